From an optimization exercise on the open Yosys and OpenROAD flow, aimed at small area and a short achievable clock period; shortcuts taken in it are not production practice.
Only simulation tests tie the RTL to the original design; equivalence was not proved.
The runs stand in the order in which they began. Some may have run side by side, so a run need not build on the results above it, and the first need not be the original design.
Not every run is shown, and edits may drop behaviour that the tests do not exercise.
Power and IR drop assume default switching activity.

==> flow/design.v <==
module SE #(parameter bitWidth = 16) (in, out);
	input logic [bitWidth-1:0] in;
	output logic [63:0] out;
	assign out[bitWidth-1:0] = in;
	genvar i;
	generate 
		for (i = bitWidth; i<64; i=i+1) begin: singlebit
			assign out[i] = in[bitWidth-1];
		end
	endgenerate
endmodule
module shifter(
	input logic		[63:0]	value,
	input logic					direction,  
	input	logic		[5:0]		distance,
	output logic	[63:0]	result
	);
	always_comb begin
		if (direction == 0)
			result = value << distance;
		else
			result = value >> distance;
	end
endmodule
`timescale 10ps/1fs
module mux2to1_lab2 (select, in1, in2, out);
	input logic select, in1, in2;
	output logic out;
	logic [2:0] temp;
	not d (temp[2], select);
	and a (temp[0], temp[2], in1);
	and b (temp[1], in2, select);
	or c (out, temp[1], temp[0]);
endmodule
module mux8to1_lab2 (select, in, out);
	input logic [2:0] select;
	input logic [7:0] in;
	output logic out;
	logic temp[10:0];
	not a (temp[0], select[0]);
	not b (temp[1], select[1]);
	not c (temp[2], select[2]);
	and d (temp[3], temp[2], temp[1], temp[0], in[0]);
	and e (temp[4], temp[2], temp[1], select[0], in[1]);
	and f (temp[5], temp[2], select[1], temp[0], in[2]);
	and g (temp[6], temp[2], select[1], select[0], in[3]);
	and h (temp[7], select[2], temp[1], temp[0], in[4]);
	and i (temp[8], select[2], temp[1], select[0], in[5]);
	and j (temp[9], select[2], select[1], temp[0], in[6]);
	and k (temp[10], select[2], select[1], select[0], in[7]);
	or l (out, temp[3], temp[4], temp[5], temp[6], temp[7], temp[8], temp[9], temp[10]);
endmodule 
`timescale 10ps/1fs
module mux64X32to1 (select, in, out);
	input logic [4:0] select;
	input logic [31:0][63:0] in;
	output logic [63:0] out;
	logic [63:0][31:0] fixed;
	int i, j;
	always_comb begin
		for (i = 0; i < 32; i=i+1)
			for (j = 0; j < 64; j=j+1)
				fixed[j][i] = in[i][j];
	end
	genvar k;
	generate 
		for (k=0; k<64; k=k+1) begin : mux32 
			mux32to1 imdonewiththislabalready (select, fixed[k][31:0], out[k]);
		end
	endgenerate
endmodule
module mux32to1 (select, in, out);
	input logic [4:0] select;
	input logic [31:0] in;
	output logic out;
	logic [1:0] muxcheck;
	mux16to1 a (select[3:0], in[15:0], muxcheck[0]);
	mux16to1 b (select[3:0], in[31:16], muxcheck[1]);
	mux2to1 c (select[4], muxcheck, out);
endmodule
module mux16to1 (select, in, out); 
	input logic [3:0] select;
	input logic [15:0] in;
	output logic out;
	logic [3:0] muxcheck;
	mux4to1 a (select[1:0], in[3:0], muxcheck[0]);
	mux4to1 b (select[1:0], in[7:4], muxcheck[1]);
	mux4to1 c (select[1:0], in[11:8], muxcheck[2]);
	mux4to1 d (select[1:0], in[15:12], muxcheck[3]);
	mux4to1 e (select[3:2], muxcheck[3:0], out);
endmodule
module mux4to1 (select, in, out);
	input logic [1:0] select;
	input logic [3:0] in;
	output logic out;
	logic [3:0] temp;
	logic [1:0] notselect;
	not a (notselect[0], select[0]);
	not b (notselect[1], select[1]);
	and c (temp[0], in[0], notselect[0], notselect[1]);
	and d (temp[1], in[1], select[0], notselect[1]);
	and e (temp[2], in[2], notselect[0], select[1]);
	and f (temp[3], in[3], select[0], select[1]);
	or g (out, temp[0], temp[2], temp[1], temp[3]);
endmodule
module mux2to1 (select, in, out);
	input logic select;
	input logic [1:0] in;
	output logic out;
	logic [1:0] temp;
	logic notselect;
	not d (notselect, select);
	and a (temp[0], notselect, in[0]);
	and b (temp[1], in[1], select);
	or c (out, temp[1], temp[0]);
endmodule
module mux2to1v2 (select, in1, in2, out);
	input logic select, in1, in2;
	output logic out;
	logic [1:0] temp;
	logic notselect;
	not d (notselect, select);
	and a (temp[0], notselect, in1);
	and b (temp[1], in2, select);
	or c (out, temp[1], temp[0]);
endmodule
`timescale 10ps/1fs
module adder (a, b, out, Cin, Cout);
	input logic a, b, Cin;
	output logic Cout, out;
	logic [2:0] temp;
	xor ab (temp[0], a, b);
	and cd (temp[1], a, b);
	xor ef (out, Cin, temp[0]);
	and gh (temp[2], Cin, temp[0]);
	or ij (Cout, temp[2], temp[1]);
endmodule
`timescale 10ps/1fs
module adder64bit (in1, in2, out);
	input logic [63:0] in1, in2;
	output logic [63:0] out; 
	logic [63:0] Cout;
	adder firstbit (in1[0], in2[0], out[0], 1'b0, Cout[0]);
	genvar i;
	generate
		for (i = 1; i<64; i=i+1) begin: adder1
			adder bits (in1[i], in2[i], out[i], Cout[i-1], Cout[i]);
		end
	endgenerate 
endmodule
`timescale 10ps/1fs
module test_zero (in, out);
	input logic [63:0] in;
	output logic out;
	logic [8:0] temp;
	or a (temp[0], in[0], in[1], in[2], in[3], in[4], in[5], in[6], in[7]);
	or b (temp[1], in[8], in[9], in[10], in[11], in[12], in[13], in[14], in[15]);
	or c (temp[2], in[16], in[17], in[18], in[19], in[20], in[21], in[22], in[23]);
	or d (temp[3], in[24], in[25], in[26], in[27], in[28], in[29], in[30], in[31]);
	or e (temp[4], in[32], in[33], in[34], in[35], in[36], in[37], in[38], in[39]);
	or f (temp[5], in[40], in[41], in[42], in[43], in[44], in[45], in[46], in[47]);
	or g (temp[6], in[48], in[49], in[50], in[51], in[52], in[53], in[54], in[55]);
	or h (temp[7], in[56], in[57], in[58], in[59], in[60], in[61], in[62], in[63]);
	or i (temp[8], temp[0], temp[1], temp[2], temp[3], temp[4], temp[5], temp[6], temp[7]);
	not j (out, temp[8]);
endmodule
`timescale 10ps/1fs
module alu1bit (select, a, b, Cin, Cout, out);
	input logic [2:0] select;
	input logic a, b, Cin;
	output logic out, Cout;
	logic bnot, badd;
	logic [7:0] temp;
	assign temp[0] = b;  
	assign temp[1] = 0;  
	assign temp[7] =0;  
	assign temp[3] = temp[2];  
	not f (bnot, b);
	and g (temp[4], a, b); 
	or h (temp[5], a, b);
	xor i (temp[6], a, b);
	mux2to1_lab2 d (select[0], b, bnot, badd);
	adder e (a, badd, temp[2], Cin, Cout);
	mux8to1_lab2 j (select, temp, out);
endmodule 
`timescale 10ps/1fs
module alu (A, B, cntrl, result, negative, zero, overflow, carry_out);
	input logic [63:0] A, B;
	input logic [2:0] cntrl;
	output logic [63:0] result;
	output logic negative, zero, overflow, carry_out;
	logic [63:0] alu_carry;
	assign negative = result[63];
	assign carry_out = alu_carry[63];
	alu1bit firstbit (cntrl, A[0], B[0], cntrl[0], alu_carry[0], result[0]);
	genvar i;
	generate 
		for (i = 1; i<64; i=i+1) begin: alubits
			alu1bit plswork (cntrl, A[i], B[i], alu_carry[i-1], alu_carry[i], result[i]);
		end
	endgenerate
	xor overflo (overflow, carry_out, alu_carry[62]);
	test_zero test00 (result, zero);
endmodule 
module D_FF (q, d, reset, clk);
	output reg q;
	input d, reset, clk;
	always_ff @(posedge clk)
		if (reset)
		q <= 0;  
		else
		q <= d;  
endmodule
`timescale 10ps/1fs
module flagReg (clk, reset, en, in, out);
	input logic clk, reset, en;
	input logic [3:0] in;
	output logic [3:0] out;
	logic [3:0] flag;
	genvar i;
	generate 
		for (i=0; i<4; i=i+1) begin: flags
			mux2to1_lab2 flagmux (en, out[i], in[i], flag[i]);
			D_FF dff_flag(out[i], flag[i], reset, clk);
		end
	endgenerate 
endmodule
`timescale 10ps/1fs
module regfile (ReadData1, ReadData2, WriteData, ReadRegister1, ReadRegister2, WriteRegister, RegWrite, clk);
	input logic clk, RegWrite;
	input logic [4:0] ReadRegister1, ReadRegister2, WriteRegister;
	input logic [63:0] WriteData;
	output logic [63:0] ReadData1, ReadData2;
	logic [31:0][63:0] regdata;
	logic [31:0] register;
	assign regdata [31][63:0] = 64'b0;
	decoder decode (RegWrite, WriteRegister, register);
	genvar i;
	generate 
		for (i = 0; i < 31; i++) begin : inputToReg
			input_register pls (WriteData[63:0], regdata[i][63:0], register[i], clk);
		end
	endgenerate
	mux64X32to1 mux1 (ReadRegister1, regdata, ReadData1);
	mux64X32to1 mux2 (ReadRegister2, regdata, ReadData2);
endmodule
module decoder (enable, in, select);
	input logic enable;
	input logic [4:0] in;
	output logic [31:0] select;
	logic[3:0] decoder_select;
	decode2to4 a (enable, in[4:3], decoder_select);
	decode3to8 b (decoder_select[0], in[2:0], select[7:0]);
	decode3to8 c (decoder_select[1], in[2:0], select[15:8]);
	decode3to8 d (decoder_select[2], in[2:0], select[23:16]);
	decode3to8 e (decoder_select[3], in[2:0], select[31:24]);
endmodule
module decode2to4 (en, in, out);
	input logic [1:0] in;
	input logic en;
	output logic [3:0] out;
	logic [1:0] notin;
	not a (notin[0], in[0]);
	not b (notin[1], in[1]);
	and c (out[0], en, notin[0], notin[1]);
	and d (out[1], en, notin[1], in[0]);
	and e (out[2], en, notin[0], in[1]);
	and f (out[3], en, in[1], in[0]);
endmodule
module decode3to8 (en, in, out);
	input logic [2:0] in;
	input logic en;
	output logic [7:0] out;
	logic [2:0] notin;
	not a (notin[0], in[0]);
	not b (notin[1], in[1]);
	not c (notin[2], in[2]);
	and d (out[0], en, notin[2], notin[1], notin[0]);
	and e (out[1], en, notin[2], notin[1], in[0]);
	and f (out[2], en, notin[2], in[1], notin[0]);
	and g (out[3], en, notin[2], in[1], in[0]);
	and h (out[4], en, in[2], notin[1], notin[0]);
	and i (out[5], en, in[2], notin[1], in[0]);
	and j (out[6], en, in[2], in[1], notin[0]);
	and k (out[7], en, in[2], in[1], in[0]);
endmodule
module input_register (data, stored, select, clk);
	input logic  [63:0] data;
	input logic  select, clk;
	output logic [63:0] stored;
	logic [63:0] temp;
	genvar i;
	generate
		for(i=0; i<64; i++) begin: eachDff
			mux2to1v2 TheMux (select, stored[i], data[i], temp[i]); 																			
			D_FF theDFF (stored[i], temp[i], 1'b0, clk);
		end
	endgenerate
endmodule
`timescale 10ps/1fs
module MOVZ (Imm16, Shamt, out);
	input logic [15:0] Imm16;
	input logic [1:0] Shamt;
	output logic [63:0] out; 
	logic [63:0] shamt1, shamt2, shamt3, shamt4;
	SE #(17) test({1'b0, Imm16}, shamt1);
	shifter X16 (shamt1, 1'b0, 6'd16, shamt2);
	shifter X32 (shamt1, 1'b0, 6'd32, shamt3);
	shifter X48 (shamt1, 1'b0, 6'd48, shamt4);
	genvar i;
	generate 
		for (i = 0; i < 64; i=i+1) begin: mux
			mux4to1 shamt_all (Shamt, {shamt4[i], shamt3[i], shamt2[i], shamt1[i]}, out[i]);
		end
	endgenerate 
endmodule
module MOVK (Db, Imm16, Shamt, out);
	input logic [63:0] Db;
	input logic [15:0] Imm16;
	input logic [1:0] Shamt;
	output logic [63:0] out; 
	logic [63:0] shamt1, shamt2, shamt3, shamt4;
	assign shamt1[15:0] = Imm16;
	assign shamt1[63:16] = Db[63:16];
	assign shamt2[15:0] = Db[15:0];
	assign shamt2[31:16] = Imm16;
	assign shamt2[63:32] = Db[63:32];
	assign shamt3[31:0] = Db[31:0];
	assign shamt3[47:32] = Imm16;
	assign shamt3[63:48] = Db[63:48];
	assign shamt4[47:0] = Db[47:0];
	assign shamt4[63:48] = Imm16;
	genvar i;
	generate 
		for (i = 0; i < 64; i=i+1) begin: mux
			mux4to1 shamt_all (Shamt, {shamt4[i], shamt3[i], shamt2[i], shamt1[i]}, out[i]);
		end
	endgenerate 
endmodule
`timescale 10ps/1fs
module instruction_datapath(clk, reset, UncondBr, BrTaken, instruction, PC);
	input logic clk, reset, UncondBr, BrTaken;
	input logic [31:0] instruction;
	output logic [63:0] PC;
	logic [63:0] CondAddr, BrAddr, newBrAddr, shifted, nextPC, added1, added2;
	SE #(19) condaddr19 (instruction[23:5], CondAddr);
	SE #(26) Braddr26 (instruction[25:0], BrAddr);
	genvar i;
	generate
		for (i=0; i < 64; i=i+1) begin: uncondbrmux
			mux2to1_lab2 branchpick (UncondBr, CondAddr[i], BrAddr[i], newBrAddr[i]);
			mux2to1_lab2 nextpc1 (BrTaken, added1[i], added2[i], nextPC[i]);
			D_FF PCnew (PC[i], nextPC[i], reset, clk);
		end
	endgenerate
	shifter X4 (newBrAddr, 1'b0, 6'b000010, shifted);
	adder64bit branch (PC, shifted, added2);
	adder64bit plus4 (PC, 64'd4, added1);
endmodule
module CPU_control (instruction, ALUOp, Reg2Loc, ALUSrc, MemToReg, RegWrite, MemWrite, BrTaken, UncondBr, xfer_size, zero, negative, overflow, carry_out, ZF, NF, OF, CoF, SetFlag, loadB);
	input logic [31:0] instruction;
	input logic zero, negative, overflow, carry_out, ZF, NF, OF, CoF;
	output logic [1:0] ALUSrc, MemToReg;
	output logic [2:0] ALUOp;
	output logic [3:0] xfer_size;
	output logic Reg2Loc, RegWrite, MemWrite, BrTaken, UncondBr, SetFlag, loadB;
	localparam logic [10:0] ADDI = 11'b1001000100X;
	localparam logic [10:0] ADDS = 11'b10101011000;
	localparam logic [10:0] B = 11'b000101XXXXX;
	localparam logic [10:0] BLT = 11'b01010100XXX;
	localparam logic [10:0] CBZ = 11'b10110100XXX;
	localparam logic [10:0] LDUR = 11'b11111000010;
	localparam logic [10:0] LDURB = 11'b00111000010;
	localparam logic [10:0] MOVK = 11'b111100101XX;
	localparam logic [10:0] MOVZ = 11'b110100101XX;
	localparam logic [10:0] STUR = 11'b11111000000;
	localparam logic [10:0] STURB = 11'b00111000000;
	localparam logic [10:0] SUBS = 11'b11101011000;
	always_comb begin
		casex (instruction[31:21])
			ADDI: begin
				Reg2Loc = 1'bX;
				ALUSrc = 2'b10;
				MemToReg = 0;
				RegWrite = 1;
				MemWrite = 0;
				BrTaken = 0;
				UncondBr = 1'bX;
				ALUOp = 3'b010;
				xfer_size = 4'd8;
				SetFlag = 0;
				loadB = 0;
			end
			ADDS: begin
				Reg2Loc = 1;
				ALUSrc = 0;
				MemToReg = 0;
				RegWrite = 1;
				MemWrite = 0;
				BrTaken = 0;
				UncondBr = 1'bX;
				ALUOp = 3'b010;
				xfer_size = 4'd8;
				SetFlag = 1;
				loadB = 0;
			end
			B: begin
				Reg2Loc = 1'bX;
				ALUSrc = 2'bXX;
				MemToReg = 2'bXX;
				RegWrite = 0;
				MemWrite = 0;
				BrTaken = 1;
				UncondBr = 1;
				SetFlag = 0;
				xfer_size = 4'd8;
				ALUOp = 3'bXXX;
				loadB = 0;
			end
			BLT: begin
				Reg2Loc = 0;
				ALUSrc = 0;
				MemToReg = 2'bXX;
				RegWrite = 0;
				MemWrite = 0;
				BrTaken = (NF ^ OF);
				UncondBr = 0;
				ALUOp = 3'bXXX;
				xfer_size = 4'd8;
				SetFlag = 0;
				loadB = 0;
			end 
			CBZ: begin
				Reg2Loc = 0;
				ALUSrc = 0;
				MemToReg = 2'bXX;
				RegWrite = 0;
				MemWrite = 0;
				BrTaken = zero;
				UncondBr = 0;
				ALUOp = 3'b000;
				xfer_size = 4'd8;
				SetFlag = 0;
				loadB = 0;
			end 
			LDUR: begin
				Reg2Loc = 1'bX;
				ALUSrc = 1;
				MemToReg = 1;
				RegWrite = 1;
				MemWrite = 0;
				BrTaken = 0;
				UncondBr = 1'bX;
				ALUOp = 3'b010;
				xfer_size = 4'd8;
				SetFlag = 0;
				loadB = 0;
			end 
			LDURB: begin
				Reg2Loc = 1'bX;
				ALUSrc = 1;
				MemToReg = 1;
				RegWrite = 1;
				MemWrite = 0;
				BrTaken = 0;
				UncondBr = 1'bX;
				ALUOp = 3'b010;
				xfer_size = 4'd1;
				SetFlag = 0;
				loadB = 1;
			end 
			MOVK: begin
				Reg2Loc = 0;
				ALUSrc = 2'bXX;
				MemToReg = 3;
				RegWrite = 1;
				MemWrite = 0;
				BrTaken = 0;
				UncondBr= 1'bX;
				ALUOp = 3'bXXX;
				xfer_size = 4'd8;
				SetFlag = 0;
				loadB = 0;
			end 
			MOVZ: begin
				Reg2Loc = 0;
				ALUSrc = 2'bXX;
				MemToReg = 2;
				RegWrite = 1;
				MemWrite = 0;
				BrTaken = 0;
				UncondBr = 1'bX;
				ALUOp = 3'bXXX;
				xfer_size = 4'd8;
				SetFlag = 0;
				loadB = 0;
			end 
			STUR: begin 
				Reg2Loc = 0;
				ALUSrc = 1;
				MemToReg = 2'bXX;
				RegWrite = 0;
				MemWrite = 1;
				BrTaken = 0;
				UncondBr = 1'bX;
				ALUOp = 3'b010;
				xfer_size = 4'd8;
				SetFlag = 0;
				loadB = 0;
			end 
			STURB: begin
				Reg2Loc = 0;
				ALUSrc = 1;
				MemToReg = 2'bXX;
				RegWrite = 0;
				MemWrite = 1;
				BrTaken = 0;
				UncondBr = 1'bX;
				ALUOp = 3'b010;
				xfer_size = 4'd1;
				SetFlag =0;
				loadB = 0;
			end 
			SUBS: begin
				Reg2Loc = 1;
				ALUSrc = 0;
				MemToReg = 0;
				RegWrite = 1;
				MemWrite = 0;
				BrTaken = 0;
				UncondBr = 1'bX;
				ALUOp = 3'b011;
				xfer_size = 4'd8;
				SetFlag = 1;
				loadB = 0;
			end
			default: begin 
				Reg2Loc = 1'bX;
				ALUSrc = 2'bXX;
				MemToReg = 2'bXX;
				BrTaken = 1'bX;
				ALUOp = 3'bXXX;
				UncondBr = 1'bX;
				xfer_size = 4'd8;
				RegWrite = 0;
				MemWrite = 0;
				SetFlag = 0;
				loadB = 0;
			end
		endcase 
	end
endmodule
`timescale 10ps/1fs
module CPU_datapath (clk, reset, instruction, Reg2Loc, ALUSrc, MemToReg, RegWrite, MemWrite, ALUOp, xfer_size, zero, negative, overflow, carry_out, ZF, NF, OF, CoF, SetFlag, loadB, dmem_addr, dmem_wdata, dmem_rdata);
	input logic clk, reset, Reg2Loc, RegWrite, MemWrite, SetFlag, loadB;
	input logic [1:0] ALUSrc, MemToReg;
	input logic [2:0] ALUOp;
	input logic [3:0] xfer_size;
	input logic [31:0] instruction;
	input logic [63:0] dmem_rdata;
	output logic zero, negative, overflow, carry_out, ZF, NF, OF, CoF;
	output logic [63:0] dmem_addr, dmem_wdata;
	logic [63:0] Da, Db, Dw, ALUB, ALU_result, Dout, Daddr64, Imm12ZE, MOVZ64, MOVK64, byte64, Dout2;
	logic [15:0] Imm16;
	logic [11:0] Imm12;
	logic [8:0] DAddr9;
	logic [7:0] byte1;
	logic [4:0] Ab, Aa, Aw;
	assign Aa = instruction[9:5];
	assign Aw = instruction[4:0];
	assign DAddr9 = instruction[20:12];
	assign Imm12 = instruction[21:10];
	assign Imm16 = instruction[20:5];
	assign byte1 = Dout[7:0];
	regfile reg32 (Da, Db, Dw, Aa, Ab, Aw, RegWrite, clk);
	genvar i;
	generate 
		for (i = 0; i < 5; i=i+1) begin: addresses
			mux2to1_lab2 reg2locmux (Reg2Loc, instruction[i], instruction[i+16], Ab[i]);
		end
	endgenerate
	genvar j;
	generate 
		for (j=0; j<64; j=j+1) begin: data64bit
			mux4to1 memtoregmux (MemToReg, {MOVK64[j], MOVZ64[j], Dout2[j], ALU_result[j]}, Dw[j]);
			mux4to1 alusrcmux (ALUSrc, {1'b0, Imm12ZE[j], Daddr64[j], Db[j]}, ALUB[j]);
			mux2to1_lab2 loadbytepls (loadB, Dout[j], byte64[j], Dout2[j]);
		end
	endgenerate 
	SE #(13) imm12 ({1'b0, Imm12}, Imm12ZE);
	SE #(9) daddr9se (DAddr9, Daddr64);
	SE #(9) loadbyte ({1'b0, byte1}, byte64);
	alu ALUP (Da, ALUB, ALUOp, ALU_result, negative, zero, overflow, carry_out);
	assign dmem_addr = ALU_result;
	assign dmem_wdata = Db;
	assign Dout = dmem_rdata;
	MOVZ movz1 (Imm16, instruction[22:21], MOVZ64);
	MOVK movk1 (Db, Imm16, instruction [22:21], MOVK64);
	flagReg updateflag (clk, reset, SetFlag, {zero, negative, overflow, carry_out}, {ZF, NF, OF, CoF});
endmodule
`timescale 10ps/1fs
module CPU (clk, reset, pc, instr, dmem_addr, dmem_wdata, dmem_we, dmem_re, dmem_size, dmem_rdata);
	input logic clk, reset;
	output logic [63:0] pc;
	input logic [31:0] instr;
	output logic [63:0] dmem_addr, dmem_wdata;
	output logic dmem_we, dmem_re;
	output logic [3:0] dmem_size;
	input logic [63:0] dmem_rdata;
	logic [63:0] PC;
	logic [31:0] instruction;
	logic [3:0] xfer_size;
	logic [2:0] ALUOp;
	logic [1:0] ALUSrc, MemToReg;
	logic Reg2Loc, RegWrite, MemWrite, BrTaken, UncondBr, SetFlag, loadB;
	logic zero, negative, overflow, carry_out, ZF, NF, OF, CoF;
	assign pc = PC;
	assign instruction = instr;
	assign dmem_we = MemWrite;
	assign dmem_re = RegWrite & (MemToReg == 2'd1);
	assign dmem_size = xfer_size;
	instruction_datapath test1 (clk, reset, UncondBr, BrTaken, instruction, PC);
	CPU_control test2 (instruction, ALUOp, Reg2Loc, ALUSrc, MemToReg, RegWrite, MemWrite, BrTaken, UncondBr, xfer_size, zero, negative, overflow, carry_out, ZF, NF, OF, CoF, SetFlag, loadB);
	CPU_datapath test3(clk, reset, instruction, Reg2Loc, ALUSrc, MemToReg, RegWrite, MemWrite, ALUOp, xfer_size, zero, negative, overflow, carry_out, ZF, NF, OF, CoF, SetFlag, loadB, dmem_addr, dmem_wdata, dmem_rdata);
endmodule
==> flow/run.sh <==
#!/bin/bash
# synth_recipe.tcl (not shown) runs the flow's synth.tcl, then flattens the netlist and writes it again
# the make line also repeats each setting of config.mk as NAME=value (left out here)
make -C /OpenROAD-flow-scripts/flow DESIGN_CONFIG=/design/flow/config.mk WORK_HOME=/design/flow/orfs CLKGATE_MAP_FILE= SYNTH_SCRIPT=/design/flow/synth_recipe.tcl finish
==> flow/config.mk <==
export PLATFORM = sky130hd
export DESIGN_NAME = CPU
export DESIGN_NICKNAME = CPU
export VERILOG_FILES = /design/flow/design.v
export SDC_FILE = /design/flow/constraint.sdc
export NUM_CORES = 4
export LEC_CHECK = 0
export CAP_MARGIN = 20
export CORE_MARGIN = 2
export CORE_UTILIZATION = 40
export SLEW_MARGIN = 20
==> flow/constraint.sdc <==
create_clock -name core_clock -period 60.0 [get_ports {clk}]
set_input_delay 12.0000 -clock core_clock [delete_from_list [all_inputs] [get_ports {clk}]]
set_output_delay 12.0000 -clock core_clock [all_outputs]
set_load 0.01 [all_outputs]
==> summary.txt, run 1 <==
Outcome
  • Status: timing/DRC/antenna clean

Synth
  • Xor and xnor fraction of the mapped netlist area: less than 1%
  • Largest family of logic cells by synthesized area: multiplexers
  • Ys Warns: 6
  • Post-synthesis mux area share: 16.3%
  • Top cells by area, synth: edfxtp_1 54%, mux4_2 13%, mux2i_1 2.7%
  • Post-synthesis compound-gate area fraction: 11.6%
  • Yosys cell types: 97
  • Post-synth EDFFs: about 2000
  • Fraction of registers with async set/reset: 0%
  • Ys flop type: edfxtp_1
  • Seq/Total Area, Yosys: 55.7%
  • Area leader, netlist: edfxtp_1
  • Mean post-synth cell area: 13.4 µm²
  • Adder-cell share of the synthesized area: 2.96%
  • Yosys reg bits: approximately 2000
  • Post-synth top area share: 54.5%
  • Mapped Cells: between 8000 and 9000
  • Synthesized area: 109000 µm²
  • Synth Area in Simple Gates: 8.26%

Route
  • DRC viols: 0
  • Antenna-violating nets left: 0
  • Initial DRC Count: ~17000
  • Vias/cell: 7.33
  • WL final: 535 mm
  • First-pass iteration count of the detailed router: 12
  • Via Count: 88000
  • DR WL/cell: ~45 µm

Critical path
  • Startpoint Class: primary input
  • Worst-path fanout max: 26
  • Crit Path Category: primary input to output pin
  • Critical Path Most Common Cell: fa_1
  • Reg2reg setup slack: 26.18 ns
  • CP Capture Type: output pin
  • CP peak stage delay: 0.82 ns
  • Crit path required time: 48.00 ns
  • CP arrival: roughly 47 ns
  • Crit path max-delay cell type: clkdlybuf4s50_1

Pwr
  • Internal power: between 2 and 3 mW
  • Static Leak: 41.1 nW
  • Power Density: approximately 29 nW/µm²
  • Final Total Pwr: 3.59 mW
  • Combinational fraction of design power: between 10% and 20%
  • Sequential share of power: 44.6%
  • VDD IR max: slightly below 0.03 mV
  • Net Sw Power: 0.981 mW
  • Sw Share: 27.3%
  • Clock network power share: between 40% and 50%

Cells and area
  • Layout cells sized above 1: between 20% and 30%
  • Fin util: 45.9%
  • Fin area: 125000 µm²
  • Post-Layout Cell Count: between 10000 and 15000
  • Most common cell after layout, fill and taps aside: edfxtp_1
  • Most frequent cells in the layout: 1984 x edfxtp_1, 710 x nand2_1, 609 x mux4_2, 496 x o21ai_0, 478 x nand3_1
  • P&R area growth vs syn: 13.9%
  • Final #Nets: 8470

Clock tree
  • Root Driver: clkbuf_16
  • Clock Latency Late Sink: 0.99 ns
  • Max Root-Sink Buffers: 4
  • Clk slew on worst S/H paths: 0.06 ns
  • TritonCTS Buffers: 228
  • # clock sinks: 2050
  • Hold_buf cts: 0
  • CTS tree: done
  • CTS H-tree lvls: 4

Global routing
  • Gr usage total: a little under two fifths
  • Initial antenna violation count: 65
  • Largest net degree at the start of global routing: 114
  • First-pass GRT wire length: around 710 mm
  • GRT overflow: 0
  • Vias in the first global route: 81300

Timing
  • Min cycle time layout: 59.18 ns
  • Final Max Slew Viols: 0
  • Slew margin rel.: 13.2%
  • Crit share post-route: between 90% and 100%
  • Clk_skew: 0.170 ns
  • RSZ-0062 raised after global routing: false
  • Final setup violating endpoints: 0
  • Setup TNS: 0 ns
  • Hold slack: 0.470 ns
  • Final worst slack: just over 0.8 ns
  • Worst Max-Slew Pin Slew: 1.30 ns
  • Final hold violation count: 0
  • Fmax: 16.9 MHz

Floorplanning
  • Ports: 296
  • Initial Util: 40.3%
  • Chip height: 527 µm
  • Core Rows: approximately 190
  • Core area: 271000 µm²
  • Die area: 278000 µm²
  • Die width: about 530 µm

Placement
  • DP Worst Slack: around 0.78 ns
  • GP Congestion: 1.01
  • Placed Instances: 11500
  • PortBufs: 293
  • Placed cell areas: 117000 µm²
  • HPWL Detailed: ~330 mm

Worst hold path
  • Worst min path class: flop to flop

Job
  • Maxcap violations: 0
repair_timing:
| action | 4_1_cts | 5_1_grt |
|---|---|---|
| gates resized for setup | 0 | 5 |
| setup endpoints to repair | 0 | 1 |
| buffers inserted | 0 | 8 |
| hold endpoints to repair | 0 | 0 |
cell families (layout without fill, tap and decap cells):
| group | after synthesis | count (layout) |
|---|---|---|
| xor gates and xnor gates | 69 | 69 |
| other | 1 | 68 |
| DFF | 2050 | 2050 |
| and+or+nand+nor | 1914 | 1917 |
| buffers and inverters | 1075 | 1295 |
| AOI/OAI and AO/OA | 1843 | 1843 |
| adders and majority gates | 185 | 185 |
| muxes | 1011 | 1011 |
cells in the mapped netlist (all sizes together), types with 162 or more instances:
master,instances
a211oi,269
a21oi,221
nand2,720
a31oi,162
buf,464
edfxtp,1984
mux4,609
nand3,481
and3,200
nor2,251
mux2i,295
clkbuf,480
o21ai,558
layer usage:
| layer | track usage, % | share of wire [%] |
|---|---|---|
| met5 | 0.329 | 0.11 |
| met4 | 27.1 | 8.8 |
| met3 | 15.8 | 16 |
| met2 | 51.7 | 41 |
| met1 | 46.8 | 34 |
worst paths after layout:
kind	start	endpoint	depth (start not counted)
worst max register to register	flop	flop	69
worst min-delay path	test1.uncondbrmux[0].PCnew.q$_SDFF_PP0_	test1.uncondbrmux[0].PCnew.q$_SDFF_PP0_	1
worst max-delay path	instr[29]	dmem_addr[63]	79
worst min register to register	test1.uncondbrmux[0].PCnew.q$_SDFF_PP0_	test1.uncondbrmux[0].PCnew.q$_SDFF_PP0_	1
area by class of cell:
type                            count  area, µm²
Multi-Input combinational cell   5027      44600
Timing Repair Buffer              750       6550
Antenna cell                       66        165
Inverter                          130        488
Clock inverter                    152       1580
Tap cell                         3570       4470
Fill cell                       23900     147000
Clock buffer                      263       5880
Sequential cell                  2050      60900
power groups by stage:
stage | combinational (mW) | sequential (mW) | clock (mW)
floorplan | 0.310 | 1.63 | 0
global placement | 0.511 | 1.63 | 0
detailed placement | 0.520 | 1.63 | 0
CTS | 0.522 | 1.60 | 1.44
global route | 0.560 | 1.60 | 1.49
finish | 0.543 | 1.60 | 1.45
worst max-delay path, delay by kind of cell:
kind	cells	cell delay [ns]
xor+xnor	1	0.17
fa+ha+maj	63	30.09
simple gates	1	0.28
buf+inv	6	2.60
compound gates	8	1.90
==> inputs of run 2 (changes only) <==
==> flow/design.v (replaced) <==
module skl64 (a, b, cin, s, c63, cout);
	input  logic [63:0] a, b;
	input  logic        cin;
	output logic [63:0] s;
	output logic        c63, cout;    
	logic cinn;
	assign cinn = ~cin;
	logic g0_0;
	logic p0_0;
	logic g0_1;
	logic p0_1;
	logic g0_2;
	logic p0_2;
	logic g0_3;
	logic p0_3;
	logic g0_4;
	logic p0_4;
	logic g0_5;
	logic p0_5;
	logic g0_6;
	logic p0_6;
	logic g0_7;
	logic p0_7;
	logic g0_8;
	logic p0_8;
	logic g0_9;
	logic p0_9;
	logic g0_10;
	logic p0_10;
	logic g0_11;
	logic p0_11;
	logic g0_12;
	logic p0_12;
	logic g0_13;
	logic p0_13;
	logic g0_14;
	logic p0_14;
	logic g0_15;
	logic p0_15;
	logic g0_16;
	logic p0_16;
	logic g0_17;
	logic p0_17;
	logic g0_18;
	logic p0_18;
	logic g0_19;
	logic p0_19;
	logic g0_20;
	logic p0_20;
	logic g0_21;
	logic p0_21;
	logic g0_22;
	logic p0_22;
	logic g0_23;
	logic p0_23;
	logic g0_24;
	logic p0_24;
	logic g0_25;
	logic p0_25;
	logic g0_26;
	logic p0_26;
	logic g0_27;
	logic p0_27;
	logic g0_28;
	logic p0_28;
	logic g0_29;
	logic p0_29;
	logic g0_30;
	logic p0_30;
	logic g0_31;
	logic p0_31;
	logic g0_32;
	logic p0_32;
	logic g0_33;
	logic p0_33;
	logic g0_34;
	logic p0_34;
	logic g0_35;
	logic p0_35;
	logic g0_36;
	logic p0_36;
	logic g0_37;
	logic p0_37;
	logic g0_38;
	logic p0_38;
	logic g0_39;
	logic p0_39;
	logic g0_40;
	logic p0_40;
	logic g0_41;
	logic p0_41;
	logic g0_42;
	logic p0_42;
	logic g0_43;
	logic p0_43;
	logic g0_44;
	logic p0_44;
	logic g0_45;
	logic p0_45;
	logic g0_46;
	logic p0_46;
	logic g0_47;
	logic p0_47;
	logic g0_48;
	logic p0_48;
	logic g0_49;
	logic p0_49;
	logic g0_50;
	logic p0_50;
	logic g0_51;
	logic p0_51;
	logic g0_52;
	logic p0_52;
	logic g0_53;
	logic p0_53;
	logic g0_54;
	logic p0_54;
	logic g0_55;
	logic p0_55;
	logic g0_56;
	logic p0_56;
	logic g0_57;
	logic p0_57;
	logic g0_58;
	logic p0_58;
	logic g0_59;
	logic p0_59;
	logic g0_60;
	logic p0_60;
	logic g0_61;
	logic p0_61;
	logic g0_62;
	logic p0_62;
	logic g0_63;
	logic p0_63;
	logic gc_0;
	logic gc_0_i;
	logic g1_1;
	logic g1_3;
	logic p1_3;
	logic g1_5;
	logic p1_5;
	logic g1_7;
	logic p1_7;
	logic g1_9;
	logic p1_9;
	logic g1_11;
	logic p1_11;
	logic g1_13;
	logic p1_13;
	logic g1_15;
	logic p1_15;
	logic g1_17;
	logic p1_17;
	logic g1_19;
	logic p1_19;
	logic g1_21;
	logic p1_21;
	logic g1_23;
	logic p1_23;
	logic g1_25;
	logic p1_25;
	logic g1_27;
	logic p1_27;
	logic g1_29;
	logic p1_29;
	logic g1_31;
	logic p1_31;
	logic g1_33;
	logic p1_33;
	logic g1_35;
	logic p1_35;
	logic g1_37;
	logic p1_37;
	logic g1_39;
	logic p1_39;
	logic g1_41;
	logic p1_41;
	logic g1_43;
	logic p1_43;
	logic g1_45;
	logic p1_45;
	logic g1_47;
	logic p1_47;
	logic g1_49;
	logic p1_49;
	logic g1_51;
	logic p1_51;
	logic g1_53;
	logic p1_53;
	logic g1_55;
	logic p1_55;
	logic g1_57;
	logic p1_57;
	logic g1_59;
	logic p1_59;
	logic g1_61;
	logic p1_61;
	logic g1_63;
	logic p1_63;
	logic g2_3;
	logic g2_7;
	logic p2_7;
	logic g2_11;
	logic p2_11;
	logic g2_15;
	logic p2_15;
	logic g2_19;
	logic p2_19;
	logic g2_23;
	logic p2_23;
	logic g2_27;
	logic p2_27;
	logic g2_31;
	logic p2_31;
	logic g2_35;
	logic p2_35;
	logic g2_39;
	logic p2_39;
	logic g2_43;
	logic p2_43;
	logic g2_47;
	logic p2_47;
	logic g2_51;
	logic p2_51;
	logic g2_55;
	logic p2_55;
	logic g2_59;
	logic p2_59;
	logic g2_63;
	logic p2_63;
	logic g3_7;
	logic g3_15;
	logic p3_15;
	logic g3_23;
	logic p3_23;
	logic g3_31;
	logic p3_31;
	logic g3_39;
	logic p3_39;
	logic g3_47;
	logic p3_47;
	logic g3_55;
	logic p3_55;
	logic g3_63;
	logic p3_63;
	logic g4_15;
	logic g4_31;
	logic p4_31;
	logic g4_47;
	logic p4_47;
	logic g4_63;
	logic p4_63;
	logic g5_31;
	logic g5_63;
	logic p5_63;
	logic g6_63;
	logic g5_31_i;
	logic g7_47;
	logic g4_15_i;
	logic g8_23;
	logic g8_39;
	logic g8_55;
	logic g3_7_i;
	logic g9_11;
	logic g9_19;
	logic g9_27;
	logic g9_35;
	logic g9_43;
	logic g7_47_i;
	logic g9_51;
	logic g9_59;
	logic g2_3_i;
	logic g10_5;
	logic g10_9;
	logic g10_13;
	logic g10_17;
	logic g10_21;
	logic g8_23_i;
	logic g10_25;
	logic g10_29;
	logic g10_33;
	logic g10_37;
	logic g8_39_i;
	logic g10_41;
	logic g10_45;
	logic g10_49;
	logic g10_53;
	logic g8_55_i;
	logic g10_57;
	logic g10_61;
	logic g1_1_i;
	logic g11_2;
	logic g11_4;
	logic g11_6;
	logic g11_8;
	logic g11_10;
	logic g9_11_i;
	logic g11_12;
	logic g11_14;
	logic g11_16;
	logic g11_18;
	logic g9_19_i;
	logic g11_20;
	logic g11_22;
	logic g11_24;
	logic g11_26;
	logic g9_27_i;
	logic g11_28;
	logic g11_30;
	logic g11_32;
	logic g11_34;
	logic g9_35_i;
	logic g11_36;
	logic g11_38;
	logic g11_40;
	logic g11_42;
	logic g9_43_i;
	logic g11_44;
	logic g11_46;
	logic g11_48;
	logic g11_50;
	logic g9_51_i;
	logic g11_52;
	logic g11_54;
	logic g11_56;
	logic g11_58;
	logic g9_59_i;
	logic g11_60;
	logic g11_62;
	c_nand2 u1 (.a(a[0]), .b(b[0]), .y(g0_0));
	c_xnor2 u2 (.a(a[0]), .b(b[0]), .y(p0_0));
	c_nand2 u3 (.a(a[1]), .b(b[1]), .y(g0_1));
	c_xnor2 u4 (.a(a[1]), .b(b[1]), .y(p0_1));
	c_nand2 u5 (.a(a[2]), .b(b[2]), .y(g0_2));
	c_xnor2 u6 (.a(a[2]), .b(b[2]), .y(p0_2));
	c_nand2 u7 (.a(a[3]), .b(b[3]), .y(g0_3));
	c_xnor2 u8 (.a(a[3]), .b(b[3]), .y(p0_3));
	c_nand2 u9 (.a(a[4]), .b(b[4]), .y(g0_4));
	c_xnor2 u10 (.a(a[4]), .b(b[4]), .y(p0_4));
	c_nand2 u11 (.a(a[5]), .b(b[5]), .y(g0_5));
	c_xnor2 u12 (.a(a[5]), .b(b[5]), .y(p0_5));
	c_nand2 u13 (.a(a[6]), .b(b[6]), .y(g0_6));
	c_xnor2 u14 (.a(a[6]), .b(b[6]), .y(p0_6));
	c_nand2 u15 (.a(a[7]), .b(b[7]), .y(g0_7));
	c_xnor2 u16 (.a(a[7]), .b(b[7]), .y(p0_7));
	c_nand2 u17 (.a(a[8]), .b(b[8]), .y(g0_8));
	c_xnor2 u18 (.a(a[8]), .b(b[8]), .y(p0_8));
	c_nand2 u19 (.a(a[9]), .b(b[9]), .y(g0_9));
	c_xnor2 u20 (.a(a[9]), .b(b[9]), .y(p0_9));
	c_nand2 u21 (.a(a[10]), .b(b[10]), .y(g0_10));
	c_xnor2 u22 (.a(a[10]), .b(b[10]), .y(p0_10));
	c_nand2 u23 (.a(a[11]), .b(b[11]), .y(g0_11));
	c_xnor2 u24 (.a(a[11]), .b(b[11]), .y(p0_11));
	c_nand2 u25 (.a(a[12]), .b(b[12]), .y(g0_12));
	c_xnor2 u26 (.a(a[12]), .b(b[12]), .y(p0_12));
	c_nand2 u27 (.a(a[13]), .b(b[13]), .y(g0_13));
	c_xnor2 u28 (.a(a[13]), .b(b[13]), .y(p0_13));
	c_nand2 u29 (.a(a[14]), .b(b[14]), .y(g0_14));
	c_xnor2 u30 (.a(a[14]), .b(b[14]), .y(p0_14));
	c_nand2 u31 (.a(a[15]), .b(b[15]), .y(g0_15));
	c_xnor2 u32 (.a(a[15]), .b(b[15]), .y(p0_15));
	c_nand2 u33 (.a(a[16]), .b(b[16]), .y(g0_16));
	c_xnor2 u34 (.a(a[16]), .b(b[16]), .y(p0_16));
	c_nand2 u35 (.a(a[17]), .b(b[17]), .y(g0_17));
	c_xnor2 u36 (.a(a[17]), .b(b[17]), .y(p0_17));
	c_nand2 u37 (.a(a[18]), .b(b[18]), .y(g0_18));
	c_xnor2 u38 (.a(a[18]), .b(b[18]), .y(p0_18));
	c_nand2 u39 (.a(a[19]), .b(b[19]), .y(g0_19));
	c_xnor2 u40 (.a(a[19]), .b(b[19]), .y(p0_19));
	c_nand2 u41 (.a(a[20]), .b(b[20]), .y(g0_20));
	c_xnor2 u42 (.a(a[20]), .b(b[20]), .y(p0_20));
	c_nand2 u43 (.a(a[21]), .b(b[21]), .y(g0_21));
	c_xnor2 u44 (.a(a[21]), .b(b[21]), .y(p0_21));
	c_nand2 u45 (.a(a[22]), .b(b[22]), .y(g0_22));
	c_xnor2 u46 (.a(a[22]), .b(b[22]), .y(p0_22));
	c_nand2 u47 (.a(a[23]), .b(b[23]), .y(g0_23));
	c_xnor2 u48 (.a(a[23]), .b(b[23]), .y(p0_23));
	c_nand2 u49 (.a(a[24]), .b(b[24]), .y(g0_24));
	c_xnor2 u50 (.a(a[24]), .b(b[24]), .y(p0_24));
	c_nand2 u51 (.a(a[25]), .b(b[25]), .y(g0_25));
	c_xnor2 u52 (.a(a[25]), .b(b[25]), .y(p0_25));
	c_nand2 u53 (.a(a[26]), .b(b[26]), .y(g0_26));
	c_xnor2 u54 (.a(a[26]), .b(b[26]), .y(p0_26));
	c_nand2 u55 (.a(a[27]), .b(b[27]), .y(g0_27));
	c_xnor2 u56 (.a(a[27]), .b(b[27]), .y(p0_27));
	c_nand2 u57 (.a(a[28]), .b(b[28]), .y(g0_28));
	c_xnor2 u58 (.a(a[28]), .b(b[28]), .y(p0_28));
	c_nand2 u59 (.a(a[29]), .b(b[29]), .y(g0_29));
	c_xnor2 u60 (.a(a[29]), .b(b[29]), .y(p0_29));
	c_nand2 u61 (.a(a[30]), .b(b[30]), .y(g0_30));
	c_xnor2 u62 (.a(a[30]), .b(b[30]), .y(p0_30));
	c_nand2 u63 (.a(a[31]), .b(b[31]), .y(g0_31));
	c_xnor2 u64 (.a(a[31]), .b(b[31]), .y(p0_31));
	c_nand2 u65 (.a(a[32]), .b(b[32]), .y(g0_32));
	c_xnor2 u66 (.a(a[32]), .b(b[32]), .y(p0_32));
	c_nand2 u67 (.a(a[33]), .b(b[33]), .y(g0_33));
	c_xnor2 u68 (.a(a[33]), .b(b[33]), .y(p0_33));
	c_nand2 u69 (.a(a[34]), .b(b[34]), .y(g0_34));
	c_xnor2 u70 (.a(a[34]), .b(b[34]), .y(p0_34));
	c_nand2 u71 (.a(a[35]), .b(b[35]), .y(g0_35));
	c_xnor2 u72 (.a(a[35]), .b(b[35]), .y(p0_35));
	c_nand2 u73 (.a(a[36]), .b(b[36]), .y(g0_36));
	c_xnor2 u74 (.a(a[36]), .b(b[36]), .y(p0_36));
	c_nand2 u75 (.a(a[37]), .b(b[37]), .y(g0_37));
	c_xnor2 u76 (.a(a[37]), .b(b[37]), .y(p0_37));
	c_nand2 u77 (.a(a[38]), .b(b[38]), .y(g0_38));
	c_xnor2 u78 (.a(a[38]), .b(b[38]), .y(p0_38));
	c_nand2 u79 (.a(a[39]), .b(b[39]), .y(g0_39));
	c_xnor2 u80 (.a(a[39]), .b(b[39]), .y(p0_39));
	c_nand2 u81 (.a(a[40]), .b(b[40]), .y(g0_40));
	c_xnor2 u82 (.a(a[40]), .b(b[40]), .y(p0_40));
	c_nand2 u83 (.a(a[41]), .b(b[41]), .y(g0_41));
	c_xnor2 u84 (.a(a[41]), .b(b[41]), .y(p0_41));
	c_nand2 u85 (.a(a[42]), .b(b[42]), .y(g0_42));
	c_xnor2 u86 (.a(a[42]), .b(b[42]), .y(p0_42));
	c_nand2 u87 (.a(a[43]), .b(b[43]), .y(g0_43));
	c_xnor2 u88 (.a(a[43]), .b(b[43]), .y(p0_43));
	c_nand2 u89 (.a(a[44]), .b(b[44]), .y(g0_44));
	c_xnor2 u90 (.a(a[44]), .b(b[44]), .y(p0_44));
	c_nand2 u91 (.a(a[45]), .b(b[45]), .y(g0_45));
	c_xnor2 u92 (.a(a[45]), .b(b[45]), .y(p0_45));
	c_nand2 u93 (.a(a[46]), .b(b[46]), .y(g0_46));
	c_xnor2 u94 (.a(a[46]), .b(b[46]), .y(p0_46));
	c_nand2 u95 (.a(a[47]), .b(b[47]), .y(g0_47));
	c_xnor2 u96 (.a(a[47]), .b(b[47]), .y(p0_47));
	c_nand2 u97 (.a(a[48]), .b(b[48]), .y(g0_48));
	c_xnor2 u98 (.a(a[48]), .b(b[48]), .y(p0_48));
	c_nand2 u99 (.a(a[49]), .b(b[49]), .y(g0_49));
	c_xnor2 u100 (.a(a[49]), .b(b[49]), .y(p0_49));
	c_nand2 u101 (.a(a[50]), .b(b[50]), .y(g0_50));
	c_xnor2 u102 (.a(a[50]), .b(b[50]), .y(p0_50));
	c_nand2 u103 (.a(a[51]), .b(b[51]), .y(g0_51));
	c_xnor2 u104 (.a(a[51]), .b(b[51]), .y(p0_51));
	c_nand2 u105 (.a(a[52]), .b(b[52]), .y(g0_52));
	c_xnor2 u106 (.a(a[52]), .b(b[52]), .y(p0_52));
	c_nand2 u107 (.a(a[53]), .b(b[53]), .y(g0_53));
	c_xnor2 u108 (.a(a[53]), .b(b[53]), .y(p0_53));
	c_nand2 u109 (.a(a[54]), .b(b[54]), .y(g0_54));
	c_xnor2 u110 (.a(a[54]), .b(b[54]), .y(p0_54));
	c_nand2 u111 (.a(a[55]), .b(b[55]), .y(g0_55));
	c_xnor2 u112 (.a(a[55]), .b(b[55]), .y(p0_55));
	c_nand2 u113 (.a(a[56]), .b(b[56]), .y(g0_56));
	c_xnor2 u114 (.a(a[56]), .b(b[56]), .y(p0_56));
	c_nand2 u115 (.a(a[57]), .b(b[57]), .y(g0_57));
	c_xnor2 u116 (.a(a[57]), .b(b[57]), .y(p0_57));
	c_nand2 u117 (.a(a[58]), .b(b[58]), .y(g0_58));
	c_xnor2 u118 (.a(a[58]), .b(b[58]), .y(p0_58));
	c_nand2 u119 (.a(a[59]), .b(b[59]), .y(g0_59));
	c_xnor2 u120 (.a(a[59]), .b(b[59]), .y(p0_59));
	c_nand2 u121 (.a(a[60]), .b(b[60]), .y(g0_60));
	c_xnor2 u122 (.a(a[60]), .b(b[60]), .y(p0_60));
	c_nand2 u123 (.a(a[61]), .b(b[61]), .y(g0_61));
	c_xnor2 u124 (.a(a[61]), .b(b[61]), .y(p0_61));
	c_nand2 u125 (.a(a[62]), .b(b[62]), .y(g0_62));
	c_xnor2 u126 (.a(a[62]), .b(b[62]), .y(p0_62));
	c_nand2 u127 (.a(a[63]), .b(b[63]), .y(g0_63));
	c_xnor2 u128 (.a(a[63]), .b(b[63]), .y(p0_63));
	c_oai21 u129 (.a1(p0_0), .a2(cinn), .b1(g0_0), .y(gc_0));
	c_inv u130 (.a(gc_0), .y(gc_0_i));
	c_oai21 u131 (.a1(p0_1), .a2(gc_0_i), .b1(g0_1), .y(g1_1));
	c_oai21 u132 (.a1(p0_3), .a2(g0_2), .b1(g0_3), .y(g1_3));
	c_nor2 u133 (.a(p0_3), .b(p0_2), .y(p1_3));
	c_oai21 u134 (.a1(p0_5), .a2(g0_4), .b1(g0_5), .y(g1_5));
	c_nor2 u135 (.a(p0_5), .b(p0_4), .y(p1_5));
	c_oai21 u136 (.a1(p0_7), .a2(g0_6), .b1(g0_7), .y(g1_7));
	c_nor2 u137 (.a(p0_7), .b(p0_6), .y(p1_7));
	c_oai21 u138 (.a1(p0_9), .a2(g0_8), .b1(g0_9), .y(g1_9));
	c_nor2 u139 (.a(p0_9), .b(p0_8), .y(p1_9));
	c_oai21 u140 (.a1(p0_11), .a2(g0_10), .b1(g0_11), .y(g1_11));
	c_nor2 u141 (.a(p0_11), .b(p0_10), .y(p1_11));
	c_oai21 u142 (.a1(p0_13), .a2(g0_12), .b1(g0_13), .y(g1_13));
	c_nor2 u143 (.a(p0_13), .b(p0_12), .y(p1_13));
	c_oai21 u144 (.a1(p0_15), .a2(g0_14), .b1(g0_15), .y(g1_15));
	c_nor2 u145 (.a(p0_15), .b(p0_14), .y(p1_15));
	c_oai21 u146 (.a1(p0_17), .a2(g0_16), .b1(g0_17), .y(g1_17));
	c_nor2 u147 (.a(p0_17), .b(p0_16), .y(p1_17));
	c_oai21 u148 (.a1(p0_19), .a2(g0_18), .b1(g0_19), .y(g1_19));
	c_nor2 u149 (.a(p0_19), .b(p0_18), .y(p1_19));
	c_oai21 u150 (.a1(p0_21), .a2(g0_20), .b1(g0_21), .y(g1_21));
	c_nor2 u151 (.a(p0_21), .b(p0_20), .y(p1_21));
	c_oai21 u152 (.a1(p0_23), .a2(g0_22), .b1(g0_23), .y(g1_23));
	c_nor2 u153 (.a(p0_23), .b(p0_22), .y(p1_23));
	c_oai21 u154 (.a1(p0_25), .a2(g0_24), .b1(g0_25), .y(g1_25));
	c_nor2 u155 (.a(p0_25), .b(p0_24), .y(p1_25));
	c_oai21 u156 (.a1(p0_27), .a2(g0_26), .b1(g0_27), .y(g1_27));
	c_nor2 u157 (.a(p0_27), .b(p0_26), .y(p1_27));
	c_oai21 u158 (.a1(p0_29), .a2(g0_28), .b1(g0_29), .y(g1_29));
	c_nor2 u159 (.a(p0_29), .b(p0_28), .y(p1_29));
	c_oai21 u160 (.a1(p0_31), .a2(g0_30), .b1(g0_31), .y(g1_31));
	c_nor2 u161 (.a(p0_31), .b(p0_30), .y(p1_31));
	c_oai21 u162 (.a1(p0_33), .a2(g0_32), .b1(g0_33), .y(g1_33));
	c_nor2 u163 (.a(p0_33), .b(p0_32), .y(p1_33));
	c_oai21 u164 (.a1(p0_35), .a2(g0_34), .b1(g0_35), .y(g1_35));
	c_nor2 u165 (.a(p0_35), .b(p0_34), .y(p1_35));
	c_oai21 u166 (.a1(p0_37), .a2(g0_36), .b1(g0_37), .y(g1_37));
	c_nor2 u167 (.a(p0_37), .b(p0_36), .y(p1_37));
	c_oai21 u168 (.a1(p0_39), .a2(g0_38), .b1(g0_39), .y(g1_39));
	c_nor2 u169 (.a(p0_39), .b(p0_38), .y(p1_39));
	c_oai21 u170 (.a1(p0_41), .a2(g0_40), .b1(g0_41), .y(g1_41));
	c_nor2 u171 (.a(p0_41), .b(p0_40), .y(p1_41));
	c_oai21 u172 (.a1(p0_43), .a2(g0_42), .b1(g0_43), .y(g1_43));
	c_nor2 u173 (.a(p0_43), .b(p0_42), .y(p1_43));
	c_oai21 u174 (.a1(p0_45), .a2(g0_44), .b1(g0_45), .y(g1_45));
	c_nor2 u175 (.a(p0_45), .b(p0_44), .y(p1_45));
	c_oai21 u176 (.a1(p0_47), .a2(g0_46), .b1(g0_47), .y(g1_47));
	c_nor2 u177 (.a(p0_47), .b(p0_46), .y(p1_47));
	c_oai21 u178 (.a1(p0_49), .a2(g0_48), .b1(g0_49), .y(g1_49));
	c_nor2 u179 (.a(p0_49), .b(p0_48), .y(p1_49));
	c_oai21 u180 (.a1(p0_51), .a2(g0_50), .b1(g0_51), .y(g1_51));
	c_nor2 u181 (.a(p0_51), .b(p0_50), .y(p1_51));
	c_oai21 u182 (.a1(p0_53), .a2(g0_52), .b1(g0_53), .y(g1_53));
	c_nor2 u183 (.a(p0_53), .b(p0_52), .y(p1_53));
	c_oai21 u184 (.a1(p0_55), .a2(g0_54), .b1(g0_55), .y(g1_55));
	c_nor2 u185 (.a(p0_55), .b(p0_54), .y(p1_55));
	c_oai21 u186 (.a1(p0_57), .a2(g0_56), .b1(g0_57), .y(g1_57));
	c_nor2 u187 (.a(p0_57), .b(p0_56), .y(p1_57));
	c_oai21 u188 (.a1(p0_59), .a2(g0_58), .b1(g0_59), .y(g1_59));
	c_nor2 u189 (.a(p0_59), .b(p0_58), .y(p1_59));
	c_oai21 u190 (.a1(p0_61), .a2(g0_60), .b1(g0_61), .y(g1_61));
	c_nor2 u191 (.a(p0_61), .b(p0_60), .y(p1_61));
	c_oai21 u192 (.a1(p0_63), .a2(g0_62), .b1(g0_63), .y(g1_63));
	c_nor2 u193 (.a(p0_63), .b(p0_62), .y(p1_63));
	c_aoi21 u194 (.a1(p1_3), .a2(g1_1), .b1(g1_3), .y(g2_3));
	c_aoi21 u195 (.a1(p1_7), .a2(g1_5), .b1(g1_7), .y(g2_7));
	c_nand2 u196 (.a(p1_7), .b(p1_5), .y(p2_7));
	c_aoi21 u197 (.a1(p1_11), .a2(g1_9), .b1(g1_11), .y(g2_11));
	c_nand2 u198 (.a(p1_11), .b(p1_9), .y(p2_11));
	c_aoi21 u199 (.a1(p1_15), .a2(g1_13), .b1(g1_15), .y(g2_15));
	c_nand2 u200 (.a(p1_15), .b(p1_13), .y(p2_15));
	c_aoi21 u201 (.a1(p1_19), .a2(g1_17), .b1(g1_19), .y(g2_19));
	c_nand2 u202 (.a(p1_19), .b(p1_17), .y(p2_19));
	c_aoi21 u203 (.a1(p1_23), .a2(g1_21), .b1(g1_23), .y(g2_23));
	c_nand2 u204 (.a(p1_23), .b(p1_21), .y(p2_23));
	c_aoi21 u205 (.a1(p1_27), .a2(g1_25), .b1(g1_27), .y(g2_27));
	c_nand2 u206 (.a(p1_27), .b(p1_25), .y(p2_27));
	c_aoi21 u207 (.a1(p1_31), .a2(g1_29), .b1(g1_31), .y(g2_31));
	c_nand2 u208 (.a(p1_31), .b(p1_29), .y(p2_31));
	c_aoi21 u209 (.a1(p1_35), .a2(g1_33), .b1(g1_35), .y(g2_35));
	c_nand2 u210 (.a(p1_35), .b(p1_33), .y(p2_35));
	c_aoi21 u211 (.a1(p1_39), .a2(g1_37), .b1(g1_39), .y(g2_39));
	c_nand2 u212 (.a(p1_39), .b(p1_37), .y(p2_39));
	c_aoi21 u213 (.a1(p1_43), .a2(g1_41), .b1(g1_43), .y(g2_43));
	c_nand2 u214 (.a(p1_43), .b(p1_41), .y(p2_43));
	c_aoi21 u215 (.a1(p1_47), .a2(g1_45), .b1(g1_47), .y(g2_47));
	c_nand2 u216 (.a(p1_47), .b(p1_45), .y(p2_47));
	c_aoi21 u217 (.a1(p1_51), .a2(g1_49), .b1(g1_51), .y(g2_51));
	c_nand2 u218 (.a(p1_51), .b(p1_49), .y(p2_51));
	c_aoi21 u219 (.a1(p1_55), .a2(g1_53), .b1(g1_55), .y(g2_55));
	c_nand2 u220 (.a(p1_55), .b(p1_53), .y(p2_55));
	c_aoi21 u221 (.a1(p1_59), .a2(g1_57), .b1(g1_59), .y(g2_59));
	c_nand2 u222 (.a(p1_59), .b(p1_57), .y(p2_59));
	c_aoi21 u223 (.a1(p1_63), .a2(g1_61), .b1(g1_63), .y(g2_63));
	c_nand2 u224 (.a(p1_63), .b(p1_61), .y(p2_63));
	c_oai21 u225 (.a1(p2_7), .a2(g2_3), .b1(g2_7), .y(g3_7));
	c_oai21 u226 (.a1(p2_15), .a2(g2_11), .b1(g2_15), .y(g3_15));
	c_nor2 u227 (.a(p2_15), .b(p2_11), .y(p3_15));
	c_oai21 u228 (.a1(p2_23), .a2(g2_19), .b1(g2_23), .y(g3_23));
	c_nor2 u229 (.a(p2_23), .b(p2_19), .y(p3_23));
	c_oai21 u230 (.a1(p2_31), .a2(g2_27), .b1(g2_31), .y(g3_31));
	c_nor2 u231 (.a(p2_31), .b(p2_27), .y(p3_31));
	c_oai21 u232 (.a1(p2_39), .a2(g2_35), .b1(g2_39), .y(g3_39));
	c_nor2 u233 (.a(p2_39), .b(p2_35), .y(p3_39));
	c_oai21 u234 (.a1(p2_47), .a2(g2_43), .b1(g2_47), .y(g3_47));
	c_nor2 u235 (.a(p2_47), .b(p2_43), .y(p3_47));
	c_oai21 u236 (.a1(p2_55), .a2(g2_51), .b1(g2_55), .y(g3_55));
	c_nor2 u237 (.a(p2_55), .b(p2_51), .y(p3_55));
	c_oai21 u238 (.a1(p2_63), .a2(g2_59), .b1(g2_63), .y(g3_63));
	c_nor2 u239 (.a(p2_63), .b(p2_59), .y(p3_63));
	c_aoi21 u240 (.a1(p3_15), .a2(g3_7), .b1(g3_15), .y(g4_15));
	c_aoi21 u241 (.a1(p3_31), .a2(g3_23), .b1(g3_31), .y(g4_31));
	c_nand2 u242 (.a(p3_31), .b(p3_23), .y(p4_31));
	c_aoi21 u243 (.a1(p3_47), .a2(g3_39), .b1(g3_47), .y(g4_47));
	c_nand2 u244 (.a(p3_47), .b(p3_39), .y(p4_47));
	c_aoi21 u245 (.a1(p3_63), .a2(g3_55), .b1(g3_63), .y(g4_63));
	c_nand2 u246 (.a(p3_63), .b(p3_55), .y(p4_63));
	c_oai21 u247 (.a1(p4_31), .a2(g4_15), .b1(g4_31), .y(g5_31));
	c_oai21 u248 (.a1(p4_63), .a2(g4_47), .b1(g4_63), .y(g5_63));
	c_nor2 u249 (.a(p4_63), .b(p4_47), .y(p5_63));
	c_aoi21 u250 (.a1(p5_63), .a2(g5_31), .b1(g5_63), .y(g6_63));
	c_inv u251 (.a(g5_31), .y(g5_31_i));
	c_oai21 u252 (.a1(p4_47), .a2(g5_31_i), .b1(g4_47), .y(g7_47));
	c_inv u253 (.a(g4_15), .y(g4_15_i));
	c_aoi21 u254 (.a1(p3_23), .a2(g4_15_i), .b1(g3_23), .y(g8_23));
	c_aoi21 u255 (.a1(p3_39), .a2(g5_31), .b1(g3_39), .y(g8_39));
	c_aoi21 u256 (.a1(p3_55), .a2(g7_47), .b1(g3_55), .y(g8_55));
	c_inv u257 (.a(g3_7), .y(g3_7_i));
	c_oai21 u258 (.a1(p2_11), .a2(g3_7_i), .b1(g2_11), .y(g9_11));
	c_oai21 u259 (.a1(p2_19), .a2(g4_15), .b1(g2_19), .y(g9_19));
	c_oai21 u260 (.a1(p2_27), .a2(g8_23), .b1(g2_27), .y(g9_27));
	c_oai21 u261 (.a1(p2_35), .a2(g5_31_i), .b1(g2_35), .y(g9_35));
	c_oai21 u262 (.a1(p2_43), .a2(g8_39), .b1(g2_43), .y(g9_43));
	c_inv u263 (.a(g7_47), .y(g7_47_i));
	c_oai21 u264 (.a1(p2_51), .a2(g7_47_i), .b1(g2_51), .y(g9_51));
	c_oai21 u265 (.a1(p2_59), .a2(g8_55), .b1(g2_59), .y(g9_59));
	c_inv u266 (.a(g2_3), .y(g2_3_i));
	c_aoi21 u267 (.a1(p1_5), .a2(g2_3_i), .b1(g1_5), .y(g10_5));
	c_aoi21 u268 (.a1(p1_9), .a2(g3_7), .b1(g1_9), .y(g10_9));
	c_aoi21 u269 (.a1(p1_13), .a2(g9_11), .b1(g1_13), .y(g10_13));
	c_aoi21 u270 (.a1(p1_17), .a2(g4_15_i), .b1(g1_17), .y(g10_17));
	c_aoi21 u271 (.a1(p1_21), .a2(g9_19), .b1(g1_21), .y(g10_21));
	c_inv u272 (.a(g8_23), .y(g8_23_i));
	c_aoi21 u273 (.a1(p1_25), .a2(g8_23_i), .b1(g1_25), .y(g10_25));
	c_aoi21 u274 (.a1(p1_29), .a2(g9_27), .b1(g1_29), .y(g10_29));
	c_aoi21 u275 (.a1(p1_33), .a2(g5_31), .b1(g1_33), .y(g10_33));
	c_aoi21 u276 (.a1(p1_37), .a2(g9_35), .b1(g1_37), .y(g10_37));
	c_inv u277 (.a(g8_39), .y(g8_39_i));
	c_aoi21 u278 (.a1(p1_41), .a2(g8_39_i), .b1(g1_41), .y(g10_41));
	c_aoi21 u279 (.a1(p1_45), .a2(g9_43), .b1(g1_45), .y(g10_45));
	c_aoi21 u280 (.a1(p1_49), .a2(g7_47), .b1(g1_49), .y(g10_49));
	c_aoi21 u281 (.a1(p1_53), .a2(g9_51), .b1(g1_53), .y(g10_53));
	c_inv u282 (.a(g8_55), .y(g8_55_i));
	c_aoi21 u283 (.a1(p1_57), .a2(g8_55_i), .b1(g1_57), .y(g10_57));
	c_aoi21 u284 (.a1(p1_61), .a2(g9_59), .b1(g1_61), .y(g10_61));
	c_inv u285 (.a(g1_1), .y(g1_1_i));
	c_oai21 u286 (.a1(p0_2), .a2(g1_1_i), .b1(g0_2), .y(g11_2));
	c_oai21 u287 (.a1(p0_4), .a2(g2_3), .b1(g0_4), .y(g11_4));
	c_oai21 u288 (.a1(p0_6), .a2(g10_5), .b1(g0_6), .y(g11_6));
	c_oai21 u289 (.a1(p0_8), .a2(g3_7_i), .b1(g0_8), .y(g11_8));
	c_oai21 u290 (.a1(p0_10), .a2(g10_9), .b1(g0_10), .y(g11_10));
	c_inv u291 (.a(g9_11), .y(g9_11_i));
	c_oai21 u292 (.a1(p0_12), .a2(g9_11_i), .b1(g0_12), .y(g11_12));
	c_oai21 u293 (.a1(p0_14), .a2(g10_13), .b1(g0_14), .y(g11_14));
	c_oai21 u294 (.a1(p0_16), .a2(g4_15), .b1(g0_16), .y(g11_16));
	c_oai21 u295 (.a1(p0_18), .a2(g10_17), .b1(g0_18), .y(g11_18));
	c_inv u296 (.a(g9_19), .y(g9_19_i));
	c_oai21 u297 (.a1(p0_20), .a2(g9_19_i), .b1(g0_20), .y(g11_20));
	c_oai21 u298 (.a1(p0_22), .a2(g10_21), .b1(g0_22), .y(g11_22));
	c_oai21 u299 (.a1(p0_24), .a2(g8_23), .b1(g0_24), .y(g11_24));
	c_oai21 u300 (.a1(p0_26), .a2(g10_25), .b1(g0_26), .y(g11_26));
	c_inv u301 (.a(g9_27), .y(g9_27_i));
	c_oai21 u302 (.a1(p0_28), .a2(g9_27_i), .b1(g0_28), .y(g11_28));
	c_oai21 u303 (.a1(p0_30), .a2(g10_29), .b1(g0_30), .y(g11_30));
	c_oai21 u304 (.a1(p0_32), .a2(g5_31_i), .b1(g0_32), .y(g11_32));
	c_oai21 u305 (.a1(p0_34), .a2(g10_33), .b1(g0_34), .y(g11_34));
	c_inv u306 (.a(g9_35), .y(g9_35_i));
	c_oai21 u307 (.a1(p0_36), .a2(g9_35_i), .b1(g0_36), .y(g11_36));
	c_oai21 u308 (.a1(p0_38), .a2(g10_37), .b1(g0_38), .y(g11_38));
	c_oai21 u309 (.a1(p0_40), .a2(g8_39), .b1(g0_40), .y(g11_40));
	c_oai21 u310 (.a1(p0_42), .a2(g10_41), .b1(g0_42), .y(g11_42));
	c_inv u311 (.a(g9_43), .y(g9_43_i));
	c_oai21 u312 (.a1(p0_44), .a2(g9_43_i), .b1(g0_44), .y(g11_44));
	c_oai21 u313 (.a1(p0_46), .a2(g10_45), .b1(g0_46), .y(g11_46));
	c_oai21 u314 (.a1(p0_48), .a2(g7_47_i), .b1(g0_48), .y(g11_48));
	c_oai21 u315 (.a1(p0_50), .a2(g10_49), .b1(g0_50), .y(g11_50));
	c_inv u316 (.a(g9_51), .y(g9_51_i));
	c_oai21 u317 (.a1(p0_52), .a2(g9_51_i), .b1(g0_52), .y(g11_52));
	c_oai21 u318 (.a1(p0_54), .a2(g10_53), .b1(g0_54), .y(g11_54));
	c_oai21 u319 (.a1(p0_56), .a2(g8_55), .b1(g0_56), .y(g11_56));
	c_oai21 u320 (.a1(p0_58), .a2(g10_57), .b1(g0_58), .y(g11_58));
	c_inv u321 (.a(g9_59), .y(g9_59_i));
	c_oai21 u322 (.a1(p0_60), .a2(g9_59_i), .b1(g0_60), .y(g11_60));
	c_oai21 u323 (.a1(p0_62), .a2(g10_61), .b1(g0_62), .y(g11_62));
	c_xor2 u324 (.a(p0_0), .b(cinn), .y(s[0]));
	c_xnor2 u325 (.a(p0_1), .b(gc_0), .y(s[1]));
	c_xnor2 u326 (.a(p0_2), .b(g1_1), .y(s[2]));
	c_xnor2 u327 (.a(p0_3), .b(g11_2), .y(s[3]));
	c_xor2 u328 (.a(p0_4), .b(g2_3), .y(s[4]));
	c_xnor2 u329 (.a(p0_5), .b(g11_4), .y(s[5]));
	c_xor2 u330 (.a(p0_6), .b(g10_5), .y(s[6]));
	c_xnor2 u331 (.a(p0_7), .b(g11_6), .y(s[7]));
	c_xnor2 u332 (.a(p0_8), .b(g3_7), .y(s[8]));
	c_xnor2 u333 (.a(p0_9), .b(g11_8), .y(s[9]));
	c_xor2 u334 (.a(p0_10), .b(g10_9), .y(s[10]));
	c_xnor2 u335 (.a(p0_11), .b(g11_10), .y(s[11]));
	c_xnor2 u336 (.a(p0_12), .b(g9_11), .y(s[12]));
	c_xnor2 u337 (.a(p0_13), .b(g11_12), .y(s[13]));
	c_xor2 u338 (.a(p0_14), .b(g10_13), .y(s[14]));
	c_xnor2 u339 (.a(p0_15), .b(g11_14), .y(s[15]));
	c_xor2 u340 (.a(p0_16), .b(g4_15), .y(s[16]));
	c_xnor2 u341 (.a(p0_17), .b(g11_16), .y(s[17]));
	c_xor2 u342 (.a(p0_18), .b(g10_17), .y(s[18]));
	c_xnor2 u343 (.a(p0_19), .b(g11_18), .y(s[19]));
	c_xnor2 u344 (.a(p0_20), .b(g9_19), .y(s[20]));
	c_xnor2 u345 (.a(p0_21), .b(g11_20), .y(s[21]));
	c_xor2 u346 (.a(p0_22), .b(g10_21), .y(s[22]));
	c_xnor2 u347 (.a(p0_23), .b(g11_22), .y(s[23]));
	c_xor2 u348 (.a(p0_24), .b(g8_23), .y(s[24]));
	c_xnor2 u349 (.a(p0_25), .b(g11_24), .y(s[25]));
	c_xor2 u350 (.a(p0_26), .b(g10_25), .y(s[26]));
	c_xnor2 u351 (.a(p0_27), .b(g11_26), .y(s[27]));
	c_xnor2 u352 (.a(p0_28), .b(g9_27), .y(s[28]));
	c_xnor2 u353 (.a(p0_29), .b(g11_28), .y(s[29]));
	c_xor2 u354 (.a(p0_30), .b(g10_29), .y(s[30]));
	c_xnor2 u355 (.a(p0_31), .b(g11_30), .y(s[31]));
	c_xnor2 u356 (.a(p0_32), .b(g5_31), .y(s[32]));
	c_xnor2 u357 (.a(p0_33), .b(g11_32), .y(s[33]));
	c_xor2 u358 (.a(p0_34), .b(g10_33), .y(s[34]));
	c_xnor2 u359 (.a(p0_35), .b(g11_34), .y(s[35]));
	c_xnor2 u360 (.a(p0_36), .b(g9_35), .y(s[36]));
	c_xnor2 u361 (.a(p0_37), .b(g11_36), .y(s[37]));
	c_xor2 u362 (.a(p0_38), .b(g10_37), .y(s[38]));
	c_xnor2 u363 (.a(p0_39), .b(g11_38), .y(s[39]));
	c_xor2 u364 (.a(p0_40), .b(g8_39), .y(s[40]));
	c_xnor2 u365 (.a(p0_41), .b(g11_40), .y(s[41]));
	c_xor2 u366 (.a(p0_42), .b(g10_41), .y(s[42]));
	c_xnor2 u367 (.a(p0_43), .b(g11_42), .y(s[43]));
	c_xnor2 u368 (.a(p0_44), .b(g9_43), .y(s[44]));
	c_xnor2 u369 (.a(p0_45), .b(g11_44), .y(s[45]));
	c_xor2 u370 (.a(p0_46), .b(g10_45), .y(s[46]));
	c_xnor2 u371 (.a(p0_47), .b(g11_46), .y(s[47]));
	c_xnor2 u372 (.a(p0_48), .b(g7_47), .y(s[48]));
	c_xnor2 u373 (.a(p0_49), .b(g11_48), .y(s[49]));
	c_xor2 u374 (.a(p0_50), .b(g10_49), .y(s[50]));
	c_xnor2 u375 (.a(p0_51), .b(g11_50), .y(s[51]));
	c_xnor2 u376 (.a(p0_52), .b(g9_51), .y(s[52]));
	c_xnor2 u377 (.a(p0_53), .b(g11_52), .y(s[53]));
	c_xor2 u378 (.a(p0_54), .b(g10_53), .y(s[54]));
	c_xnor2 u379 (.a(p0_55), .b(g11_54), .y(s[55]));
	c_xor2 u380 (.a(p0_56), .b(g8_55), .y(s[56]));
	c_xnor2 u381 (.a(p0_57), .b(g11_56), .y(s[57]));
	c_xor2 u382 (.a(p0_58), .b(g10_57), .y(s[58]));
	c_xnor2 u383 (.a(p0_59), .b(g11_58), .y(s[59]));
	c_xnor2 u384 (.a(p0_60), .b(g9_59), .y(s[60]));
	c_xnor2 u385 (.a(p0_61), .b(g11_60), .y(s[61]));
	c_xor2 u386 (.a(p0_62), .b(g10_61), .y(s[62]));
	c_xnor2 u387 (.a(p0_63), .b(g11_62), .y(s[63]));
	c_inv u388 (.a(g6_63), .y(cout));
	c_buf u389 (.a(g11_62), .y(c63));
endmodule
module c_nand2 (a, b, y);
	input logic a, b;
	output logic y;
	assign y = ~(a & b);
endmodule
module c_nor2 (a, b, y);
	input logic a, b;
	output logic y;
	assign y = ~(a | b);
endmodule
module c_xor2 (a, b, y);
	input logic a, b;
	output logic y;
	assign y = a ^ b;
endmodule
module c_xnor2 (a, b, y);
	input logic a, b;
	output logic y;
	assign y = ~(a ^ b);
endmodule
module c_inv (a, y);
	input logic a;
	output logic y;
	assign y = ~a;
endmodule
module c_buf (a, y);
	input logic a;
	output logic y;
	assign y = a;
endmodule
module c_aoi21 (a1, a2, b1, y);
	input logic a1, a2, b1;
	output logic y;
	assign y = ~((a1 & a2) | b1);
endmodule
module c_oai21 (a1, a2, b1, y);
	input logic a1, a2, b1;
	output logic y;
	assign y = ~((a1 | a2) & b1);
endmodule
module agu (a, imm, y);
	input  logic [63:0] a;
	input  logic [8:0]  imm;
	output logic [63:0] y;
	logic inc, dec, ninc, ndec, c9w;
	logic lg_0;
	logic lp_0;
	logic lg_1;
	logic lp_1;
	logic lg_2;
	logic lp_2;
	logic lg_3;
	logic lp_3;
	logic lg_4;
	logic lp_4;
	logic lg_5;
	logic lp_5;
	logic lg_6;
	logic lp_6;
	logic lg_7;
	logic lp_7;
	logic lg_8;
	logic lp_8;
	logic lg1_1;
	logic lg1_3;
	logic lp1_3;
	logic lg1_5;
	logic lp1_5;
	logic lg1_7;
	logic lp1_7;
	logic lg2_3;
	logic lg2_7;
	logic lp2_7;
	logic lg3_7;
	logic lg2_3_i;
	logic lg6_5;
	logic lg1_1_i;
	logic lg7_2;
	logic lg7_4;
	logic lg7_6;
	logic lg3_7_i;
	logic lg7_8;
	logic and0_1;
	logic and0_3;
	logic and0_5;
	logic and0_7;
	logic and0_9;
	logic and0_11;
	logic and0_13;
	logic and0_15;
	logic and0_17;
	logic and0_19;
	logic and0_21;
	logic and0_23;
	logic and0_25;
	logic and0_27;
	logic and0_29;
	logic and0_31;
	logic and0_33;
	logic and0_35;
	logic and0_37;
	logic and0_39;
	logic and0_41;
	logic and0_43;
	logic and0_45;
	logic and0_47;
	logic and0_49;
	logic and0_51;
	logic and0_53;
	logic and_64;
	logic and1_2;
	logic and1_3;
	logic and_67;
	logic and1_6;
	logic and1_7;
	logic and_70;
	logic and1_10;
	logic and1_11;
	logic and_73;
	logic and1_14;
	logic and1_15;
	logic and_76;
	logic and1_18;
	logic and1_19;
	logic and_79;
	logic and1_22;
	logic and1_23;
	logic and_82;
	logic and1_26;
	logic and1_27;
	logic and_85;
	logic and1_30;
	logic and1_31;
	logic and_88;
	logic and1_34;
	logic and1_35;
	logic and_91;
	logic and1_38;
	logic and1_39;
	logic and_94;
	logic and1_42;
	logic and1_43;
	logic and_97;
	logic and1_46;
	logic and1_47;
	logic and_100;
	logic and1_50;
	logic and1_51;
	logic and2_4;
	logic and_104;
	logic and2_5;
	logic and2_6;
	logic and2_7;
	logic and2_12;
	logic and_109;
	logic and2_13;
	logic and2_14;
	logic and2_15;
	logic and2_20;
	logic and_114;
	logic and2_21;
	logic and2_22;
	logic and2_23;
	logic and2_28;
	logic and_119;
	logic and2_29;
	logic and2_30;
	logic and2_31;
	logic and2_36;
	logic and_124;
	logic and2_37;
	logic and2_38;
	logic and2_39;
	logic and2_44;
	logic and_129;
	logic and2_45;
	logic and2_46;
	logic and2_47;
	logic and2_52;
	logic and_134;
	logic and2_53;
	logic and_136;
	logic and3_8;
	logic and3_9;
	logic and3_10;
	logic and3_11;
	logic and3_12;
	logic and3_13;
	logic and3_14;
	logic and3_15;
	logic and_145;
	logic and3_24;
	logic and3_25;
	logic and3_26;
	logic and3_27;
	logic and3_28;
	logic and3_29;
	logic and3_30;
	logic and3_31;
	logic and_154;
	logic and3_40;
	logic and3_41;
	logic and3_42;
	logic and3_43;
	logic and3_44;
	logic and3_45;
	logic and3_46;
	logic and3_47;
	logic and4_16;
	logic and_164;
	logic and4_17;
	logic and4_18;
	logic and4_19;
	logic and4_20;
	logic and4_21;
	logic and4_22;
	logic and4_23;
	logic and4_24;
	logic and4_25;
	logic and4_26;
	logic and4_27;
	logic and4_28;
	logic and4_29;
	logic and4_30;
	logic and4_31;
	logic and4_48;
	logic and_181;
	logic and4_49;
	logic and4_50;
	logic and4_51;
	logic and4_52;
	logic and4_53;
	logic and_187;
	logic and5_32;
	logic and5_33;
	logic and5_34;
	logic and5_35;
	logic and5_36;
	logic and5_37;
	logic and5_38;
	logic and5_39;
	logic and5_40;
	logic and5_41;
	logic and5_42;
	logic and5_43;
	logic and5_44;
	logic and5_45;
	logic and5_46;
	logic and5_47;
	logic and5_48;
	logic and5_49;
	logic and5_50;
	logic and5_51;
	logic and5_52;
	logic and5_53;
	logic or0_1;
	logic or0_3;
	logic or0_5;
	logic or0_7;
	logic or0_9;
	logic or0_11;
	logic or0_13;
	logic or0_15;
	logic or0_17;
	logic or0_19;
	logic or0_21;
	logic or0_23;
	logic or0_25;
	logic or0_27;
	logic or0_29;
	logic or0_31;
	logic or0_33;
	logic or0_35;
	logic or0_37;
	logic or0_39;
	logic or0_41;
	logic or0_43;
	logic or0_45;
	logic or0_47;
	logic or0_49;
	logic or0_51;
	logic or0_53;
	logic or_237;
	logic or1_2;
	logic or1_3;
	logic or_240;
	logic or1_6;
	logic or1_7;
	logic or_243;
	logic or1_10;
	logic or1_11;
	logic or_246;
	logic or1_14;
	logic or1_15;
	logic or_249;
	logic or1_18;
	logic or1_19;
	logic or_252;
	logic or1_22;
	logic or1_23;
	logic or_255;
	logic or1_26;
	logic or1_27;
	logic or_258;
	logic or1_30;
	logic or1_31;
	logic or_261;
	logic or1_34;
	logic or1_35;
	logic or_264;
	logic or1_38;
	logic or1_39;
	logic or_267;
	logic or1_42;
	logic or1_43;
	logic or_270;
	logic or1_46;
	logic or1_47;
	logic or_273;
	logic or1_50;
	logic or1_51;
	logic or2_4;
	logic or_277;
	logic or2_5;
	logic or2_6;
	logic or2_7;
	logic or2_12;
	logic or_282;
	logic or2_13;
	logic or2_14;
	logic or2_15;
	logic or2_20;
	logic or_287;
	logic or2_21;
	logic or2_22;
	logic or2_23;
	logic or2_28;
	logic or_292;
	logic or2_29;
	logic or2_30;
	logic or2_31;
	logic or2_36;
	logic or_297;
	logic or2_37;
	logic or2_38;
	logic or2_39;
	logic or2_44;
	logic or_302;
	logic or2_45;
	logic or2_46;
	logic or2_47;
	logic or2_52;
	logic or_307;
	logic or2_53;
	logic or_309;
	logic or3_8;
	logic or3_9;
	logic or3_10;
	logic or3_11;
	logic or3_12;
	logic or3_13;
	logic or3_14;
	logic or3_15;
	logic or_318;
	logic or3_24;
	logic or3_25;
	logic or3_26;
	logic or3_27;
	logic or3_28;
	logic or3_29;
	logic or3_30;
	logic or3_31;
	logic or_327;
	logic or3_40;
	logic or3_41;
	logic or3_42;
	logic or3_43;
	logic or3_44;
	logic or3_45;
	logic or3_46;
	logic or3_47;
	logic or4_16;
	logic or_337;
	logic or4_17;
	logic or4_18;
	logic or4_19;
	logic or4_20;
	logic or4_21;
	logic or4_22;
	logic or4_23;
	logic or4_24;
	logic or4_25;
	logic or4_26;
	logic or4_27;
	logic or4_28;
	logic or4_29;
	logic or4_30;
	logic or4_31;
	logic or4_48;
	logic or_354;
	logic or4_49;
	logic or4_50;
	logic or4_51;
	logic or4_52;
	logic or4_53;
	logic or_360;
	logic or5_32;
	logic or5_33;
	logic or5_34;
	logic or5_35;
	logic or5_36;
	logic or5_37;
	logic or5_38;
	logic or5_39;
	logic or5_40;
	logic or5_41;
	logic or5_42;
	logic or5_43;
	logic or5_44;
	logic or5_45;
	logic or5_46;
	logic or5_47;
	logic or5_48;
	logic or5_49;
	logic or5_50;
	logic or5_51;
	logic or5_52;
	logic or5_53;
	logic t_10;
	logic t_11;
	logic t_12;
	logic t_13;
	logic t_14;
	logic t_15;
	logic t_16;
	logic t_17;
	logic t_18;
	logic t_19;
	logic t_20;
	logic t_21;
	logic t_22;
	logic t_23;
	logic t_24;
	logic t_25;
	logic t_26;
	logic t_27;
	logic t_28;
	logic t_29;
	logic t_30;
	logic t_31;
	logic t_32;
	logic t_33;
	logic t_34;
	logic t_35;
	logic t_36;
	logic t_37;
	logic t_38;
	logic t_39;
	logic t_40;
	logic t_41;
	logic t_42;
	logic t_43;
	logic t_44;
	logic t_45;
	logic t_46;
	logic t_47;
	logic t_48;
	logic t_49;
	logic t_50;
	logic t_51;
	logic t_52;
	logic t_53;
	logic t_54;
	logic t_55;
	logic t_56;
	logic t_57;
	logic t_58;
	logic t_59;
	logic t_60;
	logic t_61;
	logic t_62;
	logic t_63;
	c_nand2 u1 (.a(a[0]), .b(imm[0]), .y(lg_0));
	c_xnor2 u2 (.a(a[0]), .b(imm[0]), .y(lp_0));
	c_nand2 u3 (.a(a[1]), .b(imm[1]), .y(lg_1));
	c_xnor2 u4 (.a(a[1]), .b(imm[1]), .y(lp_1));
	c_nand2 u5 (.a(a[2]), .b(imm[2]), .y(lg_2));
	c_xnor2 u6 (.a(a[2]), .b(imm[2]), .y(lp_2));
	c_nand2 u7 (.a(a[3]), .b(imm[3]), .y(lg_3));
	c_xnor2 u8 (.a(a[3]), .b(imm[3]), .y(lp_3));
	c_nand2 u9 (.a(a[4]), .b(imm[4]), .y(lg_4));
	c_xnor2 u10 (.a(a[4]), .b(imm[4]), .y(lp_4));
	c_nand2 u11 (.a(a[5]), .b(imm[5]), .y(lg_5));
	c_xnor2 u12 (.a(a[5]), .b(imm[5]), .y(lp_5));
	c_nand2 u13 (.a(a[6]), .b(imm[6]), .y(lg_6));
	c_xnor2 u14 (.a(a[6]), .b(imm[6]), .y(lp_6));
	c_nand2 u15 (.a(a[7]), .b(imm[7]), .y(lg_7));
	c_xnor2 u16 (.a(a[7]), .b(imm[7]), .y(lp_7));
	c_nand2 u17 (.a(a[8]), .b(imm[8]), .y(lg_8));
	c_xnor2 u18 (.a(a[8]), .b(imm[8]), .y(lp_8));
	c_oai21 u19 (.a1(lp_1), .a2(lg_0), .b1(lg_1), .y(lg1_1));
	c_oai21 u20 (.a1(lp_3), .a2(lg_2), .b1(lg_3), .y(lg1_3));
	c_nor2 u21 (.a(lp_3), .b(lp_2), .y(lp1_3));
	c_oai21 u22 (.a1(lp_5), .a2(lg_4), .b1(lg_5), .y(lg1_5));
	c_nor2 u23 (.a(lp_5), .b(lp_4), .y(lp1_5));
	c_oai21 u24 (.a1(lp_7), .a2(lg_6), .b1(lg_7), .y(lg1_7));
	c_nor2 u25 (.a(lp_7), .b(lp_6), .y(lp1_7));
	c_aoi21 u26 (.a1(lp1_3), .a2(lg1_1), .b1(lg1_3), .y(lg2_3));
	c_aoi21 u27 (.a1(lp1_7), .a2(lg1_5), .b1(lg1_7), .y(lg2_7));
	c_nand2 u28 (.a(lp1_7), .b(lp1_5), .y(lp2_7));
	c_oai21 u29 (.a1(lp2_7), .a2(lg2_3), .b1(lg2_7), .y(lg3_7));
	c_inv u30 (.a(lg2_3), .y(lg2_3_i));
	c_aoi21 u31 (.a1(lp1_5), .a2(lg2_3_i), .b1(lg1_5), .y(lg6_5));
	c_inv u32 (.a(lg1_1), .y(lg1_1_i));
	c_oai21 u33 (.a1(lp_2), .a2(lg1_1_i), .b1(lg_2), .y(lg7_2));
	c_oai21 u34 (.a1(lp_4), .a2(lg2_3), .b1(lg_4), .y(lg7_4));
	c_oai21 u35 (.a1(lp_6), .a2(lg6_5), .b1(lg_6), .y(lg7_6));
	c_inv u36 (.a(lg3_7), .y(lg3_7_i));
	c_oai21 u37 (.a1(lp_8), .a2(lg3_7_i), .b1(lg_8), .y(lg7_8));
	assign y[0] = ~lp_0;
	c_xor2 u38 (.a(lp_1), .b(lg_0), .y(y[1]));
	c_xnor2 u39 (.a(lp_2), .b(lg1_1), .y(y[2]));
	c_xnor2 u40 (.a(lp_3), .b(lg7_2), .y(y[3]));
	c_xor2 u41 (.a(lp_4), .b(lg2_3), .y(y[4]));
	c_xnor2 u42 (.a(lp_5), .b(lg7_4), .y(y[5]));
	c_xor2 u43 (.a(lp_6), .b(lg6_5), .y(y[6]));
	c_xnor2 u44 (.a(lp_7), .b(lg7_6), .y(y[7]));
	c_xnor2 u45 (.a(lp_8), .b(lg3_7), .y(y[8]));
	c_nand2 u46 (.a(a[10]), .b(a[9]), .y(and0_1));
	c_nand2 u47 (.a(a[12]), .b(a[11]), .y(and0_3));
	c_nand2 u48 (.a(a[14]), .b(a[13]), .y(and0_5));
	c_nand2 u49 (.a(a[16]), .b(a[15]), .y(and0_7));
	c_nand2 u50 (.a(a[18]), .b(a[17]), .y(and0_9));
	c_nand2 u51 (.a(a[20]), .b(a[19]), .y(and0_11));
	c_nand2 u52 (.a(a[22]), .b(a[21]), .y(and0_13));
	c_nand2 u53 (.a(a[24]), .b(a[23]), .y(and0_15));
	c_nand2 u54 (.a(a[26]), .b(a[25]), .y(and0_17));
	c_nand2 u55 (.a(a[28]), .b(a[27]), .y(and0_19));
	c_nand2 u56 (.a(a[30]), .b(a[29]), .y(and0_21));
	c_nand2 u57 (.a(a[32]), .b(a[31]), .y(and0_23));
	c_nand2 u58 (.a(a[34]), .b(a[33]), .y(and0_25));
	c_nand2 u59 (.a(a[36]), .b(a[35]), .y(and0_27));
	c_nand2 u60 (.a(a[38]), .b(a[37]), .y(and0_29));
	c_nand2 u61 (.a(a[40]), .b(a[39]), .y(and0_31));
	c_nand2 u62 (.a(a[42]), .b(a[41]), .y(and0_33));
	c_nand2 u63 (.a(a[44]), .b(a[43]), .y(and0_35));
	c_nand2 u64 (.a(a[46]), .b(a[45]), .y(and0_37));
	c_nand2 u65 (.a(a[48]), .b(a[47]), .y(and0_39));
	c_nand2 u66 (.a(a[50]), .b(a[49]), .y(and0_41));
	c_nand2 u67 (.a(a[52]), .b(a[51]), .y(and0_43));
	c_nand2 u68 (.a(a[54]), .b(a[53]), .y(and0_45));
	c_nand2 u69 (.a(a[56]), .b(a[55]), .y(and0_47));
	c_nand2 u70 (.a(a[58]), .b(a[57]), .y(and0_49));
	c_nand2 u71 (.a(a[60]), .b(a[59]), .y(and0_51));
	c_nand2 u72 (.a(a[62]), .b(a[61]), .y(and0_53));
	c_inv u73 (.a(and0_1), .y(and_64));
	c_nand2 u74 (.a(a[11]), .b(and_64), .y(and1_2));
	c_nor2 u75 (.a(and0_3), .b(and0_1), .y(and1_3));
	c_inv u76 (.a(and0_5), .y(and_67));
	c_nand2 u77 (.a(a[15]), .b(and_67), .y(and1_6));
	c_nor2 u78 (.a(and0_7), .b(and0_5), .y(and1_7));
	c_inv u79 (.a(and0_9), .y(and_70));
	c_nand2 u80 (.a(a[19]), .b(and_70), .y(and1_10));
	c_nor2 u81 (.a(and0_11), .b(and0_9), .y(and1_11));
	c_inv u82 (.a(and0_13), .y(and_73));
	c_nand2 u83 (.a(a[23]), .b(and_73), .y(and1_14));
	c_nor2 u84 (.a(and0_15), .b(and0_13), .y(and1_15));
	c_inv u85 (.a(and0_17), .y(and_76));
	c_nand2 u86 (.a(a[27]), .b(and_76), .y(and1_18));
	c_nor2 u87 (.a(and0_19), .b(and0_17), .y(and1_19));
	c_inv u88 (.a(and0_21), .y(and_79));
	c_nand2 u89 (.a(a[31]), .b(and_79), .y(and1_22));
	c_nor2 u90 (.a(and0_23), .b(and0_21), .y(and1_23));
	c_inv u91 (.a(and0_25), .y(and_82));
	c_nand2 u92 (.a(a[35]), .b(and_82), .y(and1_26));
	c_nor2 u93 (.a(and0_27), .b(and0_25), .y(and1_27));
	c_inv u94 (.a(and0_29), .y(and_85));
	c_nand2 u95 (.a(a[39]), .b(and_85), .y(and1_30));
	c_nor2 u96 (.a(and0_31), .b(and0_29), .y(and1_31));
	c_inv u97 (.a(and0_33), .y(and_88));
	c_nand2 u98 (.a(a[43]), .b(and_88), .y(and1_34));
	c_nor2 u99 (.a(and0_35), .b(and0_33), .y(and1_35));
	c_inv u100 (.a(and0_37), .y(and_91));
	c_nand2 u101 (.a(a[47]), .b(and_91), .y(and1_38));
	c_nor2 u102 (.a(and0_39), .b(and0_37), .y(and1_39));
	c_inv u103 (.a(and0_41), .y(and_94));
	c_nand2 u104 (.a(a[51]), .b(and_94), .y(and1_42));
	c_nor2 u105 (.a(and0_43), .b(and0_41), .y(and1_43));
	c_inv u106 (.a(and0_45), .y(and_97));
	c_nand2 u107 (.a(a[55]), .b(and_97), .y(and1_46));
	c_nor2 u108 (.a(and0_47), .b(and0_45), .y(and1_47));
	c_inv u109 (.a(and0_49), .y(and_100));
	c_nand2 u110 (.a(a[59]), .b(and_100), .y(and1_50));
	c_nor2 u111 (.a(and0_51), .b(and0_49), .y(and1_51));
	c_nand2 u112 (.a(a[13]), .b(and1_3), .y(and2_4));
	c_inv u113 (.a(and1_3), .y(and_104));
	c_nor2 u114 (.a(and0_5), .b(and_104), .y(and2_5));
	c_nor2 u115 (.a(and1_6), .b(and_104), .y(and2_6));
	c_nand2 u116 (.a(and1_7), .b(and1_3), .y(and2_7));
	c_nand2 u117 (.a(a[21]), .b(and1_11), .y(and2_12));
	c_inv u118 (.a(and1_11), .y(and_109));
	c_nor2 u119 (.a(and0_13), .b(and_109), .y(and2_13));
	c_nor2 u120 (.a(and1_14), .b(and_109), .y(and2_14));
	c_nand2 u121 (.a(and1_15), .b(and1_11), .y(and2_15));
	c_nand2 u122 (.a(a[29]), .b(and1_19), .y(and2_20));
	c_inv u123 (.a(and1_19), .y(and_114));
	c_nor2 u124 (.a(and0_21), .b(and_114), .y(and2_21));
	c_nor2 u125 (.a(and1_22), .b(and_114), .y(and2_22));
	c_nand2 u126 (.a(and1_23), .b(and1_19), .y(and2_23));
	c_nand2 u127 (.a(a[37]), .b(and1_27), .y(and2_28));
	c_inv u128 (.a(and1_27), .y(and_119));
	c_nor2 u129 (.a(and0_29), .b(and_119), .y(and2_29));
	c_nor2 u130 (.a(and1_30), .b(and_119), .y(and2_30));
	c_nand2 u131 (.a(and1_31), .b(and1_27), .y(and2_31));
	c_nand2 u132 (.a(a[45]), .b(and1_35), .y(and2_36));
	c_inv u133 (.a(and1_35), .y(and_124));
	c_nor2 u134 (.a(and0_37), .b(and_124), .y(and2_37));
	c_nor2 u135 (.a(and1_38), .b(and_124), .y(and2_38));
	c_nand2 u136 (.a(and1_39), .b(and1_35), .y(and2_39));
	c_nand2 u137 (.a(a[53]), .b(and1_43), .y(and2_44));
	c_inv u138 (.a(and1_43), .y(and_129));
	c_nor2 u139 (.a(and0_45), .b(and_129), .y(and2_45));
	c_nor2 u140 (.a(and1_46), .b(and_129), .y(and2_46));
	c_nand2 u141 (.a(and1_47), .b(and1_43), .y(and2_47));
	c_nand2 u142 (.a(a[61]), .b(and1_51), .y(and2_52));
	c_inv u143 (.a(and1_51), .y(and_134));
	c_nor2 u144 (.a(and0_53), .b(and_134), .y(and2_53));
	c_inv u145 (.a(and2_7), .y(and_136));
	c_nand2 u146 (.a(a[17]), .b(and_136), .y(and3_8));
	c_nor2 u147 (.a(and0_9), .b(and2_7), .y(and3_9));
	c_nor2 u148 (.a(and1_10), .b(and2_7), .y(and3_10));
	c_nand2 u149 (.a(and1_11), .b(and_136), .y(and3_11));
	c_nor2 u150 (.a(and2_12), .b(and2_7), .y(and3_12));
	c_nand2 u151 (.a(and2_13), .b(and_136), .y(and3_13));
	c_nand2 u152 (.a(and2_14), .b(and_136), .y(and3_14));
	c_nor2 u153 (.a(and2_15), .b(and2_7), .y(and3_15));
	c_inv u154 (.a(and2_23), .y(and_145));
	c_nand2 u155 (.a(a[33]), .b(and_145), .y(and3_24));
	c_nor2 u156 (.a(and0_25), .b(and2_23), .y(and3_25));
	c_nor2 u157 (.a(and1_26), .b(and2_23), .y(and3_26));
	c_nand2 u158 (.a(and1_27), .b(and_145), .y(and3_27));
	c_nor2 u159 (.a(and2_28), .b(and2_23), .y(and3_28));
	c_nand2 u160 (.a(and2_29), .b(and_145), .y(and3_29));
	c_nand2 u161 (.a(and2_30), .b(and_145), .y(and3_30));
	c_nor2 u162 (.a(and2_31), .b(and2_23), .y(and3_31));
	c_inv u163 (.a(and2_39), .y(and_154));
	c_nand2 u164 (.a(a[49]), .b(and_154), .y(and3_40));
	c_nor2 u165 (.a(and0_41), .b(and2_39), .y(and3_41));
	c_nor2 u166 (.a(and1_42), .b(and2_39), .y(and3_42));
	c_nand2 u167 (.a(and1_43), .b(and_154), .y(and3_43));
	c_nor2 u168 (.a(and2_44), .b(and2_39), .y(and3_44));
	c_nand2 u169 (.a(and2_45), .b(and_154), .y(and3_45));
	c_nand2 u170 (.a(and2_46), .b(and_154), .y(and3_46));
	c_nor2 u171 (.a(and2_47), .b(and2_39), .y(and3_47));
	c_nand2 u172 (.a(a[25]), .b(and3_15), .y(and4_16));
	c_inv u173 (.a(and3_15), .y(and_164));
	c_nor2 u174 (.a(and0_17), .b(and_164), .y(and4_17));
	c_nor2 u175 (.a(and1_18), .b(and_164), .y(and4_18));
	c_nand2 u176 (.a(and1_19), .b(and3_15), .y(and4_19));
	c_nor2 u177 (.a(and2_20), .b(and_164), .y(and4_20));
	c_nand2 u178 (.a(and2_21), .b(and3_15), .y(and4_21));
	c_nand2 u179 (.a(and2_22), .b(and3_15), .y(and4_22));
	c_nor2 u180 (.a(and2_23), .b(and_164), .y(and4_23));
	c_nor2 u181 (.a(and3_24), .b(and_164), .y(and4_24));
	c_nand2 u182 (.a(and3_25), .b(and3_15), .y(and4_25));
	c_nand2 u183 (.a(and3_26), .b(and3_15), .y(and4_26));
	c_nor2 u184 (.a(and3_27), .b(and_164), .y(and4_27));
	c_nand2 u185 (.a(and3_28), .b(and3_15), .y(and4_28));
	c_nor2 u186 (.a(and3_29), .b(and_164), .y(and4_29));
	c_nor2 u187 (.a(and3_30), .b(and_164), .y(and4_30));
	c_nand2 u188 (.a(and3_31), .b(and3_15), .y(and4_31));
	c_nand2 u189 (.a(a[57]), .b(and3_47), .y(and4_48));
	c_inv u190 (.a(and3_47), .y(and_181));
	c_nor2 u191 (.a(and0_49), .b(and_181), .y(and4_49));
	c_nor2 u192 (.a(and1_50), .b(and_181), .y(and4_50));
	c_nand2 u193 (.a(and1_51), .b(and3_47), .y(and4_51));
	c_nor2 u194 (.a(and2_52), .b(and_181), .y(and4_52));
	c_nand2 u195 (.a(and2_53), .b(and3_47), .y(and4_53));
	c_inv u196 (.a(and4_31), .y(and_187));
	c_nand2 u197 (.a(a[41]), .b(and_187), .y(and5_32));
	c_nor2 u198 (.a(and0_33), .b(and4_31), .y(and5_33));
	c_nor2 u199 (.a(and1_34), .b(and4_31), .y(and5_34));
	c_nand2 u200 (.a(and1_35), .b(and_187), .y(and5_35));
	c_nor2 u201 (.a(and2_36), .b(and4_31), .y(and5_36));
	c_nand2 u202 (.a(and2_37), .b(and_187), .y(and5_37));
	c_nand2 u203 (.a(and2_38), .b(and_187), .y(and5_38));
	c_nor2 u204 (.a(and2_39), .b(and4_31), .y(and5_39));
	c_nor2 u205 (.a(and3_40), .b(and4_31), .y(and5_40));
	c_nand2 u206 (.a(and3_41), .b(and_187), .y(and5_41));
	c_nand2 u207 (.a(and3_42), .b(and_187), .y(and5_42));
	c_nor2 u208 (.a(and3_43), .b(and4_31), .y(and5_43));
	c_nand2 u209 (.a(and3_44), .b(and_187), .y(and5_44));
	c_nor2 u210 (.a(and3_45), .b(and4_31), .y(and5_45));
	c_nor2 u211 (.a(and3_46), .b(and4_31), .y(and5_46));
	c_nand2 u212 (.a(and3_47), .b(and_187), .y(and5_47));
	c_nor2 u213 (.a(and4_48), .b(and4_31), .y(and5_48));
	c_nand2 u214 (.a(and4_49), .b(and_187), .y(and5_49));
	c_nand2 u215 (.a(and4_50), .b(and_187), .y(and5_50));
	c_nor2 u216 (.a(and4_51), .b(and4_31), .y(and5_51));
	c_nand2 u217 (.a(and4_52), .b(and_187), .y(and5_52));
	c_nor2 u218 (.a(and4_53), .b(and4_31), .y(and5_53));
	c_nor2 u219 (.a(a[10]), .b(a[9]), .y(or0_1));
	c_nor2 u220 (.a(a[12]), .b(a[11]), .y(or0_3));
	c_nor2 u221 (.a(a[14]), .b(a[13]), .y(or0_5));
	c_nor2 u222 (.a(a[16]), .b(a[15]), .y(or0_7));
	c_nor2 u223 (.a(a[18]), .b(a[17]), .y(or0_9));
	c_nor2 u224 (.a(a[20]), .b(a[19]), .y(or0_11));
	c_nor2 u225 (.a(a[22]), .b(a[21]), .y(or0_13));
	c_nor2 u226 (.a(a[24]), .b(a[23]), .y(or0_15));
	c_nor2 u227 (.a(a[26]), .b(a[25]), .y(or0_17));
	c_nor2 u228 (.a(a[28]), .b(a[27]), .y(or0_19));
	c_nor2 u229 (.a(a[30]), .b(a[29]), .y(or0_21));
	c_nor2 u230 (.a(a[32]), .b(a[31]), .y(or0_23));
	c_nor2 u231 (.a(a[34]), .b(a[33]), .y(or0_25));
	c_nor2 u232 (.a(a[36]), .b(a[35]), .y(or0_27));
	c_nor2 u233 (.a(a[38]), .b(a[37]), .y(or0_29));
	c_nor2 u234 (.a(a[40]), .b(a[39]), .y(or0_31));
	c_nor2 u235 (.a(a[42]), .b(a[41]), .y(or0_33));
	c_nor2 u236 (.a(a[44]), .b(a[43]), .y(or0_35));
	c_nor2 u237 (.a(a[46]), .b(a[45]), .y(or0_37));
	c_nor2 u238 (.a(a[48]), .b(a[47]), .y(or0_39));
	c_nor2 u239 (.a(a[50]), .b(a[49]), .y(or0_41));
	c_nor2 u240 (.a(a[52]), .b(a[51]), .y(or0_43));
	c_nor2 u241 (.a(a[54]), .b(a[53]), .y(or0_45));
	c_nor2 u242 (.a(a[56]), .b(a[55]), .y(or0_47));
	c_nor2 u243 (.a(a[58]), .b(a[57]), .y(or0_49));
	c_nor2 u244 (.a(a[60]), .b(a[59]), .y(or0_51));
	c_nor2 u245 (.a(a[62]), .b(a[61]), .y(or0_53));
	c_inv u246 (.a(or0_1), .y(or_237));
	c_nor2 u247 (.a(a[11]), .b(or_237), .y(or1_2));
	c_nand2 u248 (.a(or0_3), .b(or0_1), .y(or1_3));
	c_inv u249 (.a(or0_5), .y(or_240));
	c_nor2 u250 (.a(a[15]), .b(or_240), .y(or1_6));
	c_nand2 u251 (.a(or0_7), .b(or0_5), .y(or1_7));
	c_inv u252 (.a(or0_9), .y(or_243));
	c_nor2 u253 (.a(a[19]), .b(or_243), .y(or1_10));
	c_nand2 u254 (.a(or0_11), .b(or0_9), .y(or1_11));
	c_inv u255 (.a(or0_13), .y(or_246));
	c_nor2 u256 (.a(a[23]), .b(or_246), .y(or1_14));
	c_nand2 u257 (.a(or0_15), .b(or0_13), .y(or1_15));
	c_inv u258 (.a(or0_17), .y(or_249));
	c_nor2 u259 (.a(a[27]), .b(or_249), .y(or1_18));
	c_nand2 u260 (.a(or0_19), .b(or0_17), .y(or1_19));
	c_inv u261 (.a(or0_21), .y(or_252));
	c_nor2 u262 (.a(a[31]), .b(or_252), .y(or1_22));
	c_nand2 u263 (.a(or0_23), .b(or0_21), .y(or1_23));
	c_inv u264 (.a(or0_25), .y(or_255));
	c_nor2 u265 (.a(a[35]), .b(or_255), .y(or1_26));
	c_nand2 u266 (.a(or0_27), .b(or0_25), .y(or1_27));
	c_inv u267 (.a(or0_29), .y(or_258));
	c_nor2 u268 (.a(a[39]), .b(or_258), .y(or1_30));
	c_nand2 u269 (.a(or0_31), .b(or0_29), .y(or1_31));
	c_inv u270 (.a(or0_33), .y(or_261));
	c_nor2 u271 (.a(a[43]), .b(or_261), .y(or1_34));
	c_nand2 u272 (.a(or0_35), .b(or0_33), .y(or1_35));
	c_inv u273 (.a(or0_37), .y(or_264));
	c_nor2 u274 (.a(a[47]), .b(or_264), .y(or1_38));
	c_nand2 u275 (.a(or0_39), .b(or0_37), .y(or1_39));
	c_inv u276 (.a(or0_41), .y(or_267));
	c_nor2 u277 (.a(a[51]), .b(or_267), .y(or1_42));
	c_nand2 u278 (.a(or0_43), .b(or0_41), .y(or1_43));
	c_inv u279 (.a(or0_45), .y(or_270));
	c_nor2 u280 (.a(a[55]), .b(or_270), .y(or1_46));
	c_nand2 u281 (.a(or0_47), .b(or0_45), .y(or1_47));
	c_inv u282 (.a(or0_49), .y(or_273));
	c_nor2 u283 (.a(a[59]), .b(or_273), .y(or1_50));
	c_nand2 u284 (.a(or0_51), .b(or0_49), .y(or1_51));
	c_nor2 u285 (.a(a[13]), .b(or1_3), .y(or2_4));
	c_inv u286 (.a(or1_3), .y(or_277));
	c_nand2 u287 (.a(or0_5), .b(or_277), .y(or2_5));
	c_nand2 u288 (.a(or1_6), .b(or_277), .y(or2_6));
	c_nor2 u289 (.a(or1_7), .b(or1_3), .y(or2_7));
	c_nor2 u290 (.a(a[21]), .b(or1_11), .y(or2_12));
	c_inv u291 (.a(or1_11), .y(or_282));
	c_nand2 u292 (.a(or0_13), .b(or_282), .y(or2_13));
	c_nand2 u293 (.a(or1_14), .b(or_282), .y(or2_14));
	c_nor2 u294 (.a(or1_15), .b(or1_11), .y(or2_15));
	c_nor2 u295 (.a(a[29]), .b(or1_19), .y(or2_20));
	c_inv u296 (.a(or1_19), .y(or_287));
	c_nand2 u297 (.a(or0_21), .b(or_287), .y(or2_21));
	c_nand2 u298 (.a(or1_22), .b(or_287), .y(or2_22));
	c_nor2 u299 (.a(or1_23), .b(or1_19), .y(or2_23));
	c_nor2 u300 (.a(a[37]), .b(or1_27), .y(or2_28));
	c_inv u301 (.a(or1_27), .y(or_292));
	c_nand2 u302 (.a(or0_29), .b(or_292), .y(or2_29));
	c_nand2 u303 (.a(or1_30), .b(or_292), .y(or2_30));
	c_nor2 u304 (.a(or1_31), .b(or1_27), .y(or2_31));
	c_nor2 u305 (.a(a[45]), .b(or1_35), .y(or2_36));
	c_inv u306 (.a(or1_35), .y(or_297));
	c_nand2 u307 (.a(or0_37), .b(or_297), .y(or2_37));
	c_nand2 u308 (.a(or1_38), .b(or_297), .y(or2_38));
	c_nor2 u309 (.a(or1_39), .b(or1_35), .y(or2_39));
	c_nor2 u310 (.a(a[53]), .b(or1_43), .y(or2_44));
	c_inv u311 (.a(or1_43), .y(or_302));
	c_nand2 u312 (.a(or0_45), .b(or_302), .y(or2_45));
	c_nand2 u313 (.a(or1_46), .b(or_302), .y(or2_46));
	c_nor2 u314 (.a(or1_47), .b(or1_43), .y(or2_47));
	c_nor2 u315 (.a(a[61]), .b(or1_51), .y(or2_52));
	c_inv u316 (.a(or1_51), .y(or_307));
	c_nand2 u317 (.a(or0_53), .b(or_307), .y(or2_53));
	c_inv u318 (.a(or2_7), .y(or_309));
	c_nor2 u319 (.a(a[17]), .b(or_309), .y(or3_8));
	c_nand2 u320 (.a(or0_9), .b(or2_7), .y(or3_9));
	c_nand2 u321 (.a(or1_10), .b(or2_7), .y(or3_10));
	c_nor2 u322 (.a(or1_11), .b(or_309), .y(or3_11));
	c_nand2 u323 (.a(or2_12), .b(or2_7), .y(or3_12));
	c_nor2 u324 (.a(or2_13), .b(or_309), .y(or3_13));
	c_nor2 u325 (.a(or2_14), .b(or_309), .y(or3_14));
	c_nand2 u326 (.a(or2_15), .b(or2_7), .y(or3_15));
	c_inv u327 (.a(or2_23), .y(or_318));
	c_nor2 u328 (.a(a[33]), .b(or_318), .y(or3_24));
	c_nand2 u329 (.a(or0_25), .b(or2_23), .y(or3_25));
	c_nand2 u330 (.a(or1_26), .b(or2_23), .y(or3_26));
	c_nor2 u331 (.a(or1_27), .b(or_318), .y(or3_27));
	c_nand2 u332 (.a(or2_28), .b(or2_23), .y(or3_28));
	c_nor2 u333 (.a(or2_29), .b(or_318), .y(or3_29));
	c_nor2 u334 (.a(or2_30), .b(or_318), .y(or3_30));
	c_nand2 u335 (.a(or2_31), .b(or2_23), .y(or3_31));
	c_inv u336 (.a(or2_39), .y(or_327));
	c_nor2 u337 (.a(a[49]), .b(or_327), .y(or3_40));
	c_nand2 u338 (.a(or0_41), .b(or2_39), .y(or3_41));
	c_nand2 u339 (.a(or1_42), .b(or2_39), .y(or3_42));
	c_nor2 u340 (.a(or1_43), .b(or_327), .y(or3_43));
	c_nand2 u341 (.a(or2_44), .b(or2_39), .y(or3_44));
	c_nor2 u342 (.a(or2_45), .b(or_327), .y(or3_45));
	c_nor2 u343 (.a(or2_46), .b(or_327), .y(or3_46));
	c_nand2 u344 (.a(or2_47), .b(or2_39), .y(or3_47));
	c_nor2 u345 (.a(a[25]), .b(or3_15), .y(or4_16));
	c_inv u346 (.a(or3_15), .y(or_337));
	c_nand2 u347 (.a(or0_17), .b(or_337), .y(or4_17));
	c_nand2 u348 (.a(or1_18), .b(or_337), .y(or4_18));
	c_nor2 u349 (.a(or1_19), .b(or3_15), .y(or4_19));
	c_nand2 u350 (.a(or2_20), .b(or_337), .y(or4_20));
	c_nor2 u351 (.a(or2_21), .b(or3_15), .y(or4_21));
	c_nor2 u352 (.a(or2_22), .b(or3_15), .y(or4_22));
	c_nand2 u353 (.a(or2_23), .b(or_337), .y(or4_23));
	c_nand2 u354 (.a(or3_24), .b(or_337), .y(or4_24));
	c_nor2 u355 (.a(or3_25), .b(or3_15), .y(or4_25));
	c_nor2 u356 (.a(or3_26), .b(or3_15), .y(or4_26));
	c_nand2 u357 (.a(or3_27), .b(or_337), .y(or4_27));
	c_nor2 u358 (.a(or3_28), .b(or3_15), .y(or4_28));
	c_nand2 u359 (.a(or3_29), .b(or_337), .y(or4_29));
	c_nand2 u360 (.a(or3_30), .b(or_337), .y(or4_30));
	c_nor2 u361 (.a(or3_31), .b(or3_15), .y(or4_31));
	c_nor2 u362 (.a(a[57]), .b(or3_47), .y(or4_48));
	c_inv u363 (.a(or3_47), .y(or_354));
	c_nand2 u364 (.a(or0_49), .b(or_354), .y(or4_49));
	c_nand2 u365 (.a(or1_50), .b(or_354), .y(or4_50));
	c_nor2 u366 (.a(or1_51), .b(or3_47), .y(or4_51));
	c_nand2 u367 (.a(or2_52), .b(or_354), .y(or4_52));
	c_nor2 u368 (.a(or2_53), .b(or3_47), .y(or4_53));
	c_inv u369 (.a(or4_31), .y(or_360));
	c_nor2 u370 (.a(a[41]), .b(or_360), .y(or5_32));
	c_nand2 u371 (.a(or0_33), .b(or4_31), .y(or5_33));
	c_nand2 u372 (.a(or1_34), .b(or4_31), .y(or5_34));
	c_nor2 u373 (.a(or1_35), .b(or_360), .y(or5_35));
	c_nand2 u374 (.a(or2_36), .b(or4_31), .y(or5_36));
	c_nor2 u375 (.a(or2_37), .b(or_360), .y(or5_37));
	c_nor2 u376 (.a(or2_38), .b(or_360), .y(or5_38));
	c_nand2 u377 (.a(or2_39), .b(or4_31), .y(or5_39));
	c_nand2 u378 (.a(or3_40), .b(or4_31), .y(or5_40));
	c_nor2 u379 (.a(or3_41), .b(or_360), .y(or5_41));
	c_nor2 u380 (.a(or3_42), .b(or_360), .y(or5_42));
	c_nand2 u381 (.a(or3_43), .b(or4_31), .y(or5_43));
	c_nor2 u382 (.a(or3_44), .b(or_360), .y(or5_44));
	c_nand2 u383 (.a(or3_45), .b(or4_31), .y(or5_45));
	c_nand2 u384 (.a(or3_46), .b(or4_31), .y(or5_46));
	c_nor2 u385 (.a(or3_47), .b(or_360), .y(or5_47));
	c_nand2 u386 (.a(or4_48), .b(or4_31), .y(or5_48));
	c_nor2 u387 (.a(or4_49), .b(or_360), .y(or5_49));
	c_nor2 u388 (.a(or4_50), .b(or_360), .y(or5_50));
	c_nand2 u389 (.a(or4_51), .b(or4_31), .y(or5_51));
	c_nor2 u390 (.a(or4_52), .b(or_360), .y(or5_52));
	c_nand2 u391 (.a(or4_53), .b(or4_31), .y(or5_53));
	assign inc =  c9w & ~imm[8];
	assign dec = ~c9w &  imm[8];
	assign ninc = ~inc;
	assign ndec = ~dec;
	assign c9w = lg7_8;
	assign y[9] = a[9] ^ (inc | dec);
	c_a2bb2oi u392 (.a1_n(ndec), .a2_n(a[9]), .b1(inc), .b2(a[9]), .y(t_10));
	c_xnor2 u393 (.a(a[10]), .b(t_10), .y(y[10]));
	c_a2bb2oi u394 (.a1_n(ninc), .a2_n(and0_1), .b1(dec), .b2(or0_1), .y(t_11));
	c_xnor2 u395 (.a(a[11]), .b(t_11), .y(y[11]));
	c_a2bb2oi u396 (.a1_n(ninc), .a2_n(and1_2), .b1(dec), .b2(or1_2), .y(t_12));
	c_xnor2 u397 (.a(a[12]), .b(t_12), .y(y[12]));
	c_a2bb2oi u398 (.a1_n(ndec), .a2_n(or1_3), .b1(inc), .b2(and1_3), .y(t_13));
	c_xnor2 u399 (.a(a[13]), .b(t_13), .y(y[13]));
	c_a2bb2oi u400 (.a1_n(ninc), .a2_n(and2_4), .b1(dec), .b2(or2_4), .y(t_14));
	c_xnor2 u401 (.a(a[14]), .b(t_14), .y(y[14]));
	c_a2bb2oi u402 (.a1_n(ndec), .a2_n(or2_5), .b1(inc), .b2(and2_5), .y(t_15));
	c_xnor2 u403 (.a(a[15]), .b(t_15), .y(y[15]));
	c_a2bb2oi u404 (.a1_n(ndec), .a2_n(or2_6), .b1(inc), .b2(and2_6), .y(t_16));
	c_xnor2 u405 (.a(a[16]), .b(t_16), .y(y[16]));
	c_a2bb2oi u406 (.a1_n(ninc), .a2_n(and2_7), .b1(dec), .b2(or2_7), .y(t_17));
	c_xnor2 u407 (.a(a[17]), .b(t_17), .y(y[17]));
	c_a2bb2oi u408 (.a1_n(ninc), .a2_n(and3_8), .b1(dec), .b2(or3_8), .y(t_18));
	c_xnor2 u409 (.a(a[18]), .b(t_18), .y(y[18]));
	c_a2bb2oi u410 (.a1_n(ndec), .a2_n(or3_9), .b1(inc), .b2(and3_9), .y(t_19));
	c_xnor2 u411 (.a(a[19]), .b(t_19), .y(y[19]));
	c_a2bb2oi u412 (.a1_n(ndec), .a2_n(or3_10), .b1(inc), .b2(and3_10), .y(t_20));
	c_xnor2 u413 (.a(a[20]), .b(t_20), .y(y[20]));
	c_a2bb2oi u414 (.a1_n(ninc), .a2_n(and3_11), .b1(dec), .b2(or3_11), .y(t_21));
	c_xnor2 u415 (.a(a[21]), .b(t_21), .y(y[21]));
	c_a2bb2oi u416 (.a1_n(ndec), .a2_n(or3_12), .b1(inc), .b2(and3_12), .y(t_22));
	c_xnor2 u417 (.a(a[22]), .b(t_22), .y(y[22]));
	c_a2bb2oi u418 (.a1_n(ninc), .a2_n(and3_13), .b1(dec), .b2(or3_13), .y(t_23));
	c_xnor2 u419 (.a(a[23]), .b(t_23), .y(y[23]));
	c_a2bb2oi u420 (.a1_n(ninc), .a2_n(and3_14), .b1(dec), .b2(or3_14), .y(t_24));
	c_xnor2 u421 (.a(a[24]), .b(t_24), .y(y[24]));
	c_a2bb2oi u422 (.a1_n(ndec), .a2_n(or3_15), .b1(inc), .b2(and3_15), .y(t_25));
	c_xnor2 u423 (.a(a[25]), .b(t_25), .y(y[25]));
	c_a2bb2oi u424 (.a1_n(ninc), .a2_n(and4_16), .b1(dec), .b2(or4_16), .y(t_26));
	c_xnor2 u425 (.a(a[26]), .b(t_26), .y(y[26]));
	c_a2bb2oi u426 (.a1_n(ndec), .a2_n(or4_17), .b1(inc), .b2(and4_17), .y(t_27));
	c_xnor2 u427 (.a(a[27]), .b(t_27), .y(y[27]));
	c_a2bb2oi u428 (.a1_n(ndec), .a2_n(or4_18), .b1(inc), .b2(and4_18), .y(t_28));
	c_xnor2 u429 (.a(a[28]), .b(t_28), .y(y[28]));
	c_a2bb2oi u430 (.a1_n(ninc), .a2_n(and4_19), .b1(dec), .b2(or4_19), .y(t_29));
	c_xnor2 u431 (.a(a[29]), .b(t_29), .y(y[29]));
	c_a2bb2oi u432 (.a1_n(ndec), .a2_n(or4_20), .b1(inc), .b2(and4_20), .y(t_30));
	c_xnor2 u433 (.a(a[30]), .b(t_30), .y(y[30]));
	c_a2bb2oi u434 (.a1_n(ninc), .a2_n(and4_21), .b1(dec), .b2(or4_21), .y(t_31));
	c_xnor2 u435 (.a(a[31]), .b(t_31), .y(y[31]));
	c_a2bb2oi u436 (.a1_n(ninc), .a2_n(and4_22), .b1(dec), .b2(or4_22), .y(t_32));
	c_xnor2 u437 (.a(a[32]), .b(t_32), .y(y[32]));
	c_a2bb2oi u438 (.a1_n(ndec), .a2_n(or4_23), .b1(inc), .b2(and4_23), .y(t_33));
	c_xnor2 u439 (.a(a[33]), .b(t_33), .y(y[33]));
	c_a2bb2oi u440 (.a1_n(ndec), .a2_n(or4_24), .b1(inc), .b2(and4_24), .y(t_34));
	c_xnor2 u441 (.a(a[34]), .b(t_34), .y(y[34]));
	c_a2bb2oi u442 (.a1_n(ninc), .a2_n(and4_25), .b1(dec), .b2(or4_25), .y(t_35));
	c_xnor2 u443 (.a(a[35]), .b(t_35), .y(y[35]));
	c_a2bb2oi u444 (.a1_n(ninc), .a2_n(and4_26), .b1(dec), .b2(or4_26), .y(t_36));
	c_xnor2 u445 (.a(a[36]), .b(t_36), .y(y[36]));
	c_a2bb2oi u446 (.a1_n(ndec), .a2_n(or4_27), .b1(inc), .b2(and4_27), .y(t_37));
	c_xnor2 u447 (.a(a[37]), .b(t_37), .y(y[37]));
	c_a2bb2oi u448 (.a1_n(ninc), .a2_n(and4_28), .b1(dec), .b2(or4_28), .y(t_38));
	c_xnor2 u449 (.a(a[38]), .b(t_38), .y(y[38]));
	c_a2bb2oi u450 (.a1_n(ndec), .a2_n(or4_29), .b1(inc), .b2(and4_29), .y(t_39));
	c_xnor2 u451 (.a(a[39]), .b(t_39), .y(y[39]));
	c_a2bb2oi u452 (.a1_n(ndec), .a2_n(or4_30), .b1(inc), .b2(and4_30), .y(t_40));
	c_xnor2 u453 (.a(a[40]), .b(t_40), .y(y[40]));
	c_a2bb2oi u454 (.a1_n(ninc), .a2_n(and4_31), .b1(dec), .b2(or4_31), .y(t_41));
	c_xnor2 u455 (.a(a[41]), .b(t_41), .y(y[41]));
	c_a2bb2oi u456 (.a1_n(ninc), .a2_n(and5_32), .b1(dec), .b2(or5_32), .y(t_42));
	c_xnor2 u457 (.a(a[42]), .b(t_42), .y(y[42]));
	c_a2bb2oi u458 (.a1_n(ndec), .a2_n(or5_33), .b1(inc), .b2(and5_33), .y(t_43));
	c_xnor2 u459 (.a(a[43]), .b(t_43), .y(y[43]));
	c_a2bb2oi u460 (.a1_n(ndec), .a2_n(or5_34), .b1(inc), .b2(and5_34), .y(t_44));
	c_xnor2 u461 (.a(a[44]), .b(t_44), .y(y[44]));
	c_a2bb2oi u462 (.a1_n(ninc), .a2_n(and5_35), .b1(dec), .b2(or5_35), .y(t_45));
	c_xnor2 u463 (.a(a[45]), .b(t_45), .y(y[45]));
	c_a2bb2oi u464 (.a1_n(ndec), .a2_n(or5_36), .b1(inc), .b2(and5_36), .y(t_46));
	c_xnor2 u465 (.a(a[46]), .b(t_46), .y(y[46]));
	c_a2bb2oi u466 (.a1_n(ninc), .a2_n(and5_37), .b1(dec), .b2(or5_37), .y(t_47));
	c_xnor2 u467 (.a(a[47]), .b(t_47), .y(y[47]));
	c_a2bb2oi u468 (.a1_n(ninc), .a2_n(and5_38), .b1(dec), .b2(or5_38), .y(t_48));
	c_xnor2 u469 (.a(a[48]), .b(t_48), .y(y[48]));
	c_a2bb2oi u470 (.a1_n(ndec), .a2_n(or5_39), .b1(inc), .b2(and5_39), .y(t_49));
	c_xnor2 u471 (.a(a[49]), .b(t_49), .y(y[49]));
	c_a2bb2oi u472 (.a1_n(ndec), .a2_n(or5_40), .b1(inc), .b2(and5_40), .y(t_50));
	c_xnor2 u473 (.a(a[50]), .b(t_50), .y(y[50]));
	c_a2bb2oi u474 (.a1_n(ninc), .a2_n(and5_41), .b1(dec), .b2(or5_41), .y(t_51));
	c_xnor2 u475 (.a(a[51]), .b(t_51), .y(y[51]));
	c_a2bb2oi u476 (.a1_n(ninc), .a2_n(and5_42), .b1(dec), .b2(or5_42), .y(t_52));
	c_xnor2 u477 (.a(a[52]), .b(t_52), .y(y[52]));
	c_a2bb2oi u478 (.a1_n(ndec), .a2_n(or5_43), .b1(inc), .b2(and5_43), .y(t_53));
	c_xnor2 u479 (.a(a[53]), .b(t_53), .y(y[53]));
	c_a2bb2oi u480 (.a1_n(ninc), .a2_n(and5_44), .b1(dec), .b2(or5_44), .y(t_54));
	c_xnor2 u481 (.a(a[54]), .b(t_54), .y(y[54]));
	c_a2bb2oi u482 (.a1_n(ndec), .a2_n(or5_45), .b1(inc), .b2(and5_45), .y(t_55));
	c_xnor2 u483 (.a(a[55]), .b(t_55), .y(y[55]));
	c_a2bb2oi u484 (.a1_n(ndec), .a2_n(or5_46), .b1(inc), .b2(and5_46), .y(t_56));
	c_xnor2 u485 (.a(a[56]), .b(t_56), .y(y[56]));
	c_a2bb2oi u486 (.a1_n(ninc), .a2_n(and5_47), .b1(dec), .b2(or5_47), .y(t_57));
	c_xnor2 u487 (.a(a[57]), .b(t_57), .y(y[57]));
	c_a2bb2oi u488 (.a1_n(ndec), .a2_n(or5_48), .b1(inc), .b2(and5_48), .y(t_58));
	c_xnor2 u489 (.a(a[58]), .b(t_58), .y(y[58]));
	c_a2bb2oi u490 (.a1_n(ninc), .a2_n(and5_49), .b1(dec), .b2(or5_49), .y(t_59));
	c_xnor2 u491 (.a(a[59]), .b(t_59), .y(y[59]));
	c_a2bb2oi u492 (.a1_n(ninc), .a2_n(and5_50), .b1(dec), .b2(or5_50), .y(t_60));
	c_xnor2 u493 (.a(a[60]), .b(t_60), .y(y[60]));
	c_a2bb2oi u494 (.a1_n(ndec), .a2_n(or5_51), .b1(inc), .b2(and5_51), .y(t_61));
	c_xnor2 u495 (.a(a[61]), .b(t_61), .y(y[61]));
	c_a2bb2oi u496 (.a1_n(ninc), .a2_n(and5_52), .b1(dec), .b2(or5_52), .y(t_62));
	c_xnor2 u497 (.a(a[62]), .b(t_62), .y(y[62]));
	c_a2bb2oi u498 (.a1_n(ndec), .a2_n(or5_53), .b1(inc), .b2(and5_53), .y(t_63));
	c_xnor2 u499 (.a(a[63]), .b(t_63), .y(y[63]));
endmodule
module c_a2bb2oi (a1_n, a2_n, b1, b2, y);
	input logic a1_n, a2_n, b1, b2;
	output logic y;
	assign y = ~((~a1_n & ~a2_n) | (b1 & b2));
endmodule
module CPU (clk, reset, pc, instr, dmem_addr, dmem_wdata, dmem_we, dmem_re, dmem_size, dmem_rdata);
	input  logic        clk, reset;
	output logic [63:0] pc;
	input  logic [31:0] instr;
	output logic [63:0] dmem_addr, dmem_wdata;
	output logic        dmem_we, dmem_re;
	output logic [3:0]  dmem_size;
	input  logic [63:0] dmem_rdata;
	logic is_br, is_b, is_blt, is_cbz, is_mem, is_ld, is_st, is_byte;
	logic is_arith, is_sub, is_addi, is_mov, is_movk, reg_write;
	assign is_br    = instr[26];                          
	assign is_cbz   = instr[26] &  instr[31];
	assign is_blt   = instr[26] & ~instr[31] &  instr[30];
	assign is_b     = instr[26] & ~instr[31] & ~instr[30];
	assign is_mem   = instr[27] & ~instr[24];             
	assign is_ld    = is_mem &  instr[22];
	assign is_st    = is_mem & ~instr[22];
	assign is_byte  = ~instr[31];
	assign is_arith = instr[27] &  instr[24];             
	assign is_sub   = instr[30];
	assign is_addi  = instr[31] & ~instr[27] & instr[24] & ~instr[26];
	assign is_mov   = instr[31] & ~instr[27] & instr[25] & ~instr[26];
	assign is_movk  = instr[29];
	assign reg_write = ~is_br & ~is_st;
	logic [30:0][63:0] rf;
	logic [4:0]  ra, rb, rw;
	logic [63:0] da, db, dw;
	assign ra = instr[9:5];
	assign rb = instr[24] ? instr[20:16] : instr[4:0];
	assign rw = instr[4:0];
	logic [30:0] sela, selb, wen, hold;
	always_comb
		for (int i = 0; i < 31; i++) begin
			sela[i] = (ra == 5'(i));
			selb[i] = (rb == 5'(i));
			wen[i]  = reg_write & (rw == 5'(i));
			hold[i] = ~wen[i];
		end
	genvar gi, gb;
	generate
		for (gb = 0; gb < 64; gb++) begin : rdbit
			logic [30:0] col;
			for (gi = 0; gi < 31; gi++) begin : colbit
				assign col[gi] = rf[gi][gb];
			end
			rd31 pa (.sel(sela), .d(col), .y(da[gb]));
			rd31 pb (.sel(selb), .d(col), .y(db[gb]));
		end
		for (gi = 0; gi < 31; gi++) begin : wr
			logic [63:0] nxt;
			for (gb = 0; gb < 64; gb++) begin : wrbit
				ao22 hm (.a0(wen[gi]), .b0(dw[gb]), .a1(hold[gi]), .b1(rf[gi][gb]), .y(nxt[gb]));
			end
			always_ff @(posedge clk) rf[gi] <= nxt;
		end
	endgenerate
	logic [63:0] opb, sum;
	logic        sub, c63, c64;
	assign sub = is_arith & is_sub;
	always_comb begin
		if (is_arith) opb = is_sub ? ~db : db;
		else          opb = {52'd0, instr[21:10]};
	end
	skl64 add (.a(da), .b(opb), .cin(sub), .s(sum), .c63(c63), .cout(c64));
	logic [63:0] addr;
	agu addrgen (.a(da), .imm(instr[20:12]), .y(addr));
	logic flag_n, flag_v;
	always_ff @(posedge clk)
		if (reset) begin
			flag_n <= 1'b0;
			flag_v <= 1'b0;
		end else if (is_arith) begin
			flag_n <= sum[63];
			flag_v <= c63 ^ c64;
		end
	logic [63:0] movv, ldv;
	always_comb begin
		for (int k = 0; k < 4; k++)
			movv[16*k +: 16] = (instr[22:21] == 2'(k)) ? instr[20:5] :
			                   (is_movk ? db[16*k +: 16] : 16'd0);
	end
	assign ldv = is_byte ? {56'd0, dmem_rdata[7:0]} : dmem_rdata;
	assign dw  = is_mem ? ldv : (is_mov ? movv : sum);
	logic [61:0] pcq, off, pcn;
	logic        taken;
	assign off   = is_b ? {{36{instr[25]}}, instr[25:0]} : {{43{instr[23]}}, instr[23:5]};
	assign taken = is_b | (is_blt & (flag_n ^ flag_v)) | (is_cbz & (db == 64'd0));
	assign pcn   = pcq + (taken ? off : 62'd1);
	always_ff @(posedge clk)
		if (reset) pcq <= 62'd0;
		else       pcq <= pcn;
	assign pc         = {pcq, 2'b00};
	assign dmem_addr  = addr;
	assign dmem_wdata = db;
	assign dmem_we    = is_st;
	assign dmem_re    = is_ld;
	assign dmem_size  = {~is_byte, 2'b00, is_byte};
endmodule
module rd31 (sel, d, y);
	input  logic [30:0] sel, d;
	output logic        y;
	logic [10:0] t;
	genvar k;
	generate
		for (k = 0; k < 10; k++) begin : g
			aoi222 u (.a0(sel[3*k]), .b0(d[3*k]), .a1(sel[3*k+1]), .b1(d[3*k+1]), .a2(sel[3*k+2]), .b2(d[3*k+2]), .y(t[k]));
		end
	endgenerate
	assign t[10] = ~(sel[30] & d[30]);
	assign y = ~&t;
endmodule
module aoi222 (a0, b0, a1, b1, a2, b2, y);
	input  logic a0, b0, a1, b1, a2, b2;
	output logic y;
	assign y = ~((a0 & b0) | (a1 & b1) | (a2 & b2));
endmodule
module ao22 (a0, b0, a1, b1, y);
	input  logic a0, b0, a1, b1;
	output logic y;
	assign y = (a0 & b0) | (a1 & b1);
endmodule
==> flow/flow/run.sh (new file) <==
#!/bin/bash
set -o pipefail
export BUFFER_PORTS_ARGS="-buffer_cell sky130_fd_sc_hd__buf_2"
export SETUP_SLACK_MARGIN=31
bash standard.sh > standard.log 2>&1
==> flow/standard.sh (new file) <==
#!/bin/bash
# synth_recipe.tcl (not shown) runs the flow's synth.tcl, then flattens the netlist and writes it again
# the make line also repeats each setting of config.mk as NAME=value (left out here)
make -C /OpenROAD-flow-scripts/flow DESIGN_CONFIG=/design/flow/config.mk WORK_HOME=/design/flow/orfs CLKGATE_MAP_FILE= SYNTH_SCRIPT=/design/flow/synth_recipe.tcl "${@:-finish}"
--- a/flow/config.mk
+++ b/flow/config.mk
@@ -7,5 +7,9 @@
 export LEC_CHECK = 0
 export CAP_MARGIN = 20
 export CORE_MARGIN = 2
-export CORE_UTILIZATION = 40
+export CORE_UTILIZATION = 45
+export CTS_CLUSTER_DIAMETER = 80
+export CTS_CLUSTER_SIZE = 25
+export MIN_ROUTING_LAYER = met2
 export SLEW_MARGIN = 20
+export SYNTH_HIERARCHICAL = 1
removed: flow/run.sh
==> run 2 against run 1 <==
  * The run now fails in 5_1_grt
  * Synthesized area decreased by 19%
  * Synthesized cell count grew 1.5%
==> summary.txt, run 2 <==
Outcome
  • Status: aborted with a tool error
  • Exit stage: 5_1_grt
  • First error: [ERROR GRT-0116] Global routing finished with congestion. Check the congestion regions in the DRC Viewer.

Synth
  • Seq/Total Area, Yosys: 46.2%
  • Area leader, netlist: dfxtp_1
  • Synthesized area: between 80000 and 90000 µm²
  • Ys Warns: 7
  • Fraction of registers with async set/reset: 0%
  • Top cells by area, synth: dfxtp_1 46%, a22o_1 20%, a222oi_1 14%
  • Ys flop type: dfxtp_1
  • Most common cell in the synthesized netlist: dfxtp_1
  • Yosys reg bits: 2048
  • Mapped Cells: 8267
  • Mean post-synth cell area: 10.7 µm²
  • Post-synth EDFFs: 0
  • Yosys cell types: 80
  • Post-synth top area share: approximately 46%
  • Synth top cells by count: 2048 x dfxtp_1, 1984 x a22o_1, 1280 x a222oi_1, 586 x nand2_1, 404 x nor2_1

Placement
  • DP Worst Slack: 28.95 ns
  • HPWL Detailed: 319 mm
  • Placed Instances: between 10000 and 15000
  • GP Congestion: between 1 and 1.5
  • PortBufs: 290

Floorplanning
  • Core Rows: 162
  • Die width: 448 µm
  • Chip height: 448 µm
  • Initial Util: 45.4%
  • Ports: approximately 300

Clock tree
  • # clock sinks: 2048
  • Max Root-Sink Buffers: 3
  • TritonCTS Buffers: 119
  • Root Driver: clkbuf_16
  • CTS H-tree lvls: 3

Global routing
  • GRT overflow: around 1000
  • Largest net degree at the start of global routing: 101
  • First-pass GRT wire length: between 800 and 900 mm
  • Vias in the first global route: 145000
  • Gr usage total: 88.8%
==> run 2: per-module statistics from Yosys, one instance, submodules excluded, excerpt <==
module     cells inside  area (µm²)  flops+latches
CPU                3592       49600           2048
c_a2bb2oi             1        15.0              0
ao22                  1        8.76              0
c_aoi21               1        8.76              0
c_xor2                1        8.76              0
c_buf                 1        7.51              0
c_nand2               1        3.75              0
c_inv                 1        3.75              0
==> run 2: power by group through the flow <==
| stage | sequential, mW | clock (mW) | combinational [mW] |
|---|---|---|---|
| after detailed placement | 1.79 | 0 | 0.828 |
| after global placement | 1.78 | 0 | 0.817 |
| after CTS | 1.76 | 1.00 | 0.846 |
| after floorplan | 1.75 | 0 | 0.513 |
==> run 2: routing by layer <==
layer / GRT usage, % / GRT overflow
met1: - / -
met2: 90.0 / 165
met3: 94.9 / 594
met4: 77.9 / 140
met5: 79.7 / 145
==> run 2: cells by family after synthesis <==
family / synth area share (%)
flip-flops: 46.2
adder cells (fa/ha/maj): 0.940
multiplexers: 0.154
XOR/XNOR: 3.09
AND/OR/NAND/NOR: 7.75
AO/OA/AOI/OAI: 40.5
buffers and inverters: 1.27
other: 0.00423
==> run 2: worst min-delay path by stage <==
stage | to | cells after the start | start | slack [ns]
floorplan | flag_n$_SDFFE_PP0P_ | 2 | flag_n$_SDFFE_PP0P_ | 0.45
global placement | flag_n$_SDFFE_PP0P_ | 2 | flag_n$_SDFFE_PP0P_ | 0.47
detailed placement | rf[1567]$_DFF_P_ | 1 | rf[1567]$_DFF_P_ | 0.48
CTS | flag_n$_SDFFE_PP0P_ | 2 | flag_n$_SDFFE_PP0P_ | 0.50
==> run 2: stage by stage <==
stage | total power [mW] | utilization (%) | cell area, µm²
after CTS | 3.61 | 51.9 | 101000
after floorplan | 2.26 | - | 88800
after global placement | 2.60 | 49.2 | 96200
after detailed placement | 2.62 | 49.2 | 96200
==> run 2: what timing repair did <==
item | CTS
buffers inserted | 26
hold buffers | 0
setup endpoints to repair | 60
hold endpoints to repair | 0
pin swaps | 17
gates resized for setup | 134
cloned | 1

## afterwards: timing with drivers on the ports
In the flow no input, the clock included, has a driving cell. The finished layout below was timed again as built, in two steps.
Step 1 (the two cells are an assumption about what drives the block):
set clk [get_ports {clk}]
set_driving_cell -lib_cell sky130_fd_sc_hd__clkbuf_16 $clk
set_driving_cell -lib_cell sky130_fd_sc_hd__buf_2 [delete_from_list [all_inputs] $clk]
Step 2 moves the port delays by t, midway between the first and last clock arrival at a register: inputs arrive t later, outputs are due t later. That takes back most of the time a late clock gives input paths.
a / b / c = no drivers / after step 1 / after step 2; a / b = the first two.
run: run 1
shift t [ns]: 1.010
setup WS [ns]: 0.822 / 0.797 / 0.797
worst setup path after step 2: input to output
worst slew at a driven data input, ns: 0.23
After both steps setup and hold are still met in run 1. The setup slack of run 1 moves by -0.025 ns with the drivers and by -0.025 ns with both steps.
